What follows belongs to an exercise in optimizing a design on an open flow for a short achievable clock period; a production flow would make more cautious choices. Function was checked by simulation only, so behaviour that the tests miss may differ from the original. Order is by start time. A run may have started before the one above it ended, and the first run may already hold edits. Some runs may be left out. An edit can pass the tests and still lose a function that they never use. Power figures rest on the tool's default switching activity, not on a simulated workload.

File: flow/config.mk
export PLATFORM = sky130hd
export DESIGN_NAME = Microprocessor
export DESIGN_NICKNAME = Microprocessor
export VERILOG_FILES = /design/flow/design.v
export SDC_FILE = /design/flow/constraint.sdc
export NUM_CORES = 4
export LEC_CHECK = 0
export CAP_MARGIN = 20
export CORE_MARGIN = 2
export CORE_UTILIZATION = 40
export SLEW_MARGIN = 20
File: flow/constraint.sdc
create_clock -name core_clock -period 8.0 [get_ports {ClK}]
set_input_delay 1.6000 -clock core_clock [delete_from_list [all_inputs] [get_ports {ClK}]]
set_output_delay 1.6000 -clock core_clock [all_outputs]
set_load 0.01 [all_outputs]
File: flow/design.v
`timescale 1ns / 1ps
module mux_2_1( CHOICE0 , CHOICE1 , SEL , OUT
    );
	 parameter DataPathSize = 2 ; 
	 input [ DataPathSize - 1 : 0 ] CHOICE0 , CHOICE1  ;
	 input SEL ;  
	 output [ DataPathSize - 1 : 0 ] OUT ;
	 reg [ DataPathSize - 1 : 0 ] OUT ; 
	 always @( CHOICE0 or CHOICE1 or SEL ) 
		begin 
			if ( SEL == 1 )
				begin 
					OUT = CHOICE1 ;
				end 
			else 
				begin 
					OUT = CHOICE0 ;
				end 
		end
endmodule
`timescale 1ns / 1ps
module mux_4_1( CHOICE0 , CHOICE1 , CHOICE2 , CHOICE3 , SEL , OUT
    );
	 parameter DataPathSize = 3 ; 
	 parameter CH0 = 2'b00 ,
				  CH1 = 2'b01 ,
				  CH2 = 2'b10 ,
				  CH3 = 2'b11 ;
	 input [ DataPathSize - 1 : 0 ] CHOICE0 , CHOICE1 , CHOICE2 , CHOICE3 ;
	 input [ 1  : 0 ] SEL ;  
	 output [ DataPathSize - 1 : 0 ] OUT ;
	 reg [ DataPathSize - 1 : 0 ] OUT ; 
	 always @( CHOICE0 or CHOICE1 or CHOICE2 or CHOICE3 or SEL ) 
		begin 
			case ( SEL ) 
				CH0: begin 
							OUT = CHOICE0 ;
					  end
				CH1: begin 
							OUT = CHOICE1 ;
					  end
				CH2: begin 
							OUT = CHOICE2 ;
					  end
				CH3: begin 
							OUT = CHOICE3 ;
					  end
			endcase
		end
endmodule
`timescale 1ns / 1ps
module mux8_1(CHOICE0 , CHOICE1 , CHOICE2 , CHOICE3 , CHOICE4 , CHOICE5 , CHOICE6 , CHOICE7 , SEL , OUT
    );
	 parameter DataPathSize = 2 ; 
	 parameter CH0 = 3'b000 ,
				  CH1 = 3'b001 ,
				  CH2 = 3'b010 ,
				  CH3 = 3'b011 ,
				  CH4 = 3'b100 ,
				  CH5 = 3'b101 ,
				  CH6 = 3'b110 ,
				  CH7 = 3'b111 ;
	 input [ DataPathSize - 1 : 0 ] CHOICE0 , CHOICE1 , CHOICE2 , CHOICE3 , CHOICE4 , CHOICE5 , CHOICE6 , CHOICE7;
	 input [ 2  : 0 ] SEL ;  
	 output [ DataPathSize - 1 : 0 ] OUT ;
	 reg [ DataPathSize - 1 : 0 ] OUT ; 
	 always @( CHOICE0 or CHOICE1 or CHOICE2 or CHOICE3  or CHOICE4 or CHOICE5  or CHOICE6 or CHOICE7 or SEL ) 
		begin 
			case ( SEL )  
				CH0: begin 
							OUT = CHOICE0 ;
					  end
				CH1: begin 
							OUT = CHOICE1 ;
					  end
				CH2: begin 
							OUT = CHOICE2 ;
					  end
				CH3: begin 
							OUT = CHOICE3 ;
					  end
			   CH4: begin 
							OUT = CHOICE4 ;
					  end
			   CH5: begin 
							OUT = CHOICE5 ;
					  end
				CH6: begin 
							OUT = CHOICE6 ;
					  end
			   CH7: begin 
							OUT = CHOICE7 ;
					  end
			endcase
		end
endmodule
`timescale 1ns / 1ps
module signextension( INPUT , OUTPUT 
    );
	 parameter INPUTSize  = 1 ,
				  OUTPUTSize = 2 ;
	 input [ INPUTSize - 1 : 0 ] INPUT ;
	 output [ OUTPUTSize - 1 : 0 ] OUTPUT ;
	 assign OUTPUT = { { (OUTPUTSize - INPUTSize) { INPUT[INPUTSize-1] }} , INPUT } ;
endmodule
`timescale 1ns / 1ps
module controlunit( OPCODE , ControlSignals
    );
	 parameter PCLOAD    = 0 ,
				  PCMUX1    = 1 ,
				  PCMUX2    = 2 ,
				  BRANCHE   = 3 ,
				  BRANCHNE  = 4 ,
				  REGWEN    = 5 ,
				  REGDMUX1  = 6 ,
				  REGDMUX2  = 7 ,
				  REGAMUX1  = 8 ,
				  REGAMUX2  = 9 ,
				  RAMWEN    = 10 ,
				  OUTWEN    = 11 ,
				  ALUOPB    = 12 ,
				  ALUMUX1   = 13 ,
				  ALUMUX2   = 14 ,
				  ALUMUX3   = 15 ;
	parameter  SIZE     = 16 ;    
	parameter  ALU  = 4'b0000 ,   
				  ADDI = 4'b0100 ,
				  ANDI = 4'b0101 ,
				  ORI  = 4'b0110 ,
				  LW   = 4'b0111 ,
				  SW   = 4'b1000 ,
				  J    = 4'b1011 ,
				  JAL  = 4'b1100 ,
				  JR   = 4'b0011 ,
				  BEQ  = 4'b1001 ,
				  BNE  = 4'b1010 ,
				  IN   = 4'b0001 ,
				  OUT  = 4'b0010 ,
				  NOP  = 4'b1110 ,
				  HLT  = 4'b1111 ;
	input [ 3 : 0 ] OPCODE ;
	output [ SIZE - 1 : 0 ] ControlSignals ;
	reg [ SIZE - 1 : 0 ] ControlSignals ;	  
	always @( OPCODE ) 
		begin 
			case ( OPCODE ) 
				ALU : 
					ControlSignals = 16'b000_0_0_0_00_00_1_00_00_1 ; 
				ADDI : 
					ControlSignals = 16'b010_1_0_0_01_00_1_00_00_1 ;
				ANDI : 
					ControlSignals = 16'b011_1_0_0_01_00_1_00_00_1 ;
				ORI : 
					ControlSignals = 16'b100_1_0_0_01_00_1_00_00_1 ;
				LW  : 
					ControlSignals = 16'b010_0_0_0_01_01_1_00_00_1 ;
				SW : 
					ControlSignals = 16'b010_0_0_1_00_01_0_00_00_1 ;
				J  : 
					ControlSignals = 16'b000_0_0_0_00_00_0_00_10_1 ;
				JAL : 
					ControlSignals = 16'b000_0_0_0_10_11_1_00_10_1 ;
				JR : 
					ControlSignals = 16'b000_0_0_0_00_00_0_00_11_1 ;
				BEQ : 
					ControlSignals = 16'b001_1_0_0_00_01_0_01_01_1 ;
				BNE : 
					ControlSignals = 16'b001_1_0_0_00_01_0_10_01_1 ;
				IN : 
					ControlSignals = 16'b000_0_0_0_00_10_1_00_00_1 ;
				OUT : 
					ControlSignals = 16'b000_0_1_0_00_00_0_00_00_1 ;
				HLT : 
					ControlSignals = 16'b000_0_0_0_00_00_0_00_00_0 ;
				NOP : 
					ControlSignals = 16'b000_0_0_0_00_00_0_00_00_1 ;
				default :  
					ControlSignals = 16'b000_0_0_0_00_00_0_00_00_1 ;
			endcase
		end
endmodule
`timescale 1ns / 1ps
module alu( OPERAND1 , OPERAND2 , FUNC , ZF , RESULT  
    );
	 parameter OperandSize =  2 ;  
	 parameter ADD = 3'b000 ,  
				  SUB = 3'b001 ,  
				  AND = 3'b010 ,  
				  OR  = 3'b011 ,  
				  NOR = 3'b100 ,  
				  XOR = 3'b101 ,  
				  SLL = 3'b110 ,  
				  SRL = 3'b111 ;  
	 input [ OperandSize - 1 : 0 ] OPERAND1 , OPERAND2 ;  
	 input [ 3 - 1 : 0 ] FUNC ;   
	 output ZF ;   
	 output [ OperandSize - 1 : 0 ] RESULT ;  
	 reg [ OperandSize - 1 : 0 ] RESULT ;  
	 always @( OPERAND1 or OPERAND2 or FUNC )
		begin : EXCUTE_FUNC
			case ( FUNC ) 
				ADD : begin : ADD_OPERATION  
							RESULT = OPERAND1 + OPERAND2 ;
						end
				SUB : begin : SUN_OPERATION  
							RESULT = OPERAND1 - OPERAND2 ;
						end
				AND : begin : AND_OPERATION  
							RESULT = OPERAND1 & OPERAND2 ;
						end
				OR  : begin : OR_OPERATION  
							RESULT = OPERAND1 | OPERAND2 ;
						end
				NOR : begin : NOR_OPERATION  
							RESULT = ~(OPERAND1 | OPERAND2) ;
						end
				XOR : begin : XOR_OPERATION  
							RESULT = OPERAND1 ^ OPERAND2 ;
						end
				SLL : begin : SLL_OPERATION  
							RESULT = ( OPERAND1 << 1 ) ;
						end
				SRL : begin : SRL_OPERATION  
							RESULT = ( OPERAND1 >> 1 ) ;
						end
			endcase
		end
		assign ZF = RESULT? 1'b0 : 1'b1 ;  
endmodule
`timescale 1ns / 1ps
module registerfile( ADD1 , ADD2 , WADD , CLK , WEN , R1 , R2 , DATAIN , RESET
    );
	 parameter DataWidth = 16 ,
				  AddWidth  = 3 ;
	 input [ AddWidth - 1 : 0 ] ADD1 , ADD2 , WADD ;  
	 input [ DataWidth - 1 : 0 ] DATAIN ;
	 input CLK ; 
	 input WEN ;   
	 input RESET ;
	 integer i ;
	 output [ DataWidth - 1 : 0 ] R1 , R2 ;
	 reg [ DataWidth - 1 : 0 ] MEM [ 0 : ( 1 << AddWidth) - 1 ] ;
	 always @( posedge CLK or posedge RESET ) 
		begin 
		if ( RESET == 1 ) 
			begin 
				for ( i = 0 ; i < ( 1 << AddWidth) ; i = i + 1 )
				MEM[i]  <= 0 ;
			end
		else
			begin
				if ( WEN == 1 )
					begin 
						MEM [ WADD ] <= DATAIN ;
					end
				else   ;
			end
		end 
		assign R1 = MEM [ ADD1 ] ,
			    R2 = MEM [ ADD2 ] ;
endmodule
`timescale 1ns / 1ps
module programcounter( INDATA , OUTDATA , CLK , RESET , LOAD
    );
	 parameter DataSize = 2 ;
	 input [ DataSize - 1 : 0 ] INDATA ;  
	 input CLK ;  
	 input RESET ;  
	 input LOAD ;  
	 output [ DataSize - 1 : 0 ] OUTDATA ;
	 reg [ DataSize - 1 : 0 ] OUTDATA ;
	 always @( posedge CLK or posedge RESET )
		begin 
			if ( RESET == 1 )
				begin 
					OUTDATA <= 0 ;
				end 
			else 
				begin 
					if (LOAD == 1) 
						begin
							OUTDATA <= INDATA ;
                  end
               else   ;						
				end
		end
endmodule
`timescale 1ns / 1ps
module datamem( ADD , DATAIN , DATAOUT , CLK , WEN
    ); 
	 parameter AddWidth  = 2 ,  
				  DataWidth = 2 ;  
	 input [ DataWidth - 1 : 0 ]  DATAIN ;  
	 input [ AddWidth  - 1 : 0 ]  ADD ;  
	 input CLK ;  
	 input WEN ;  
	 output [ DataWidth - 1 : 0 ] DATAOUT ;  
	 reg [ DataWidth - 1 : 0 ] MEM [ 0 : ( 1 << AddWidth ) - 1 ] ;  
	 always @( posedge CLK ) 
		begin : WRITE_PROCESS
			if (WEN == 1)  
				begin 
					MEM [ ADD ] <= DATAIN ;  
				end 
			else   ;
		end
		assign DATAOUT = MEM [ ADD ] ;  
endmodule
`timescale 1ns / 1ps
module input_port( INPUT , INPUTD
    );
	 parameter InSize = 2 ,
				  DataSize = 4 ;
	 input [ InSize - 1 : 0 ] INPUT ;
	 output [ DataSize - 1 : 0 ] INPUTD ;	 
	 reg [ DataSize - 1 : 0 ] INPUTD ;
		always @(INPUT) 
			INPUTD = INPUT ;
endmodule
`timescale 1ns / 1ps
module output_port( DATA , OUT , Load , CLK
    );
	 parameter OutSize = 2 ;  
	 input [ OutSize - 1 : 0] DATA ;  
	 input Load ;  
	 input CLK ;   
	 output [ OutSize - 1 : 0 ] OUT ;  
	 reg [ OutSize - 1 : 0 ] OUT ;  
	 always @( posedge CLK ) 
		begin  
			if ( Load == 1) 
				begin  
					OUT <= DATA ;   
				end 
			else ;  
		end
endmodule
`timescale 1ns / 1ps
module Microprocessor( INPUT , OUTPUT , ClK , RESET , IADDR , IDATA
    );
	 parameter InputPortSize  = 4 ,  
			 OutputPortSize = 16 ,  
			 BusWidth = 16 ;
	 input [ InputPortSize - 1 : 0 ] INPUT ;  
	 input ClK ;  
	 input RESET ;  
	 output [ OutputPortSize -1 : 0 ] OUTPUT ;  
	 output [ BusWidth - 1 : 0 ] IADDR ;  
	 input  [ BusWidth - 1 : 0 ] IDATA ;  
	 wire M_RESET , ZeroFlag ;
	 wire [ 15  : 0 ] Control , INPUTD ;
	 wire [ BusWidth - 1 : 0 ] PCOUT , PCINC , PCJUMP , PCIN , PCOFFSET , PCOFFSETM ;
	 wire [ BusWidth - 1 : 0 ] INS , OFFSET ;
	 wire [ 2 : 0 ] WADD , ALUFUNC ;
	 wire [ BusWidth - 1 : 0 ] RFDATA , R1 , R2 ;
	 wire [ BusWidth - 1 : 0 ] ALUB , ALURESULT ;
	 wire [ BusWidth - 1 : 0 ] RAMOUT ;
	 wire BRANCH ;
	  controlunit CU ( .OPCODE(INS[15:12]) , .ControlSignals(Control)
    );
	  mux_2_1#(16) BRANCHMUX ( .CHOICE0(PCINC) , .CHOICE1(PCOFFSET) ,    
	          .SEL(BRANCH) , .OUT(PCOFFSETM)
    );
	 mux_4_1#(16) PCMUX ( .CHOICE0(PCINC) , .CHOICE1(PCOFFSETM) , .CHOICE2(PCJUMP) , 
	                 .CHOICE3(R1) , .SEL(Control[2:1]) , 
						  .OUT(PCIN) 
    );
	 programcounter#(16) PC ( .INDATA(PCIN) , .OUTDATA(PCOUT) , 
	                 .CLK(ClK) , .RESET(M_RESET) , .LOAD(Control[0])
    );
	 assign IADDR = PCOUT ;
	 assign INS = IDATA ;
	 mux_4_1#(3) WREGMUX ( .CHOICE0(INS[5:3]) , .CHOICE1(INS[8:6]) , .CHOICE2(3'b111) , 
	          .CHOICE3(INS[5:3]) , .SEL(Control[9:8]) , .OUT(WADD)
    );
	 signextension#(6,16) SIGNEXTENSION ( .INPUT(INS[5:0]) , .OUTPUT(OFFSET) 
    );
	 registerfile RF ( .ADD1(INS[11:9]) , .ADD2(INS[8:6]) , .WADD(WADD) , 
	               .CLK(ClK) , .WEN(Control[5]) , 
						.R1(R1) , .R2(R2) , .DATAIN(RFDATA) , .RESET(M_RESET)
    );
	 mux_4_1#(16) DATAINMUX ( .CHOICE0(ALURESULT) , .CHOICE1(RAMOUT) , .CHOICE2(INPUTD) , 
	                          .CHOICE3(PCINC) , .SEL(Control[7:6]) , .OUT(RFDATA)
    );
	 mux_2_1#(16) ALUBOPERAND ( .CHOICE0(R2) , .CHOICE1(OFFSET) , 
	          .SEL(Control[12]) , .OUT(ALUB)
    );
	 mux8_1#(3) ALUCU ( .CHOICE0(INS[2:0]) , .CHOICE1(3'b001) , .CHOICE2(3'b000) , 
	                    .CHOICE3(3'b010) , .CHOICE4(3'b011) , .CHOICE5(3'b000) , 
							  .CHOICE6(3'b000) , .CHOICE7(3'b000) , .SEL(Control[15:13]) , 
							  .OUT(ALUFUNC)
    );
	 alu#(16) ALU ( .OPERAND1(R1) , .OPERAND2(ALUB) , 
	               .FUNC(ALUFUNC) , .ZF(ZeroFlag) , .RESULT(ALURESULT)  
    );
	 datamem#(7,16) RAM ( .ADD(R1[6:0]) , .DATAIN(R2) , .DATAOUT(RAMOUT) , 
								 .CLK(ClK) , .WEN(Control[10]) 
	 );
	 output_port#(16) OUTPUTPORT ( .DATA(R1) , .OUT(OUTPUT) , 
	                               .Load(Control[11]) , .CLK(ClK)
    );
	 input_port#(4,16) instance_name (
    .INPUT(INPUT), 
    .INPUTD(INPUTD)
    );
	 assign PCINC = PCOUT + 1 ;
	 assign PCJUMP = PCOUT[15:12] + INS[11:0] ;
	 assign M_RESET = ~RESET ;
	 assign PCOFFSET = OFFSET + PCOUT + 1 ;
	 assign BRANCH = (Control[3] && (!ZeroFlag)) || (Control[4] && (ZeroFlag)) ; 
endmodule
File: flow/run.sh
#!/bin/bash
# synth_recipe.tcl (not shown) runs the flow's synth.tcl, then flattens the netlist and writes it again
# the make line also repeats each setting of config.mk as NAME=value (left out here)
make -C /OpenROAD-flow-scripts/flow DESIGN_CONFIG=/design/flow/config.mk WORK_HOME=/design/flow/orfs CLKGATE_MAP_FILE= SYNTH_SCRIPT=/design/flow/synth_recipe.tcl finish
==> results of run 1 <==
## cells in the final DEF (no fill, tap or decap), drive strengths merged, types with 35 or more instances in the layout
cell           count
a221oi            61
inv               71
nand3            406
clkbuf           276
and3              35
nor3              50
o211ai            89
clkinv           111
clkdlybuf4s50     49
dfrtp            144
o21ai            196
buf              535
a31oi            128
nand2           1211
edfxtp          2064
o22ai            317
ha                74
xnor2             47
a21oi            259
mux2              94
a311oi           109
nor2             456
mux2i             79
o221ai           117
## worst max-delay path by stage
stage                    from        endpoint  slack, ps  cells after the start
floorplan            IDATA[8]   PC.OUTDATA[4]        330                     23
global placement    IDATA[12]   PC.OUTDATA[4]        240                     26
detailed placement  IDATA[12]  PC.OUTDATA[12]        240                     27
CTS                 IDATA[12]  PC.OUTDATA[12]       1150                     27
global route        IDATA[12]  PC.OUTDATA[12]        710                     28
finish              IDATA[12]  PC.OUTDATA[12]       1060                     27
## critical path: cells and delay by family
family | cells | cell delay, ps
AO/OA/AOI/OAI | 8 | 1580
AND/OR/NAND/NOR | 7 | 1550
buffers and inverters | 6 | 1270
multiplexers | 3 | 800
adder cells (fa/ha/maj) | 2 | 680
XOR/XNOR | 1 | 170
## per-stage QoR
stage	total power, W	hold slack (ps)	util, %	std cells	area, µm²
2_1_floorplan	0.0215	455	-	6878	91800
3_3_place_gp	0.0283	483	43.4	9996	98800
4_1_cts	0.0386	502	46.6	10400	106000
5_1_grt	0.0399	553	46.6	10400	106000
3_5_place_dp	0.0284	488	43.4	9997	98800
6_report	0.0389	506	46.6	10400	106000
## Yosys cell counts, types with 48 or more instances
master	number	area (µm²)
inv_1	60	225
nand2_1	1211	4550
nor3_1	48	240
o221ai_1	117	1020
a31oi_1	128	801
nand3_1	406	2030
o21ai_0	180	901
nor2_1	454	1700
a21oi_1	257	1290
ha_1	74	926
edfxtp_1	2064	62000
mux2i_1	77	771
o211ai_1	89	668
buf_1	54	203
clkbuf_1	187	702
o22ai_1	316	1980
mux2_2	91	1020
a221oi_1	58	508
dfrtp_1	144	3600
a311oi_1	109	955
buf_2	177	886
## cell families (layout without fill, tap and decap cells)
| family | after synthesis | count (layout) | share of synthesized area, % |
|---|---|---|---|
| mux | 182 | 182 | 2.27 |
| compound gates | 1512 | 1512 | 11.3 |
| buf+inv | 541 | 1067 | 2.77 |
| other cells | 0 | 4 | 0 |
| simple gates | 2295 | 2295 | 10.6 |
| flops | 2208 | 2208 | 71.5 |
| fa+ha+maj | 77 | 77 | 1.07 |
| xor+xnor | 63 | 63 | 0.601 |
## where the power goes
group          internal (W)  switching, W
clock               0.00579       0.00452
combinational       0.00383        0.0102
sequential           0.0142      0.000412
total                0.0238        0.0152
## registers in the layout (all words and copies together), names as in the netlist
register        flops
RAM.MEM          2048
RF.MEM            128
PC.OUTDATA         16
OUTPUTPORT.OUT     16
## area by class of cell
| cell class | count | area [µm²] |
|---|---|---|
| inverters | 69 | 293 |
| well taps | 3009 | 3760 |
| clock inverters | 138 | 1300 |
| fillers | 20000 | 122000 |
| flip-flops and latches | 2208 | 65600 |
| clock buffers | 276 | 5860 |
| repair buffers | 584 | 5150 |
| multi-input cells | 4129 | 24100 |
| diodes | 4 | 10.0 |
## metal layers
metal	up-vias	wire length, µm	track usage [%]
met3	843	36900	6.62
met4	12	20700	14.5
met5	-	151	0
met1	32500	129000	38.1
li1	27100	-	-
met2	4037	152000	43.8
==> results by group, run 1 <==
Outcome
  – Outcome: timing/DRC/antenna clean

Drt
  – Number of remaining DRC errors: 0
  – First-pass iteration count of the detailed router: 6
  – Via-to-Cell Ratio: 6.19
  – Wire length after detailed routing: 339,000 µm
  – Detail-routed net length per standard cell: 32.5 µm
  – Routed Antenna Nets: 0
  – Number of vias after detailed routing: 64,500
  – Count of routing violations after the opening detailed-route iteration: 9,378

STA
  – Maximum clock skew at final layout: 37.9 ps
  – Final critical-path share of the clock period: 86.8%
  – Slew margin rel.: 22.1%
  – Post-layout min period: 6950 ps
  – RSZ-0062 raised after global routing: false
  – Highest clock frequency the design can meet: 144 MHz
  – Hold Vio Cnt, Final: 0
  – Final count of pins violating max slew: 0
  – Final setup fails: 0
  – Slew at the pin closest to its max-slew limit: 1170 ps
  – Final worst setup slack: 1060 ps
  – Post-route setup TNS: 0 ps

Min path
  – Startpoint of the tightest hold check path: RF.MEM[4][12]
  – Hold path cells: 2
  – Worst hold-check path type: reg -> reg
  – Hold worst-path end: RF.MEM[4][12]

Power
  – Power per unit of standard cell area: 367 nW/µm²
  – VDD IR max: 0.266 mV
  – LEAKAGE: 35.9 nW

Setup path
  – Required time at the endpoint of the critical path: 8720 ps
  – Cell with the largest stage delay on the worst path: clkdlybuf4s50_1
  – Critical Path Max Stage Delay: 530 ps
  – Worst-path fanout max: 11
  – Data arrival time of the critical path: 7660 ps
  – Critical R2R Capture: PC.OUTDATA[12]
  – Endpoint kind of the worst setup timing path: register
  – CP startpoint kind: input port
  – R2r startpoint: RF.MEM[6][3]
  – R2r setup slk: 2180 ps
  – Kind of critical path: in -> reg
  – Worst R2R Path Depth: 25

CTS
  – Clock buffers created by TritonCTS: 224
  – Clock-pin slew reported for the worst setup and hold paths after clock tree synthesis: 60 ps
  – Cts-stage hold buffer count: 0
  – Clock network latency to the later pin of the worst-skew pair: 880 ps
  – Clk sink count: 2,208
  – Number of H-tree levels: 4
  – TritonCTS clock tree: built
  – CTS Root Buffer Type: clkbuf_16
  – Post-CTS sizing: 0
  – Deepest clock path buffer count: 3
  – Total setup buffers inserted after CTS: 0

Synth
  – Synth Cell Area: 91,800 µm²
  – Number of flip-flops and latches in the synthesized netlist: 2,208
  – Part of the Yosys area used for sequential elements: 71.5%
  – Warnings from Yosys: 12
  – Count of flip-flops with a built-in enable after synthesis: 2,064
  – Mapped Nets: 6,977
  – Share of synthesized registers carrying an async set or reset: 6.52%
  – Most used DFF post-synth: edfxtp_1
  – Post-Syn Instances: 6,878
  – Post-synthesis average cell area: 13.3 µm²
  – Count of distinct cell types in the synthesized netlist: 96

Floorplanning
  – Area of the die: 233,000 µm²
  – Area of the core region: 228,000 µm²
  – Ports: 54
  – Die X-Extent: 483 µm
  – Vertical die dimension: 483 µm
  – Starting density of the core: 40.3%
  – Number of cell rows: 175

Finish
  – Synthesis-to-finish area growth: 15.6%
  – Fraction of layout instances using a drive strength above 1: 14.7%
  – Nets: 7,315

Placement
  – Input/output buffers: 53
  – Weighted congestion at the end of routability-driven global placement: 0.967
  – Placement-stage worst setup slack: 237 ps
  – Half-perimeter wire length after detailed placement: 213,000 µm

Job
  – Max capacitance violation total: 0

GRT
  – Number of antenna violations at the first check in global routing: 13
  – Wire length of the first global-routing pass: 475,000 µm
  – Number of global-route vias before repair: 60,500
  – Total Routing Usage GR: 28.6%
  – GRT overflow: 0
  – Largest net degree at the start of global routing: 129
==> run 2: changes to the inputs <==
--- a/flow/design.v
+++ b/flow/design.v
@@ -340,72 +340,186 @@
     );
-	 parameter InputPortSize  = 4 ,  
-			 OutputPortSize = 16 ,  
+	 parameter InputPortSize  = 4 ,
+			 OutputPortSize = 16 ,
 			 BusWidth = 16 ;
-	 input [ InputPortSize - 1 : 0 ] INPUT ;  
-	 input ClK ;  
-	 input RESET ;  
-	 output [ OutputPortSize -1 : 0 ] OUTPUT ;  
-	 output [ BusWidth - 1 : 0 ] IADDR ;  
-	 input  [ BusWidth - 1 : 0 ] IDATA ;  
-	 wire M_RESET , ZeroFlag ;
-	 wire [ 15  : 0 ] Control , INPUTD ;
-	 wire [ BusWidth - 1 : 0 ] PCOUT , PCINC , PCJUMP , PCIN , PCOFFSET , PCOFFSETM ;
-	 wire [ BusWidth - 1 : 0 ] INS , OFFSET ;
-	 wire [ 2 : 0 ] WADD , ALUFUNC ;
-	 wire [ BusWidth - 1 : 0 ] RFDATA , R1 , R2 ;
-	 wire [ BusWidth - 1 : 0 ] ALUB , ALURESULT ;
-	 wire [ BusWidth - 1 : 0 ] RAMOUT ;
-	 wire BRANCH ;
-	  controlunit CU ( .OPCODE(INS[15:12]) , .ControlSignals(Control)
-    );
-	  mux_2_1#(16) BRANCHMUX ( .CHOICE0(PCINC) , .CHOICE1(PCOFFSET) ,    
-	          .SEL(BRANCH) , .OUT(PCOFFSETM)
-    );
-	 mux_4_1#(16) PCMUX ( .CHOICE0(PCINC) , .CHOICE1(PCOFFSETM) , .CHOICE2(PCJUMP) , 
-	                 .CHOICE3(R1) , .SEL(Control[2:1]) , 
-						  .OUT(PCIN) 
-    );
-	 programcounter#(16) PC ( .INDATA(PCIN) , .OUTDATA(PCOUT) , 
-	                 .CLK(ClK) , .RESET(M_RESET) , .LOAD(Control[0])
-    );
-	 assign IADDR = PCOUT ;
-	 assign INS = IDATA ;
-	 mux_4_1#(3) WREGMUX ( .CHOICE0(INS[5:3]) , .CHOICE1(INS[8:6]) , .CHOICE2(3'b111) , 
-	          .CHOICE3(INS[5:3]) , .SEL(Control[9:8]) , .OUT(WADD)
-    );
-	 signextension#(6,16) SIGNEXTENSION ( .INPUT(INS[5:0]) , .OUTPUT(OFFSET) 
-    );
-	 registerfile RF ( .ADD1(INS[11:9]) , .ADD2(INS[8:6]) , .WADD(WADD) , 
-	               .CLK(ClK) , .WEN(Control[5]) , 
-						.R1(R1) , .R2(R2) , .DATAIN(RFDATA) , .RESET(M_RESET)
-    );
-	 mux_4_1#(16) DATAINMUX ( .CHOICE0(ALURESULT) , .CHOICE1(RAMOUT) , .CHOICE2(INPUTD) , 
-	                          .CHOICE3(PCINC) , .SEL(Control[7:6]) , .OUT(RFDATA)
-    );
-	 mux_2_1#(16) ALUBOPERAND ( .CHOICE0(R2) , .CHOICE1(OFFSET) , 
-	          .SEL(Control[12]) , .OUT(ALUB)
-    );
-	 mux8_1#(3) ALUCU ( .CHOICE0(INS[2:0]) , .CHOICE1(3'b001) , .CHOICE2(3'b000) , 
-	                    .CHOICE3(3'b010) , .CHOICE4(3'b011) , .CHOICE5(3'b000) , 
-							  .CHOICE6(3'b000) , .CHOICE7(3'b000) , .SEL(Control[15:13]) , 
-							  .OUT(ALUFUNC)
-    );
-	 alu#(16) ALU ( .OPERAND1(R1) , .OPERAND2(ALUB) , 
-	               .FUNC(ALUFUNC) , .ZF(ZeroFlag) , .RESULT(ALURESULT)  
-    );
-	 datamem#(7,16) RAM ( .ADD(R1[6:0]) , .DATAIN(R2) , .DATAOUT(RAMOUT) , 
-								 .CLK(ClK) , .WEN(Control[10]) 
-	 );
-	 output_port#(16) OUTPUTPORT ( .DATA(R1) , .OUT(OUTPUT) , 
-	                               .Load(Control[11]) , .CLK(ClK)
-    );
-	 input_port#(4,16) instance_name (
-    .INPUT(INPUT), 
-    .INPUTD(INPUTD)
-    );
-	 assign PCINC = PCOUT + 1 ;
-	 assign PCJUMP = PCOUT[15:12] + INS[11:0] ;
-	 assign M_RESET = ~RESET ;
-	 assign PCOFFSET = OFFSET + PCOUT + 1 ;
-	 assign BRANCH = (Control[3] && (!ZeroFlag)) || (Control[4] && (ZeroFlag)) ; 
+	 input [ InputPortSize - 1 : 0 ] INPUT ;
+	 input ClK ;
+	 input RESET ;
+	 output [ OutputPortSize -1 : 0 ] OUTPUT ;
+	 output [ BusWidth - 1 : 0 ] IADDR ;
+	 input  [ BusWidth - 1 : 0 ] IDATA ;
+	 reg [15:0]   pc ;
+	 reg [127:0]  rfv ;         
+	 reg [2047:0] memv ;        
+	 reg [15:0]   outr ;
+	 assign IADDR  = pc ;
+	 assign OUTPUT = outr ;
+	 wire [15:0] i = IDATA ;
+	 wire [3:0] op = i[15:12] ;
+	 wire [2:0] rs = i[11:9] , rt = i[8:6] , rd = i[5:3] , fn = i[2:0] ;
+	 wire [15:0] imm = { {10{i[5]}} , i[5:0] } ;
+	 wire isALU  = op == 4'b0000 ;
+	 wire isIN   = op == 4'b0001 ;
+	 wire isOUT  = op == 4'b0010 ;
+	 wire isJR   = op == 4'b0011 ;
+	 wire isADDI = op == 4'b0100 ;
+	 wire isANDI = op == 4'b0101 ;
+	 wire isORI  = op == 4'b0110 ;
+	 wire isLW   = op == 4'b0111 ;
+	 wire isSW   = op == 4'b1000 ;
+	 wire isBEQ  = op == 4'b1001 ;
+	 wire isBNE  = op == 4'b1010 ;
+	 wire isJ    = op == 4'b1011 ;
+	 wire isJAL  = op == 4'b1100 ;
+	 wire isHLT  = op == 4'b1111 ;
+	 wire [7:0] rsh , rth , rdh ;
+	 genvar k , j ;
+	 generate
+		for ( k = 0 ; k < 8 ; k = k + 1 ) begin : g_dec
+			assign rsh[k] = rs == k ;
+			assign rth[k] = rt == k ;
+			assign rdh[k] = rd == k ;
+		end
+	 endgenerate
+	 wire [7:0]   eqk ;           
+	 wire [79:0]  rincv , rdecv ;  
+	 wire [1023:0] adec ;         
+	 wire [127:0] rmem ;          
+	 wire [127:0] raddi ;         
+	 generate
+		for ( k = 0 ; k < 8 ; k = k + 1 ) begin : g_pre
+			wire [15:0] r = rfv[16*k +: 16] ;
+			wire hi1 = &r[15:5] ;
+			wire hi0 = ~|r[15:5] ;
+			assign eqk[k] = ( r[4:0] == i[4:0] ) & ( i[5] ? hi1 : hi0 ) ;
+			assign rincv[10*k +: 10] = r[15:6] + 10'd1 ;
+			assign rdecv[10*k +: 10] = r[15:6] - 10'd1 ;
+			for ( j = 0 ; j < 128 ; j = j + 1 ) begin : g_ad
+				assign adec[128*k + j] = r[6:0] == j ;
+			end
+			reg [15:0] rd_k ;
+			integer m ;
+			always @* begin
+				rd_k = 16'd0 ;
+				for ( m = 0 ; m < 128 ; m = m + 1 )
+					rd_k = rd_k | ( {16{adec[128*k + m]}} & memv[16*m +: 16] ) ;
+			end
+			assign rmem[16*k +: 16] = rd_k ;
+			wire [6:0] lo = { 1'b0 , r[5:0] } + { 1'b0 , i[5:0] } ;
+			wire [9:0] hi = ( lo[6] & ~i[5] ) ? rincv[10*k +: 10] :
+			                ( ~lo[6] & i[5] ) ? rdecv[10*k +: 10] : r[15:6] ;
+			assign raddi[16*k +: 16] = { hi , lo[5:0] } ;
+		end
+	 endgenerate
+	 reg [15:0] A , B ;
+	 reg [15:0] ramout , addi ;
+	 reg        eq ;
+	 reg [127:0] asel ;
+	 integer n ;
+	 always @* begin
+		A = 16'd0 ; B = 16'd0 ; ramout = 16'd0 ; addi = 16'd0 ; eq = 1'b0 ; asel = 128'd0 ;
+		for ( n = 0 ; n < 8 ; n = n + 1 ) begin
+			A    = A    | ( {16{rsh[n]}} & rfv[16*n +: 16] ) ;
+			B    = B    | ( {16{rth[n]}} & rfv[16*n +: 16] ) ;
+			ramout = ramout | ( {16{rsh[n]}} & rmem[16*n +: 16] ) ;
+			addi   = addi   | ( {16{rsh[n]}} & raddi[16*n +: 16] ) ;
+			eq   = eq   | ( rsh[n] & eqk[n] ) ;
+			asel = asel | ( {128{rsh[n]}} & adec[128*n +: 128] ) ;
+		end
+	 end
+	 wire [127:0] psum , pdif ;    
+	 wire [1023:0] sumv , difv ;   
+	 generate
+		for ( k = 0 ; k < 8 ; k = k + 1 ) begin : g_pv
+			for ( j = 0 ; j < 8 ; j = j + 1 ) begin : g_pj
+				if ( j < k ) begin : g_sym
+					assign sumv[16*(8*k+j) +: 16] = sumv[16*(8*j+k) +: 16] ;
+				end else begin : g_add
+					assign sumv[16*(8*k+j) +: 16] = rfv[16*k +: 16] + rfv[16*j +: 16] ;
+				end
+				if ( j == k ) begin : g_zero
+					assign difv[16*(8*k+j) +: 16] = 16'd0 ;
+				end else begin : g_sub
+					assign difv[16*(8*k+j) +: 16] = rfv[16*k +: 16] - rfv[16*j +: 16] ;
+				end
+			end
+		end
+		for ( k = 0 ; k < 8 ; k = k + 1 ) begin : g_pair
+			wire [127:0] s_k = sumv[128*k +: 128] ;
+			wire [127:0] d_k = difv[128*k +: 128] ;
+			reg [15:0] ss , dd ;
+			integer m ;
+			always @* begin
+				ss = 16'd0 ; dd = 16'd0 ;
+				for ( m = 0 ; m < 8 ; m = m + 1 ) begin
+					ss = ss | ( {16{rth[m]}} & s_k[16*m +: 16] ) ;
+					dd = dd | ( {16{rth[m]}} & d_k[16*m +: 16] ) ;
+				end
+			end
+			assign psum[16*k +: 16] = ss ;
+			assign pdif[16*k +: 16] = dd ;
+		end
+	 endgenerate
+	 reg [15:0] sum_ab , dif_ab ;
+	 always @* begin
+		sum_ab = 16'd0 ; dif_ab = 16'd0 ;
+		for ( n = 0 ; n < 8 ; n = n + 1 ) begin
+			sum_ab = sum_ab | ( {16{rsh[n]}} & psum[16*n +: 16] ) ;
+			dif_ab = dif_ab | ( {16{rsh[n]}} & pdif[16*n +: 16] ) ;
+		end
+	 end
+	 wire [15:0] pc1 = pc + 16'd1 ;
+	 wire s_add = isALU & ( fn == 3'b000 ) ;
+	 wire s_sub = isALU & ( fn == 3'b001 ) ;
+	 wire s_and = isALU & ( fn == 3'b010 ) ;
+	 wire s_or  = isALU & ( fn == 3'b011 ) ;
+	 wire s_nor = isALU & ( fn == 3'b100 ) ;
+	 wire s_xor = isALU & ( fn == 3'b101 ) ;
+	 wire s_shl = isALU & ( fn == 3'b110 ) ;
+	 wire s_shr = isALU & ( fn == 3'b111 ) ;
+	 wire [15:0] wdata =
+		  ( {16{s_add}}  & sum_ab )
+		| ( {16{s_sub}}  & dif_ab )
+		| ( {16{s_and}}  & ( A & B ) )
+		| ( {16{s_or}}   & ( A | B ) )
+		| ( {16{s_nor}}  & ~( A | B ) )
+		| ( {16{s_xor}}  & ( A ^ B ) )
+		| ( {16{s_shl}}  & { A[14:0] , 1'b0 } )
+		| ( {16{s_shr}}  & { 1'b0 , A[15:1] } )
+		| ( {16{isADDI}} & addi )
+		| ( {16{isANDI}} & ( A & imm ) )
+		| ( {16{isORI}}  & ( A | imm ) )
+		| ( {16{isLW}}   & ramout )
+		| ( {16{isIN}}   & { 12'd0 , INPUT } )
+		| ( {16{isJAL}}  & pc1 ) ;
+	 wire wrd = isALU | isIN ;
+	 wire wrt = isADDI | isANDI | isORI | isLW ;
+	 wire [7:0] rwe = ( {8{wrd}} & rdh ) | ( {8{wrt}} & rth ) | { isJAL , 7'd0 } ;
+	 wire [6:0]  lo_bt = { 1'b0 , pc1[5:0] } + { 1'b0 , i[5:0] } ;
+	 wire        cb6 = lo_bt[6] ;
+	 wire [9:0]  p1inc = pc1[15:6] + 10'd1 ;
+	 wire [9:0]  p1dec = pc1[15:6] - 10'd1 ;
+	 wire [9:0]  hi_bt = ( cb6 & ~i[5] ) ? p1inc : ( ~cb6 & i[5] ) ? p1dec : pc1[15:6] ;
+	 wire [15:0] btgt = { hi_bt , lo_bt[5:0] } ;
+	 wire [15:0] jtgt = { 3'b000 , { 1'b0 , i[11:0] } + { 9'd0 , pc[15:12] } } ;
+	 wire taken = ( isBEQ & ~eq ) | ( isBNE & eq ) ;
+	 wire [15:0] pcn = isHLT ? pc :
+	                   ( isJ | isJAL ) ? jtgt :
+	                   isJR ? A :
+	                   taken ? btgt : pc1 ;
+	 always @( posedge ClK or negedge RESET )
+		if ( !RESET ) pc <= 16'd0 ;
+		else pc <= pcn ;
+	 generate
+		for ( k = 0 ; k < 8 ; k = k + 1 ) begin : g_rf
+			always @( posedge ClK or negedge RESET )
+				if ( !RESET ) rfv[16*k +: 16] <= 16'd0 ;
+				else if ( rwe[k] ) rfv[16*k +: 16] <= wdata ;
+		end
+		for ( j = 0 ; j < 128 ; j = j + 1 ) begin : g_mem
+			always @( posedge ClK )
+				if ( isSW & asel[j] ) memv[16*j +: 16] <= B ;
+		end
+	 endgenerate
+	 always @( posedge ClK )
+		if ( isOUT ) outr <= A ;
 endmodule
--- a/flow/config.mk
+++ b/flow/config.mk
@@ -7,5 +7,8 @@
 export LEC_CHECK = 0
+export ABC_CLOCK_PERIOD_IN_PS = 2000
 export CAP_MARGIN = 20
 export CORE_MARGIN = 2
-export CORE_UTILIZATION = 40
+export CORE_UTILIZATION = 50
+export SETUP_SLACK_MARGIN = 4.5
 export SLEW_MARGIN = 20
+export TNS_END_PERCENT = 5
==> results by group, run 2 <==
Outcome
  – Outcome: aborted with a tool error
  – Stopped at: 5_1_grt
  – Err: [ERROR GRT-0116] Global routing finished with congestion. Check the congestion regions in the DRC Viewer.

Synth
  – Count of distinct cell types in the synthesized netlist: 112
  – Leading cell types by count after synthesis: 4,345 x a22oi_1, 3,170 x clkbuf_1, 2,474 x nor2_1
  – Most used DFF post-synth: edfxtp_1
  – Share of the synthesized area in the top cell type: 21.8%
  – Top-count cell post-synth: a22oi_1
  – Count of flip-flops with a built-in enable after synthesis: 2,064
  – Number of flip-flops and latches in the synthesized netlist: 2,208
  – Part of the Yosys area used for sequential elements: 23.0%
  – Cell types with the largest area share after synthesis: edfxtp_1 22%, a22oi_1 11%, ha_1 6.0%
  – Post-Syn Instances: 35,600
  – Mapped Nets: 37,100
  – Share of synthesized registers carrying an async set or reset: 6.52%
  – Post-synthesis average cell area: 7.99 µm²
  – Synth Cell Area: 285,000 µm²
  – Warnings from Yosys: 1
  – Leading area contributor after synthesis: edfxtp_1

Floorplanning
  – Ports: 54
  – Die X-Extent: 758 µm
  – Vertical die dimension: 758 µm
  – Number of cell rows: 277
  – Starting density of the core: 50.1%

GRT
  – Wire length of the first global-routing pass: 5,690,000 µm
  – Total Routing Usage GR: 152%
  – GRT overflow: 250,000
  – Largest net degree at the start of global routing: 129
  – Number of global-route vias before repair: 462,000

Placement
  – Input/output buffers: 53
  – Inst Count DP: 41,800
  – Half-perimeter wire length after detailed placement: 2,950,000 µm
  – Weighted congestion at the end of routability-driven global placement: 2.78
  – Placed cell area: 314,000 µm²

CTS
  – Number of H-tree levels: 4
  – Deepest clock path buffer count: 4
  – Clock buffers created by TritonCTS: 230
  – Clk sink count: 2,208
  – CTS Root Buffer Type: clkbuf_16
## run 2: changes by cell type after synthesis, moves of 1005 or more
| cell | previous run | this run |
|---|---|---|
| a21oi_1 | 257 | 1870 |
| a22o_1 | 7 | 1022 |
| a22oi_1 | 19 | 4345 |
| buf_1 | 54 | 1201 |
| clkbuf_1 | 187 | 3170 |
| ha_1 | 74 | 1369 |
| nor2_1 | 454 | 2474 |
| o21ai_0 | 180 | 1185 |
## run 2: metrics by stage
stage / utilization (%) / worst slack (ps)
after floorplan: - / 1580
after global placement: 55.2 / 264
after detailed placement: 55.3 / 897
after CTS: 60.8 / 2810
## run 2: how the worst max path moves through the flow
stage | cells after the start | startpoint | end | slack, ps
floorplan | 23 | IDATA[7] | rfv[100] | 1580
global placement | 16 | rfv[65] | rfv[88] | 260
detailed placement | 14 | IDATA[7] | rfv[120] | 900
CTS | 16 | rfv[65] | rfv[24] | 2810
## run 2: metal layers
metal,GRT overflow,track usage (%)
met2,143000,217
met5,2725,106
met1,69900,143
met4,16600,119
met3,18400,109
## run 2: power groups by stage
stage,logic (W),registers [W],clock network [W]
floorplan,0.0417,0.0147,0
global placement,0.0884,0.0156,0
detailed placement,0.0888,0.0156,0
CTS,0.0994,0.0144,0.0113
## run 2: timing repair
action / 4_1_cts
cloned: 104
hold buffers: 0
gates resized for setup: 2207
pin swaps: 346
setup endpoints to repair: 4274
buffers inserted: 1057
## run 2: cell families after synthesis
logic type	after synthesis	share of synthesized area (%)
simple gates	8765	15.5
buf+inv	5722	7.95
compound gates	15000	38.6
fa+ha+maj	1463	6.68
xor+xnor	1159	3.57
flops	2208	23.0
mux	1227	4.64
==> run 3: changes to the inputs <==
--- a/flow/design.v
+++ b/flow/design.v
@@ -374,3 +374,3 @@
 	 wire [7:0] rsh , rth , rdh ;
-	 genvar k , j ;
+	 genvar k , j , n2 ;
 	 generate
@@ -385,3 +385,2 @@
 	 wire [1023:0] adec ;         
-	 wire [127:0] rmem ;          
 	 wire [127:0] raddi ;         
@@ -398,10 +397,2 @@
 			end
-			reg [15:0] rd_k ;
-			integer m ;
-			always @* begin
-				rd_k = 16'd0 ;
-				for ( m = 0 ; m < 128 ; m = m + 1 )
-					rd_k = rd_k | ( {16{adec[128*k + m]}} & memv[16*m +: 16] ) ;
-			end
-			assign rmem[16*k +: 16] = rd_k ;
 			wire [6:0] lo = { 1'b0 , r[5:0] } + { 1'b0 , i[5:0] } ;
@@ -412,59 +403,44 @@
 	 endgenerate
-	 reg [15:0] A , B ;
-	 reg [15:0] ramout , addi ;
 	 reg        eq ;
-	 reg [127:0] asel ;
 	 integer n ;
 	 always @* begin
-		A = 16'd0 ; B = 16'd0 ; ramout = 16'd0 ; addi = 16'd0 ; eq = 1'b0 ; asel = 128'd0 ;
+		eq = 1'b0 ;
 		for ( n = 0 ; n < 8 ; n = n + 1 ) begin
-			A    = A    | ( {16{rsh[n]}} & rfv[16*n +: 16] ) ;
-			B    = B    | ( {16{rth[n]}} & rfv[16*n +: 16] ) ;
-			ramout = ramout | ( {16{rsh[n]}} & rmem[16*n +: 16] ) ;
-			addi   = addi   | ( {16{rsh[n]}} & raddi[16*n +: 16] ) ;
 			eq   = eq   | ( rsh[n] & eqk[n] ) ;
-			asel = asel | ( {128{rsh[n]}} & adec[128*n +: 128] ) ;
 		end
 	 end
-	 wire [127:0] psum , pdif ;    
-	 wire [1023:0] sumv , difv ;   
+	 wire [127:0] asel ;
+	 wire [15:0]  ramout ;
 	 generate
-		for ( k = 0 ; k < 8 ; k = k + 1 ) begin : g_pv
-			for ( j = 0 ; j < 8 ; j = j + 1 ) begin : g_pj
-				if ( j < k ) begin : g_sym
-					assign sumv[16*(8*k+j) +: 16] = sumv[16*(8*j+k) +: 16] ;
-				end else begin : g_add
-					assign sumv[16*(8*k+j) +: 16] = rfv[16*k +: 16] + rfv[16*j +: 16] ;
-				end
-				if ( j == k ) begin : g_zero
-					assign difv[16*(8*k+j) +: 16] = 16'd0 ;
-				end else begin : g_sub
-					assign difv[16*(8*k+j) +: 16] = rfv[16*k +: 16] - rfv[16*j +: 16] ;
-				end
+		for ( j = 0 ; j < 128 ; j = j + 1 ) begin : g_asel
+			wire [7:0] ac ;
+			for ( n2 = 0 ; n2 < 8 ; n2 = n2 + 1 ) begin : g_c
+				assign ac[n2] = adec[128*n2 + j] ;
 			end
+			mp_sel8 u_a ( .s( rsh ) , .d( ac ) , .y( asel[j] ) ) ;
 		end
-		for ( k = 0 ; k < 8 ; k = k + 1 ) begin : g_pair
-			wire [127:0] s_k = sumv[128*k +: 128] ;
-			wire [127:0] d_k = difv[128*k +: 128] ;
-			reg [15:0] ss , dd ;
-			integer m ;
-			always @* begin
-				ss = 16'd0 ; dd = 16'd0 ;
-				for ( m = 0 ; m < 8 ; m = m + 1 ) begin
-					ss = ss | ( {16{rth[m]}} & s_k[16*m +: 16] ) ;
-					dd = dd | ( {16{rth[m]}} & d_k[16*m +: 16] ) ;
-				end
+		for ( j = 0 ; j < 16 ; j = j + 1 ) begin : g_rd
+			wire [127:0] col ;
+			for ( n2 = 0 ; n2 < 128 ; n2 = n2 + 1 ) begin : g_col
+				assign col[n2] = memv[16*n2 + j] ;
 			end
-			assign psum[16*k +: 16] = ss ;
-			assign pdif[16*k +: 16] = dd ;
+			mp_sel128 u_rd ( .s( asel ) , .d( col ) , .y( ramout[j] ) ) ;
 		end
 	 endgenerate
-	 reg [15:0] sum_ab , dif_ab ;
-	 always @* begin
-		sum_ab = 16'd0 ; dif_ab = 16'd0 ;
-		for ( n = 0 ; n < 8 ; n = n + 1 ) begin
-			sum_ab = sum_ab | ( {16{rsh[n]}} & psum[16*n +: 16] ) ;
-			dif_ab = dif_ab | ( {16{rsh[n]}} & pdif[16*n +: 16] ) ;
+	 wire [15:0] sum_ab , dif_ab , addi ;
+	 wire [15:0] A , B ;
+	 generate
+		for ( j = 0 ; j < 16 ; j = j + 1 ) begin : g_fin
+			wire [7:0] c1 , c4 ;
+			for ( n2 = 0 ; n2 < 8 ; n2 = n2 + 1 ) begin : g_c
+				assign c1[n2] = rfv[16*n2 + j] ;
+				assign c4[n2] = raddi[16*n2 + j] ;
+			end
+			mp_sel8 u_a ( .s( rsh ) , .d( c1 ) , .y( A[j] ) ) ;
+			mp_sel8 u_b ( .s( rth ) , .d( c1 ) , .y( B[j] ) ) ;
+			mp_sel8 u_4 ( .s( rsh ) , .d( c4 ) , .y( addi[j] ) ) ;
 		end
-	 end
+	 endgenerate
+	 mp_add16 u_add ( .a( A ) , .b( B ) , .y( sum_ab ) ) ;
+	 mp_sub16 u_sub ( .a( A ) , .b( B ) , .y( dif_ab ) ) ;
 	 wire [15:0] pc1 = pc + 16'd1 ;
@@ -478,6 +454,4 @@
 	 wire s_shr = isALU & ( fn == 3'b111 ) ;
-	 wire [15:0] wdata =
-		  ( {16{s_add}}  & sum_ab )
-		| ( {16{s_sub}}  & dif_ab )
-		| ( {16{s_and}}  & ( A & B ) )
+	 wire [15:0] rest =
+		  ( {16{s_and}}  & ( A & B ) )
 		| ( {16{s_or}}   & ( A | B ) )
@@ -487,8 +461,16 @@
 		| ( {16{s_shr}}  & { 1'b0 , A[15:1] } )
-		| ( {16{isADDI}} & addi )
 		| ( {16{isANDI}} & ( A & imm ) )
 		| ( {16{isORI}}  & ( A | imm ) )
-		| ( {16{isLW}}   & ramout )
 		| ( {16{isIN}}   & { 12'd0 , INPUT } )
 		| ( {16{isJAL}}  & pc1 ) ;
+	 wire [15:0] nrest = ~rest ;
+	 wire [15:0] wdata ;
+	 generate
+		for ( j = 0 ; j < 16 ; j = j + 1 ) begin : g_wd
+			wire t1 , t2 ;
+			mp_a22oi u_1 ( .a( s_add ) , .b( sum_ab[j] ) , .c( s_sub ) , .d( dif_ab[j] ) , .y( t1 ) ) ;
+			mp_a22oi u_2 ( .a( isADDI ) , .b( addi[j] ) , .c( isLW ) , .d( ramout[j] ) , .y( t2 ) ) ;
+			mp_nand3 u_3 ( .a( t1 ) , .b( t2 ) , .c( nrest[j] ) , .y( wdata[j] ) ) ;
+		end
+	 endgenerate
 	 wire wrd = isALU | isIN ;
@@ -525 +507,160 @@
 endmodule
+module mp_a22oi ( a , b , c , d , y ) ;
+	input a , b , c , d ;
+	output y ;
+	assign y = ~( ( a & b ) | ( c & d ) ) ;
+endmodule
+module mp_nand4 ( a , b , c , d , y ) ;
+	input a , b , c , d ;
+	output y ;
+	assign y = ~( a & b & c & d ) ;
+endmodule
+module mp_nor4 ( a , b , c , d , y ) ;
+	input a , b , c , d ;
+	output y ;
+	assign y = ~( a | b | c | d ) ;
+endmodule
+module mp_sel8 ( s , d , y ) ;
+	input [7:0] s , d ;
+	output y ;
+	wire [3:0] t ;
+	genvar m ;
+	generate
+		for ( m = 0 ; m < 4 ; m = m + 1 ) begin : g
+			mp_a22oi u ( .a( s[2*m] ) , .b( d[2*m] ) , .c( s[2*m+1] ) , .d( d[2*m+1] ) , .y( t[m] ) ) ;
+		end
+	endgenerate
+	mp_nand4 u_o ( .a( t[0] ) , .b( t[1] ) , .c( t[2] ) , .d( t[3] ) , .y( y ) ) ;
+endmodule
+module mp_sel128 ( s , d , y ) ;
+	input [127:0] s , d ;
+	output y ;
+	wire [15:0] t ;
+	wire [3:0] u ;
+	genvar m ;
+	generate
+		for ( m = 0 ; m < 16 ; m = m + 1 ) begin : g8
+			mp_sel8 u8 ( .s( s[8*m +: 8] ) , .d( d[8*m +: 8] ) , .y( t[m] ) ) ;
+		end
+		for ( m = 0 ; m < 4 ; m = m + 1 ) begin : g32
+			mp_nor4 u4 ( .a( t[4*m] ) , .b( t[4*m+1] ) , .c( t[4*m+2] ) , .d( t[4*m+3] ) , .y( u[m] ) ) ;
+		end
+	endgenerate
+	mp_nand4 u_o ( .a( u[0] ) , .b( u[1] ) , .c( u[2] ) , .d( u[3] ) , .y( y ) ) ;
+endmodule
+module mp_xor2 ( a , b , y ) ;
+	input a , b ;
+	output y ;
+	assign y = a ^ b ;
+endmodule
+module mp_xnor2 ( a , b , y ) ;
+	input a , b ;
+	output y ;
+	assign y = ~( a ^ b ) ;
+endmodule
+module mp_and2 ( a , b , y ) ;
+	input a , b ;
+	output y ;
+	assign y = a & b ;
+endmodule
+module mp_and2b ( a , b , y ) ;    
+	input a , b ;
+	output y ;
+	assign y = a & ~b ;
+endmodule
+module mp_or2 ( a , b , y ) ;
+	input a , b ;
+	output y ;
+	assign y = a | b ;
+endmodule
+module mp_a21o ( a1 , a2 , b1 , y ) ;
+	input a1 , a2 , b1 ;
+	output y ;
+	assign y = ( a1 & a2 ) | b1 ;
+endmodule
+module mp_inv ( a , y ) ;
+	input a ;
+	output y ;
+	assign y = ~a ;
+endmodule
+module mp_nand3 ( a , b , c , y ) ;
+	input a , b , c ;
+	output y ;
+	assign y = ~( a & b & c ) ;
+endmodule
+module mp_ks16 ( g , p , y ) ;
+	parameter CIN = 0 ;
+	input [15:0] g , p ;
+	output [15:0] y ;
+	wire [15:0] G0 , P0 , G1 , P1 , G2 , P2 , G3 , P3 , G4 , P4 ;
+	genvar i ;
+	generate
+		if ( CIN ) begin : g_c1
+			mp_or2 u_g0 ( .a( g[0] ) , .b( p[0] ) , .y( G0[0] ) ) ;
+		end else begin : g_c0
+			assign G0[0] = g[0] ;
+		end
+		assign G0[15:1] = g[15:1] ;
+		assign P0 = p ;
+		for ( i = 0 ; i < 16 ; i = i + 1 ) begin : g_l
+			if ( i >= 1 ) begin : l1
+				mp_a21o u_g ( .a1( P0[i] ) , .a2( G0[i-1] ) , .b1( G0[i] ) , .y( G1[i] ) ) ;
+				mp_and2 u_p ( .a( P0[i] ) , .b( P0[i-1] ) , .y( P1[i] ) ) ;
+			end else begin : k1
+				assign G1[i] = G0[i] ; assign P1[i] = P0[i] ;
+			end
+			if ( i >= 2 ) begin : l2
+				mp_a21o u_g ( .a1( P1[i] ) , .a2( G1[i-2] ) , .b1( G1[i] ) , .y( G2[i] ) ) ;
+				mp_and2 u_p ( .a( P1[i] ) , .b( P1[i-2] ) , .y( P2[i] ) ) ;
+			end else begin : k2
+				assign G2[i] = G1[i] ; assign P2[i] = P1[i] ;
+			end
+			if ( i >= 4 ) begin : l3
+				mp_a21o u_g ( .a1( P2[i] ) , .a2( G2[i-4] ) , .b1( G2[i] ) , .y( G3[i] ) ) ;
+				mp_and2 u_p ( .a( P2[i] ) , .b( P2[i-4] ) , .y( P3[i] ) ) ;
+			end else begin : k3
+				assign G3[i] = G2[i] ; assign P3[i] = P2[i] ;
+			end
+			if ( i >= 8 ) begin : l4
+				mp_a21o u_g ( .a1( P3[i] ) , .a2( G3[i-8] ) , .b1( G3[i] ) , .y( G4[i] ) ) ;
+			end else begin : k4
+				assign G4[i] = G3[i] ;
+			end
+			if ( i == 0 ) begin : s0
+				if ( CIN ) begin : c1
+					mp_inv u_s ( .a( p[0] ) , .y( y[0] ) ) ;
+				end else begin : c0
+					assign y[0] = p[0] ;
+				end
+			end else begin : s1
+				mp_xor2 u_s ( .a( p[i] ) , .b( G4[i-1] ) , .y( y[i] ) ) ;
+			end
+		end
+	endgenerate
+endmodule
+module mp_add16 ( a , b , y ) ;
+	input [15:0] a , b ;
+	output [15:0] y ;
+	wire [15:0] g , p ;
+	genvar i ;
+	generate
+		for ( i = 0 ; i < 16 ; i = i + 1 ) begin : g_pg
+			mp_and2 u_g ( .a( a[i] ) , .b( b[i] ) , .y( g[i] ) ) ;
+			mp_xor2 u_p ( .a( a[i] ) , .b( b[i] ) , .y( p[i] ) ) ;
+		end
+	endgenerate
+	mp_ks16 #( 0 ) u_ks ( .g( g ) , .p( p ) , .y( y ) ) ;
+endmodule
+module mp_sub16 ( a , b , y ) ;
+	input [15:0] a , b ;
+	output [15:0] y ;
+	wire [15:0] g , p ;
+	genvar i ;
+	generate
+		for ( i = 0 ; i < 16 ; i = i + 1 ) begin : g_pg
+			mp_and2b u_g ( .a( a[i] ) , .b( b[i] ) , .y( g[i] ) ) ;
+			mp_xnor2 u_p ( .a( a[i] ) , .b( b[i] ) , .y( p[i] ) ) ;
+		end
+	endgenerate
+	mp_ks16 #( 1 ) u_ks ( .g( g ) , .p( p ) , .y( y ) ) ;
+endmodule
--- a/flow/config.mk
+++ b/flow/config.mk
@@ -7,8 +7,9 @@
 export LEC_CHECK = 0
-export ABC_CLOCK_PERIOD_IN_PS = 2000
-export CAP_MARGIN = 20
+export CAP_MARGIN = 50
 export CORE_MARGIN = 2
-export CORE_UTILIZATION = 50
+export CORE_UTILIZATION = 35
 export SETUP_SLACK_MARGIN = 4.5
-export SLEW_MARGIN = 20
+export SLEW_MARGIN = 70
+export SYNTH_HIERARCHICAL = 1
+export SYNTH_MINIMUM_KEEP_SIZE = 0
 export TNS_END_PERCENT = 5
==> results by group, run 3 <==
Finish
  – Nets: 8,877
  – Filler instances: 27,700
  – Number of flip-flops under the largest register name: 2,048
  – Largest registers in the final layout: memv (2048), rfv (128)
  – Design Area, Final: 135,000 µm²
  – Highest-count cells in the layout ignoring fill and taps: 2,064 x edfxtp_1, 1,760 x a22oi_2, 1,109 x nor2_1
  – Commonest non-fill, non-tap cell in the layout: edfxtp_1
  – Largest register by flop count: memv
  – Fraction of layout instances using a drive strength above 1: 43.6%
  – Synthesis-to-finish area growth: 23.7%

Synth
  – Post-synthesis average cell area: 14.2 µm²
  – Post-Syn Instances: 7,677
  – Mapped Nets: 7,818
  – Synth Cell Area: 109,000 µm²
  – Warnings from Yosys: 7

Min path
  – Worst hold-check path type: in -> async

Floorplanning
  – Starting density of the core: 35.1%
  – Ports: 54
  – Die X-Extent: 563 µm
  – Vertical die dimension: 563 µm
  – Area of the die: 317,000 µm²
  – Area of the core region: 311,000 µm²
  – Number of cell rows: 205

Setup path
  – Worst-path fanout max: 10
  – Endpoint kind of the worst setup timing path: register
  – Data arrival time of the critical path: 5700 ps
  – Kind of critical path: in -> reg
  – CP startpoint kind: input port
  – Required time at the endpoint of the critical path: 8770 ps

Drt
  – Detail-routed net length per standard cell: 33.6 µm
  – First-pass iteration count of the detailed router: 9
  – Routed Antenna Nets: 0
  – Number of vias after detailed routing: 80,700
  – Number of remaining DRC errors: 0
  – Wire length after detailed routing: 440,000 µm
  – Via-to-Cell Ratio: 6.17
  – Count of routing violations after the opening detailed-route iteration: 10,700

STA
  – Final setup fails: 0
  – Slew margin rel.: 63.1%
  – Post-layout min period: 4930 ps
  – Final critical-path share of the clock period: 61.7%
  – Highest clock frequency the design can meet: 203 MHz
  – RSZ-0062 raised after global routing: true
  – Maximum clock skew at final layout: 75.9 ps
  – Final worst setup slack: 3070 ps
  – Hold Vio Cnt, Final: 0
  – Worst slack on hold paths: 478 ps
  – Final count of pins violating max slew: 0
  – Slew at the pin closest to its max-slew limit: 552 ps

Outcome
  – Outcome: timing/DRC/antenna clean

CTS
  – TritonCTS clock tree: built
  – Deepest clock path buffer count: 4
  – Clock network latency to the later pin of the worst-skew pair: 950 ps
  – Clk sink count: 2,208
  – Clock-pin slew reported for the worst setup and hold paths after clock tree synthesis: 60 ps
  – Number of H-tree levels: 4
  – CTS Root Buffer Type: clkbuf_16
  – Clock buffers created by TritonCTS: 229

GRT
  – Number of antenna violations at the first check in global routing: 14
  – Number of global-route vias before repair: 77,000
  – GRT overflow: 0
  – Largest net degree at the start of global routing: 65
  – Total Routing Usage GR: 26.8%
  – Wire length of the first global-routing pass: 609,000 µm

Placement
  – Half-perimeter wire length after detailed placement: 291,000 µm
  – Placed cell area: 123,000 µm²
  – Input/output buffers: 53
  – Weighted congestion at the end of routability-driven global placement: 1.09
  – Placement-stage worst setup slack: 1470 ps

Job
  – Max capacitance violation total: 0

Power
  – Final Total Pwr: 0.0348 W
  – Power per unit of standard cell area: 257 nW/µm²
  – LEAKAGE: 43.1 nW
  – VDD IR max: 0.195 mV
==> run 3: critical path, cell delays in order <==
cell	delay [ps]
buf_16	120
and3b_4	240
buf_12	150
buf_16	160
buf_16	170
buf_4	150
a22oi_2	170
nand4_1	180
buf_4	190
buf_4	190
a22oi_2	160
nand4_1	400
nor4_4	370
buf_6	270
nand4_1	250
a22oi_2	350
nand3_4	190
mux2_2	310
==> run 3: final timing paths <==
check	start	end	slack, ps	cells after the start
worst min-delay path	RESET	rfv[91]	480	1
worst max-delay path	IDATA[9]	rfv[114]	3070	18
min in group core_clock	pc[6]	pc[6]	630	2
worst max register to register	rfv[34]	rfv[110]	3090	14
worst min register to register	pc[6]	pc[6]	630	2
max in group asynchronous	RESET	rfv[100]	6400	4
==> run 3: through the flow <==
step                       TNS, ps  utilization, %  instances
after detailed placement         0            39.6      12400
final                            0            43.4      13100
after floorplan           -2657700               -       7677
after CTS                        0            42.9      13000
after global placement           0            37.9      12100
after global routing             0            43.4      13100
==> run 3: metal layers <==
layer / share of wire [%] / global-route usage [%]
met2: 43 / 39.5
met4: 6.9 / 14.6
met1: 40 / 35.4
met5: 0.068 / 0.648
met3: 10 / 7.84
==> run 3: what timing repair did <==
item                                    4_1_cts  5_1_grt
endpoints found under the setup margin     2562      233
gates resized for setup                     263       98
buffers inserted                            119       88
cloned                                       22        9
hold buffers                                  0        0
pin swaps                                   181       78
==> run 3: layout make-up <==
type                            instances  area [µm²]  area share, %
Sequential cell                      2208       65700           48.7
Multi-Input combinational cell       5133       45700           33.8
Timing Repair Buffer                 1043       10400           7.71
Clock buffer                          266        5950           4.41
Tap cell                             4140        5180           3.83
Clock inverter                        159        1680           1.24
Inverter                              121         462          0.342
Antenna cell                            6        15.0         0.0111
==> run 3: where the power goes <==
part	switching, W	internal [W]
combinational	0.00643	0.00294
sequential	0.000991	0.0135
clock	0.00462	0.00625
total	0.0120	0.0227
==> run 4: changes to the inputs <==
--- a/flow/design.v
+++ b/flow/design.v
@@ -389,2 +389,10 @@
 			wire [15:0] r = rfv[16*k +: 16] ;
+			wire [7:0]  plo ;
+			wire [15:0] phi ;
+			for ( j = 0 ; j < 16 ; j = j + 1 ) begin : g_pd
+				if ( j < 8 ) begin : g_l
+					assign plo[j] = r[2:0] == j ;
+				end
+				assign phi[j] = r[6:3] == j ;
+			end
 			wire hi1 = &r[15:5] ;
@@ -395,5 +403,6 @@
 			for ( j = 0 ; j < 128 ; j = j + 1 ) begin : g_ad
-				assign adec[128*k + j] = r[6:0] == j ;
+				mp_and2 u_ad ( .a( plo[j % 8] ) , .b( phi[j / 8] ) , .y( adec[128*k + j] ) ) ;
 			end
-			wire [6:0] lo = { 1'b0 , r[5:0] } + { 1'b0 , i[5:0] } ;
+			wire [6:0] lo ;
+			mp_add6 u_lo ( .a( r[5:0] ) , .b( i[5:0] ) , .y( lo ) ) ;
 			wire [9:0] hi = ( lo[6] & ~i[5] ) ? rincv[10*k +: 10] :
@@ -411,5 +420,9 @@
 	 end
-	 wire [127:0] asel ;
+	 wire [127:0] rlv ;            
+	 wire [511:0] asel ;           
 	 wire [15:0]  ramout ;
 	 generate
+		for ( j = 0 ; j < 16 ; j = j + 1 ) begin : g_rdec
+			mp_dec3 u_d ( .a( rs ) , .y( rlv[8*j +: 8] ) ) ;
+		end
 		for ( j = 0 ; j < 128 ; j = j + 1 ) begin : g_asel
@@ -419,3 +432,5 @@
 			end
-			mp_sel8 u_a ( .s( rsh ) , .d( ac ) , .y( asel[j] ) ) ;
+			for ( n2 = 0 ; n2 < 4 ; n2 = n2 + 1 ) begin : g_cp
+				mp_sel8 u_a ( .s( rlv[8*(j/8) +: 8] ) , .d( ac ) , .y( asel[128*n2 + j] ) ) ;
+			end
 		end
@@ -426,3 +441,3 @@
 			end
-			mp_sel128 u_rd ( .s( asel ) , .d( col ) , .y( ramout[j] ) ) ;
+			mp_sel128 u_rd ( .s( asel[128*(j/4) +: 128] ) , .d( col ) , .y( ramout[j] ) ) ;
 		end
@@ -478,3 +493,4 @@
 	 wire [7:0] rwe = ( {8{wrd}} & rdh ) | ( {8{wrt}} & rth ) | { isJAL , 7'd0 } ;
-	 wire [6:0]  lo_bt = { 1'b0 , pc1[5:0] } + { 1'b0 , i[5:0] } ;
+	 wire [6:0]  lo_bt ;
+	 mp_add6 u_lobt ( .a( pc1[5:0] ) , .b( i[5:0] ) , .y( lo_bt ) ) ;
 	 wire        cb6 = lo_bt[6] ;
@@ -486,6 +502,6 @@
 	 wire taken = ( isBEQ & ~eq ) | ( isBNE & eq ) ;
-	 wire [15:0] pcn = isHLT ? pc :
-	                   ( isJ | isJAL ) ? jtgt :
-	                   isJR ? A :
-	                   taken ? btgt : pc1 ;
+	 wire [15:0] pbase = isHLT ? pc :
+	                     ( isJ | isJAL ) ? jtgt :
+	                     isJR ? A : pc1 ;
+	 wire [15:0] pcn = taken ? btgt : pbase ;
 	 always @( posedge ClK or negedge RESET )
@@ -666 +682,46 @@
 endmodule
+module mp_add6 ( a , b , y ) ;
+	input [5:0] a , b ;
+	output [6:0] y ;
+	wire [5:0] g , p , G1 , P1 , G2 , P2 , G3 ;
+	genvar i ;
+	generate
+		for ( i = 0 ; i < 6 ; i = i + 1 ) begin : g_b
+			mp_and2 u_g ( .a( a[i] ) , .b( b[i] ) , .y( g[i] ) ) ;
+			mp_xor2 u_p ( .a( a[i] ) , .b( b[i] ) , .y( p[i] ) ) ;
+			if ( i >= 1 ) begin : l1
+				mp_a21o u_g1 ( .a1( p[i] ) , .a2( g[i-1] ) , .b1( g[i] ) , .y( G1[i] ) ) ;
+				mp_and2 u_p1 ( .a( p[i] ) , .b( p[i-1] ) , .y( P1[i] ) ) ;
+			end else begin : k1
+				assign G1[i] = g[i] ; assign P1[i] = p[i] ;
+			end
+			if ( i >= 2 ) begin : l2
+				mp_a21o u_g2 ( .a1( P1[i] ) , .a2( G1[i-2] ) , .b1( G1[i] ) , .y( G2[i] ) ) ;
+				mp_and2 u_p2 ( .a( P1[i] ) , .b( P1[i-2] ) , .y( P2[i] ) ) ;
+			end else begin : k2
+				assign G2[i] = G1[i] ; assign P2[i] = P1[i] ;
+			end
+			if ( i >= 4 ) begin : l3
+				mp_a21o u_g3 ( .a1( P2[i] ) , .a2( G2[i-4] ) , .b1( G2[i] ) , .y( G3[i] ) ) ;
+			end else begin : k3
+				assign G3[i] = G2[i] ;
+			end
+			if ( i == 0 ) begin : s0
+				assign y[0] = p[0] ;
+			end else begin : s1
+				mp_xor2 u_s ( .a( p[i] ) , .b( G3[i-1] ) , .y( y[i] ) ) ;
+			end
+		end
+	endgenerate
+	assign y[6] = G3[5] ;
+endmodule
+module mp_dec3 ( a , y ) ;
+	input [2:0] a ;
+	output [7:0] y ;
+	genvar m ;
+	generate
+		for ( m = 0 ; m < 8 ; m = m + 1 ) begin : g
+			assign y[m] = a == m ;
+		end
+	endgenerate
+endmodule
--- a/flow/config.mk
+++ b/flow/config.mk
@@ -9,4 +9,4 @@
 export CORE_MARGIN = 2
-export CORE_UTILIZATION = 35
-export SETUP_SLACK_MARGIN = 4.5
+export CORE_UTILIZATION = 30
+export SETUP_SLACK_MARGIN = 5
 export SLEW_MARGIN = 70
@@ -14,2 +14,2 @@
 export SYNTH_MINIMUM_KEEP_SIZE = 0
-export TNS_END_PERCENT = 5
+export TNS_END_PERCENT = 10
==> results by group, run 4 <==
Outcome
  – Outcome: complete, but fails checks
  – Layout Check Failures: antenna violations

Drt
  – Count of routing violations after the opening detailed-route iteration: 14,200
  – Uppermost layer routed: met5
  – Via-to-Cell Ratio: 6.15
  – Number of vias after detailed routing: 111,000
  – Routed wire length on met3: 59,800 µm
  – Number of remaining DRC errors: 0
  – Detail-routed net length per standard cell: 31.7 µm
  – Routed Antenna Nets: 3
  – Wire length after detailed routing: 570,000 µm
  – Length of routed wiring on met1: 222,000 µm
  – First-pass iteration count of the detailed router: 7
  – Routed length on met2: 246,000 µm

Setup path
  – Kind of critical path: reg -> reg
  – Endpoint kind of the worst setup timing path: register
  – R2r startpoint: rfv[98]
  – Critical R2R Capture: rfv[8]
  – Worst R2R Path Depth: 17
  – Data arrival time of the critical path: 5750 ps
  – CP startpoint kind: register
  – R2r setup slk: 3100 ps
  – Worst-path fanout max: 14
  – Required time at the endpoint of the critical path: 8850 ps

Synth
  – Warnings from Yosys: 7
  – Mapped Nets: 9,824
  – Synth Cell Area: 135,000 µm²
  – Post-synthesis average cell area: 13.9 µm²
  – Post-Syn Instances: 9,746

STA
  – Slew at the pin closest to its max-slew limit: 550 ps
  – RSZ-0062 raised after global routing: true
  – Worst slack on hold paths: 507 ps
  – Hold Vio Cnt, Final: 0
  – Highest clock frequency the design can meet: 204 MHz
  – Slew margin rel.: 63.2%
  – Final count of pins violating max slew: 0
  – Post-route setup TNS: 0 ps
  – Post-layout min period: 4900 ps
  – Final critical-path share of the clock period: 61.3%
  – Maximum clock skew at final layout: 146 ps
  – Final setup fails: 0

Floorplanning
  – Starting density of the core: 30.1%
  – Area of the core region: 448,000 µm²
  – Number of cell rows: 246
  – Area of the die: 456,000 µm²
  – Ports: 54
  – Vertical die dimension: 675 µm
  – Die X-Extent: 675 µm

CTS
  – Deepest clock path buffer count: 4
  – Cts-stage hold buffer count: 0
  – Clk sink count: 2,208
  – Clock network latency to the later pin of the worst-skew pair: 1010 ps
  – CTS Root Buffer Type: clkbuf_16
  – Clock buffers created by TritonCTS: 226
  – TritonCTS clock tree: built
  – Clock-pin slew reported for the worst setup and hold paths after clock tree synthesis: 70 ps
  – Number of H-tree levels: 4

Finish
  – Final instance count without filler cells: 18,000
  – Commonest non-fill, non-tap cell in the layout: a22oi_2
  – Filler instances: 41,800
  – Largest register by flop count: memv
  – Fraction of layout instances using a drive strength above 1: 54.2%
  – Highest-count cells in the layout ignoring fill and taps: 3,298 x a22oi_2, 2,064 x edfxtp_1, 1,199 x and2_1
  – Synthesis-to-finish area growth: 28.4%
  – Nets: 11,700
  – Number of flip-flops under the largest register name: 2,048
  – Largest registers in the final layout: memv (2048), rfv (128)

Power
  – VDD IR max: 0.203 mV
  – LEAKAGE: 54.7 nW
  – Power per unit of standard cell area: 214 nW/µm²

GRT
  – Number of antenna violations at the first check in global routing: 81
  – Largest net degree at the start of global routing: 58
  – Total Routing Usage GR: 23.6%
  – GRT overflow: 0
  – Wire length of the first global-routing pass: 775,000 µm
  – Number of global-route vias before repair: 101,000

Placement
  – Inst Count DP: 16,600
  – Input/output buffers: 53
  – Weighted congestion at the end of routability-driven global placement: 1.03
  – Half-perimeter wire length after detailed placement: 399,000 µm

Job
  – Max capacitance violation total: 0

Min path
  – Worst hold-check path type: in -> async
[run 4: timing repair]
item                                    4_1_cts  5_1_grt
pin swaps                                   245      188
endpoints found under the hold margin         0        0
gates resized for setup                     533      281
cloned                                       32       34
buffers inserted                            455      222
endpoints found under the setup margin     2653     2651
[run 4: worst max path at each step]
stage / slack, ps / end / cells after the start / startpoint
floorplan: 1120 / rfv[109] / 14 / IDATA[6]
global placement: 500 / rfv[67] / 14 / IDATA[7]
detailed placement: 1690 / rfv[115] / 17 / IDATA[9]
CTS: 3330 / rfv[79] / 18 / IDATA[10]
global route: 3220 / rfv[63] / 18 / IDATA[11]
finish: 3100 / rfv[8] / 17 / rfv[98]
[run 4: where the power goes]
| group | internal (W) | switching (W) | total [W] |
|---|---|---|---|
| combinational | 0.00397 | 0.00804 | 0.0120 |
| sequential | 0.0135 | 0.000720 | 0.0142 |
| clock | 0.00608 | 0.00473 | 0.0108 |
| total | 0.0236 | 0.0135 | 0.0371 |
[run 4: metrics by stage]
stage	area (µm²)	utilization, %	setup WS, ps	power (W)
after CTS	169000	37.6	3330	0.0361
after floorplan	136000	-	1120	0.0191
final	173000	38.7	3100	0.0371
after global placement	146000	32.7	504	0.0237
after detailed placement	155000	34.6	1690	0.0247
after global routing	173000	38.6	3220	0.0376
[run 4: area by class of cell]
type                    instances  area [µm²]  share of cell area, %
multi-input cells            7308       73100                   42.2
flip-flops and latches       2208       65800                   37.9
repair buffers               1830       18700                   10.8
well taps                    5952        7450                   4.30
clock buffers                 270        5830                   3.36
clock inverters               147        1630                  0.938
diodes                        228         571                  0.329
inverters                      65         254                  0.147
[run 4: per-layer routing]
layer / vias to the layer above / global-route usage (%)
met2: 7295 / 35.3
met1: 55900 / 30.3
li1: 45500 / -
met5: - / 0.117
met3: 2128 / 6.16
met4: 16 / 15.1
[run 4: worst max-delay path, cell delays in order, from the launching register on]
cell and delay [ps]:
dfrtp_4 520, nor3b_4 180, buf_2 180, clkbuf_8 280, and2_1 340, a22oi_2 220
nand4_1 180, buf_6 180, a22oi_2 180, nand4_1 300, buf_6 250, nor4_4 300
buf_4 220, buf_8 140, nand4_1 310, a22oi_2 380, nand3_4 190, mux2_4 310

## afterwards: timing with drivers on the ports
Ports are ideal in the flow. The routed layouts listed here were re-timed in OpenROAD.
Step 1, drivers: a clkbuf_16 drives ClK and a buf_2 each remaining input, both assumed.
Step 2 moves the port delays by t, midway between the first and last clock arrival at a register: inputs arrive t later, outputs are due t later. That takes back most of the time a late clock gives input paths.
Three values: no drivers, after step 1, after step 2; two values: the first two.
| run | t, ns | setup WS [ns] | worst slew at a driven data input, ns | pins driven straight from the clock port |
|---|---|---|---|---|
| run 1 | 0.960 | 1.055 / 1.115 / 0.155 | 0.06 | 1 |
| run 3 | 1.010 | 3.066 / 2.977 / 1.967 | 0.24 | 1 |
| run 4 | 1.050 | 3.097 / 3.063 / 2.012 | 0.32 | 1 |
The setup slack of run 3, which loses most, moves by -0.089 ns with the drivers and by -1.099 ns with both steps.
